What follows belongs to an exercise in optimizing a design on an open flow for small area; a production flow would make more cautious choices.
At most, simulation tests tie the RTL to the original design; equivalence was not proved.
Order is by start time. A run may have started before the one above it ended, and the first run may already hold edits.
The series may have gaps, and a smaller design here may also do less where the tests do not look.
Function not checked in run 10: the RTL went through the layout flow alone.
No driver is modelled on the clock port, so clock power and skew are understated where the tree is cut down; a real chip needs a root buffer or a tree.
Power is estimated from default activity; no workload was simulated.

## design/flow/config.mk

```make
export PLATFORM = sky130hd
export DESIGN_NAME = uart_top
export DESIGN_NICKNAME = uart_top
export VERILOG_FILES = /design/flow/design.v
export SDC_FILE = /design/flow/constraint.sdc
export NUM_CORES = 4
export LEC_CHECK = 0
export CAP_MARGIN = 20
export CORE_MARGIN = 2
export CORE_UTILIZATION = 40
export SLEW_MARGIN = 20
```

## design/flow/constraint.sdc

```tcl
create_clock -name core_clock -period 20.0 [get_ports {clk}]
set_input_delay 4.0000 -clock core_clock [delete_from_list [all_inputs] [get_ports {clk}]]
set_output_delay 4.0000 -clock core_clock [all_outputs]
set_load 0.01 [all_outputs]
```

## design/flow/design.v

```verilog
module baud_controller(reset, clk, baud_select, sample_ENABLE);
input reset, clk;
input [2:0] baud_select;
output sample_ENABLE;
wire [2:0] baud_select;
reg [16:0] baud_rate;
reg sample_ENABLE;
reg [13:0] counter;
always @ ( baud_select )
begin
	case (baud_select)
	3'b000: baud_rate <= 17'd10416;		 
	3'b001: baud_rate <= 17'd2603;			 
	3'b010: baud_rate <= 17'd650;			 
	3'b011: baud_rate <= 17'd325;			 
	3'b100: baud_rate <= 17'd162;			 
	3'b101: baud_rate <= 17'd80;			 
	3'b110: baud_rate <= 17'd53; 			 
	3'b111: baud_rate <= 17'd26;			 
  default:baud_rate <= 17'd10416;
  endcase
end
always @ ( posedge clk or posedge reset )
begin
	if (reset == 1)
	begin
		counter <= 14'b0;
		sample_ENABLE <= 0;
	end
	else
	begin
		if (counter == baud_rate)
		begin
			counter <= 14'b0;
			sample_ENABLE <= 1'b1;
		end
		else
		begin
			counter <= counter + 14'b1;
			sample_ENABLE <= 1'b0;
		end
	end
end
endmodule
module counter_generator (clk, reset, sample_ENABLE, bit_cnt, next_data);
  input clk, reset, sample_ENABLE, next_data;
  output [3:0]bit_cnt;
  reg [3:0]counter;
  reg [3:0]bit_cnt;
  always @ ( posedge clk or posedge reset ) begin
    if (reset == 1'b1)
    begin
      counter <= 4'b0000;
      bit_cnt <= 4'b0000;
    end
    else
    begin
      if (next_data == 1'b0)
      begin
        if (sample_ENABLE == 1'b1)
        begin
          counter <= counter + 4'b0001;
          if (counter == 4'b1111)
          begin
            bit_cnt <= bit_cnt + 4'b0001;
          end
        end
      end
      else
      begin
        counter <= 4'b0000;
        bit_cnt <= 4'b0000;
      end
    end  
  end  
endmodule  
module receiver_counter_generator (clk, reset, sample_ENABLE, bit_cnt, counter, next_data);
  input clk, reset, sample_ENABLE, next_data;
  output [3:0]bit_cnt;
  output [3:0]counter;
  reg [3:0]counter;
  reg [3:0]bit_cnt;
  always @ ( posedge clk or posedge reset ) begin
    if (reset == 1'b1)
    begin
      counter <= 4'b0000;
      bit_cnt <= 4'b0000;
    end
    else
    begin
      if (next_data == 1'b0)
      begin
        if (sample_ENABLE == 1'b1)
        begin
          counter <= counter + 4'b0001;
          if (counter == 4'b1111)
          begin
            bit_cnt <= bit_cnt + 4'b0001;
          end
        end
      end
      else
      begin
        counter <= 4'b0000;
        bit_cnt <= 4'b0000;
      end
    end  
  end  
endmodule
module uart_transmitter(reset, clk, Tx_DATA, baud_select, Tx_WR, Tx_EN, TxD, Tx_BUSY);
input reset, clk;
input [7:0] Tx_DATA;
input [2:0] baud_select;
input Tx_EN;
input Tx_WR;
output TxD;
output Tx_BUSY;
wire Tx_sample_ENABLE;
wire [3:0]bit_cnt;
reg TxD, Tx_BUSY, next_data;
wire [3:0]state;
reg [3:0]next_state;
baud_controller baud_controller_tx_instance(
	.reset					(reset),
	.clk						(clk),
	.baud_select		(baud_select),
	.sample_ENABLE	(Tx_sample_ENABLE)
);
counter_generator counter_generator(
	.reset					(reset),
	.clk						(clk),
	.sample_ENABLE	(Tx_sample_ENABLE),
	.bit_cnt				(bit_cnt),
	.next_data			(next_data)
);
assign state = next_state;
always @ ( posedge clk or posedge reset ) begin
  if (reset == 1) begin
  	next_state <= 4'b0000;	 
  end
	else begin
	  case (state)
	    4'b0000: begin        
	      if (Tx_EN == 1'b1) begin
	        next_state <= 4'b0001;	 
	      end
	      else begin
	        next_state <= 4'b0000;	 
	      end
	    end
	    4'b0001: begin        
	      if (Tx_WR == 1'b1) begin
	        next_state <= 4'b0010;	 
	      end
	      else begin
	        next_state <= 4'b0001;	 
	      end
	    end
	    4'b0010: begin        
	      if (bit_cnt == 4'd1) begin
	        next_state <= 4'b0011;	 
	      end
	      else begin
	        next_state <= 4'b0010;	 
	      end
	    end
	    4'b0011: begin        
	      if (bit_cnt == 4'd2) begin
	        next_state <= 4'b0100;	 
	      end
	      else begin
	        next_state <= 4'b0011;	 
	      end
	    end
			4'b0100: begin        
	      if (bit_cnt == 4'd3) begin
	        next_state <= 4'b0101;	 
	      end
	      else begin
	        next_state <= 4'b0100;	 
	      end
	    end
			4'b0101: begin        
	      if (bit_cnt == 4'd4) begin
	        next_state <= 4'b0110;	 
	      end
	      else begin
	        next_state <= 4'b0101;	 
	      end
	    end
			4'b0110: begin        
	      if (bit_cnt == 4'd5) begin
	        next_state <= 4'b0111;	 
	      end
	      else begin
	        next_state <= 4'b0110;	 
	      end
	    end
			4'b0111: begin        
	      if (bit_cnt == 4'd6) begin
	        next_state <= 4'b1000;	 
	      end
	      else begin
	        next_state <= 4'b0111;	 
	      end
	    end
			4'b1000: begin        
	      if (bit_cnt == 4'd7) begin
	        next_state <= 4'b1001;	 
	      end
	      else begin
	        next_state <= 4'b1000;	 
	      end
	    end
			4'b1001: begin        
	      if (bit_cnt == 4'd8) begin
	        next_state <= 4'b1010;	 
	      end
	      else begin
	        next_state <= 4'b1001;	 
	      end
	    end
			4'b1010: begin        
	      if (bit_cnt == 4'd9) begin
	        next_state <= 4'b1011;	 
	      end
	      else begin
	        next_state <= 4'b1010;	 
	      end
	    end
	    4'b1011: begin        
	      if (bit_cnt == 4'd10) begin
	        next_state <= 4'b1100;	 
	      end
	      else begin
	        next_state <= 4'b1011;	 
	      end
	    end
	    4'b1100: begin        
				if (bit_cnt == 4'd11) begin
		      if (Tx_EN == 1'b0) begin
		        next_state <= 4'b0000;	 
		      end
					else begin
						next_state <= 4'b0001;	 
					end
				end
	      else begin
	        next_state <= 4'b1100;		 
	      end
	    end
	    default: begin        
	      next_state <= 4'b0000;	  
	    end
	  endcase
	end
end
always @ (posedge clk) begin
  case (state)
    4'b0000: begin        
      TxD <= 1'b1;
      Tx_BUSY <= 1'b0;
			next_data <= 1'b1;
    end
    4'b0001: begin        
      TxD <= 1'b1;
      Tx_BUSY <= 1'b0;
			next_data <= 1'b1;
    end
    4'b0010: begin        
      TxD <= 1'b0;       
      Tx_BUSY <= 1'b1;
			next_data <= 1'b0;
    end
    4'b0011: begin        
      TxD <= Tx_DATA[0];
      Tx_BUSY <= 1'b1;
			next_data <= 1'b0;
    end
		4'b0100: begin        
			TxD <= Tx_DATA[1];
			Tx_BUSY <= 1'b1;
			next_data <= 1'b0;
		end
		4'b0101: begin        
			TxD <= Tx_DATA[2];
			Tx_BUSY <= 1'b1;
			next_data <= 1'b0;
		end
		4'b0110: begin        
			TxD <= Tx_DATA[3];
			Tx_BUSY <= 1'b1;
			next_data <= 1'b0;
		end
		4'b0111: begin        
			TxD <= Tx_DATA[4];
			Tx_BUSY <= 1'b1;
			next_data <= 1'b0;
		end
		4'b1000: begin        
			TxD <= Tx_DATA[5];
			Tx_BUSY <= 1'b1;
			next_data <= 1'b0;
		end
		4'b1001: begin        
			TxD <= Tx_DATA[6];
			Tx_BUSY <= 1'b1;
			next_data <= 1'b0;
		end
		4'b1010: begin        
			TxD <= Tx_DATA[7];
			Tx_BUSY <= 1'b1;
			next_data <= 1'b0;
		end
    4'b1011: begin        
      TxD <= Tx_DATA[7]^Tx_DATA[6]^Tx_DATA[5]^Tx_DATA[4]^Tx_DATA[3]^Tx_DATA[2]^Tx_DATA[1]^Tx_DATA[0];
      Tx_BUSY <= 1'b1;
			next_data <= 1'b0;
    end
    4'b1100: begin        
      TxD <= 1'b1;       
      Tx_BUSY <= 1'b1;
			next_data <= 1'b0;
    end
    default: begin       
      TxD <= 1'b1;
      Tx_BUSY <= 1'b0;
			next_data <= 1'b0;
    end
  endcase
end
endmodule
module uart_receiver(reset, clk, Rx_DATA, baud_select, Rx_EN, RxD, Rx_FERROR, Rx_PERROR, Rx_VALID);
input reset, clk;
input [2:0] baud_select;
input Rx_EN;
input RxD;
output [7:0] Rx_DATA;
output Rx_FERROR;  
output Rx_PERROR;  
output Rx_VALID;  
wire [3:0]state;
reg [3:0]next_state;
reg [2:0]f_sampling;
wire [7:0]Rx_DATA;
reg [7:0]DATA;
reg Rx_FERROR, Rx_PERROR, Rx_VALID, next_data;
wire Rx_sample_ENABLE;
wire [3:0]counter;
wire [3:0]bit_cnt;
baud_controller baud_controller_rx_instance(
  .reset          (reset),
  .clk            (clk),
  .baud_select    (baud_select),
  .sample_ENABLE  (Rx_sample_ENABLE)
);
receiver_counter_generator receiver_counter_generator(
  .reset          (reset),
  .clk            (clk),
  .sample_ENABLE  (Rx_sample_ENABLE),
  .bit_cnt        (bit_cnt),
  .counter        (counter),
  .next_data      (next_data)
);
assign state = next_state;
assign Rx_DATA = DATA[7:0];
  always @ ( posedge clk or posedge reset ) begin
    if (reset == 1'b1) begin
      next_state <= 4'b0000;  
    end
    else begin
      case (state)
        4'd0: begin     
          if (Rx_EN == 1'b1) begin
            next_state <= 4'd1;  
          end
          else begin
            next_state <= 4'd0;  
          end
        end
        4'd1: begin     
          if (RxD == 1'b0) begin
            next_state <= 4'd2;  
          end
          else begin
            next_state <= 4'd1;  
          end
        end
        4'd2: begin     
          if (bit_cnt == 4'd1) begin
            if (f_sampling == 3'b000) begin
              next_state <= 4'd3;
            end
            else begin
              next_state <= 4'd14;  
            end
          end
          else begin
            next_state <= 4'd2;
          end
        end
        4'd3: begin     
          if (bit_cnt == 4'd2) begin
            next_state <= 4'd4;  
          end
          else begin
            next_state <= 4'd3;  
          end
        end
        4'd4: begin     
          if (bit_cnt == 4'd3) begin
            next_state <= 4'd5;  
          end
          else begin
            next_state <= 4'd4;  
          end
        end
        4'd5: begin     
          if (bit_cnt == 4'd4) begin
            next_state <= 4'd6;  
          end
          else begin
            next_state <= 4'd5;  
          end
        end
        4'd6: begin     
          if (bit_cnt == 4'd5) begin
            next_state <= 4'd7;  
          end
          else begin
            next_state <= 4'd6;  
          end
        end
        4'd7: begin     
          if (bit_cnt == 4'd6) begin
            next_state <= 4'd8;  
          end
          else begin
            next_state <= 4'd7;  
          end
        end
        4'd8: begin     
          if (bit_cnt == 4'd7) begin
            next_state <= 4'd9;  
          end
          else begin
            next_state <= 4'd8;  
          end
        end
        4'd9: begin     
          if (bit_cnt == 4'd8) begin
            next_state <= 4'd10;  
          end
          else begin
            next_state <= 4'd9;  
          end
        end
        4'd10: begin     
          if (bit_cnt == 4'd9) begin
            next_state <= 4'd11;  
          end
          else begin
            next_state <= 4'd10;  
          end
        end
        4'd11: begin     
          if (bit_cnt == 4'd10) begin
            if (RxD != ^DATA) begin
              next_state <= 4'd1;  
            end
            else begin
              next_state <= 4'd12;  
            end
          end
          else begin
            next_state <= 4'd11;  
          end
        end
        4'd12: begin     
          if (bit_cnt == 4'd11) begin
            if (f_sampling == 3'b111) begin
              next_state <= 4'd13;  
            end
            else begin
              next_state <= 4'd1;  
            end
          end
          else begin
            next_state <= 4'd12;  
          end
        end
        4'd13: begin     
          if (Rx_EN == 1'b0) begin
            next_state <= 4'd0;	 
          end
          else begin
            next_state <= 4'd1;	 
          end
        end
        4'd14: begin     
          if (bit_cnt == 4'd11) begin
            next_state <= 4'd1;  
          end
          else begin
            next_state <= 4'd14;  
          end
        end
        default: begin     
          next_state <= 4'd0;  
        end
      endcase
    end
  end
  always @ (posedge clk or posedge reset) begin
    if (reset == 1'b1) begin
      DATA <= 8'b00000000;
      Rx_FERROR <= 1'b0;
      Rx_PERROR <= 1'b0;
      Rx_VALID <= 1'b0;
      next_data <= 1'b1;
      f_sampling <= 3'b111;
    end else begin
      case (state)
        4'd0: begin     
          DATA <= 8'bxxxxxxxx;
          Rx_FERROR <= 1'b0;
          Rx_PERROR <= 1'b0;
          Rx_VALID <= 1'b0;
          next_data <= 1'b1;
        end
        4'd1: begin     
          DATA <= 8'bxxxxxxxx;
          Rx_FERROR <= 1'b0;
          Rx_PERROR <= 1'b0;
          Rx_VALID <= 1'b0;
          next_data <= 1'b1;
          f_sampling <= 3'b111;
        end
        4'd2: begin     
          DATA <= 8'bxxxxxxxx;
          if ((counter == 4'b1110 || counter == 4'b1111) && (Rx_sample_ENABLE == 1'b1)) begin
            if (f_sampling == 3'b000) begin
              Rx_FERROR <= 1'b0;
            end
            else begin
              Rx_FERROR <= 1'b1;
            end
          end
          Rx_PERROR <= 1'b0;
          Rx_VALID <= 1'b0;
          next_data <= 1'b0;
          if ((counter == 4'b0100) && (Rx_sample_ENABLE == 1'b1)) begin
            f_sampling[0] <= RxD;
          end
          if ((counter == 4'b1000) && (Rx_sample_ENABLE == 1'b1)) begin
            f_sampling[1] <= RxD;
          end
          if ((counter == 4'b1100) && (Rx_sample_ENABLE == 1'b1)) begin
            f_sampling[2] <= RxD;
          end
        end
        4'd3: begin     
          if ((counter == 4'b1000) && (Rx_sample_ENABLE == 1'b1)) begin
            DATA <= {RxD, DATA[7:1]};
          end
          Rx_FERROR <= 1'b0;
          Rx_PERROR <= 1'b0;
          Rx_VALID <= 1'b0;
          next_data <= 1'b0;
        end
        4'd4: begin     
          if ((counter == 4'b1000) && (Rx_sample_ENABLE == 1'b1)) begin
            DATA <= {RxD, DATA[7:1]};
          end
          Rx_FERROR <= 1'b0;
          Rx_PERROR <= 1'b0;
          Rx_VALID <= 1'b0;
          next_data <= 1'b0;
        end
        4'd5: begin     
          if ((counter == 4'b1000) && (Rx_sample_ENABLE == 1'b1)) begin
            DATA <= {RxD, DATA[7:1]};
          end
          Rx_FERROR <= 1'b0;
          Rx_PERROR <= 1'b0;
          Rx_VALID <= 1'b0;
          next_data <= 1'b0;
        end
        4'd6: begin     
          if ((counter == 4'b1000) && (Rx_sample_ENABLE == 1'b1)) begin
            DATA <= {RxD, DATA[7:1]};
          end
          Rx_FERROR <= 1'b0;
          Rx_PERROR <= 1'b0;
          Rx_VALID <= 1'b0;
          next_data <= 1'b0;
        end
        4'd7: begin     
          if ((counter == 4'b1000) && (Rx_sample_ENABLE == 1'b1)) begin
            DATA <= {RxD, DATA[7:1]};
          end
          Rx_FERROR <= 1'b0;
          Rx_PERROR <= 1'b0;
          Rx_VALID <= 1'b0;
          next_data <= 1'b0;
        end
        4'd8: begin     
          if ((counter == 4'b1000) && (Rx_sample_ENABLE == 1'b1)) begin
            DATA <= {RxD, DATA[7:1]};
          end
          Rx_FERROR <= 1'b0;
          Rx_PERROR <= 1'b0;
          Rx_VALID <= 1'b0;
          next_data <= 1'b0;
        end
        4'd9: begin     
          if ((counter == 4'b1000) && (Rx_sample_ENABLE == 1'b1)) begin
            DATA <= {RxD, DATA[7:1]};
          end
          Rx_FERROR <= 1'b0;
          Rx_PERROR <= 1'b0;
          Rx_VALID <= 1'b0;
          next_data <= 1'b0;
        end
        4'd10: begin     
          if ((counter == 4'b1000) && (Rx_sample_ENABLE == 1'b1)) begin
            DATA <= {RxD, DATA[7:1]};
          end
          Rx_FERROR <= 1'b0;
          Rx_PERROR <= 1'b0;
          Rx_VALID <= 1'b0;
          next_data <= 1'b0;
        end
        4'd11: begin     
          Rx_FERROR <= 1'b0;
          if ((counter == 4'b1000) && (Rx_sample_ENABLE == 1'b1)) begin
            if (RxD != ^DATA) begin
              Rx_PERROR <= 1'b1;
            end
            else begin
              Rx_PERROR <= 1'b0;
            end
          end
          Rx_VALID <= 1'b0;
          next_data <= 1'b0;
        end
        4'd12: begin     
          if ((counter == 4'b1110 || counter == 4'b1111) && (Rx_sample_ENABLE == 1'b1)) begin
            if (f_sampling == 3'b111) begin
              Rx_FERROR <= 1'b0;
            end
            else begin
              Rx_FERROR <= 1'b1;
            end
          end
          Rx_PERROR <= 1'b0;
          Rx_VALID <= 1'b0;
          next_data <= 1'b0;
          if ((counter == 4'b0100) && (Rx_sample_ENABLE == 1'b1)) begin
            f_sampling[0] <= RxD;
          end
          if ((counter == 4'b1000) && (Rx_sample_ENABLE == 1'b1)) begin
            f_sampling[1] <= RxD;
          end
          if ((counter == 4'b1100) && (Rx_sample_ENABLE == 1'b1)) begin
            f_sampling[2] <= RxD;
          end
        end
        4'd13: begin     
          Rx_FERROR <= 1'b0;
          Rx_PERROR <= 1'b0;
          Rx_VALID <= 1'b1;
          next_data <= 1'b0;
        end
        4'd14: begin     
          Rx_FERROR <= 1'b1;
          Rx_PERROR <= 1'b0;
          Rx_VALID <= 1'b0;
          next_data <= 1'b0;
        end
        default: begin     
          DATA <= 8'bxxxxxxxx;
          Rx_FERROR <= 1'b0;
          Rx_PERROR <= 1'b0;
          Rx_VALID <= 1'b0;
          next_data <= 1'b1;
        end
      endcase
    end
  end
endmodule
module uart_top (reset, clk, baud_select, Tx_EN, Tx_WR, Tx_DATA, TxD, Tx_BUSY,
                 Rx_EN, RxD, Rx_DATA, Rx_FERROR, Rx_PERROR, Rx_VALID);
input reset, clk;
input [2:0] baud_select;
input Tx_EN;
input Tx_WR;
input [7:0] Tx_DATA;
output TxD;
output Tx_BUSY;
input Rx_EN;
input RxD;
output [7:0] Rx_DATA;
output Rx_FERROR;
output Rx_PERROR;
output Rx_VALID;
uart_transmitter DUT_Transmitter(
  .reset        (reset),
  .clk          (clk),
  .Tx_DATA      (Tx_DATA),
  .baud_select  (baud_select),
  .Tx_WR        (Tx_WR),
  .Tx_EN        (Tx_EN),
  .TxD          (TxD),
  .Tx_BUSY      (Tx_BUSY)
);
uart_receiver DUT_Receiver(
  .reset        (reset),
  .clk          (clk),
  .baud_select  (baud_select),
  .Rx_EN        (Rx_EN),
  .RxD          (RxD),
  .Rx_DATA      (Rx_DATA),
  .Rx_FERROR    (Rx_FERROR),
  .Rx_PERROR    (Rx_PERROR),
  .Rx_VALID     (Rx_VALID)
);
endmodule
```

## design/flow/run.sh

```bash
#!/bin/bash
# synth_recipe.tcl (not shown) runs the flow's synth.tcl, then flattens the netlist and writes it again
# the make line also repeats each setting of config.mk as NAME=value (left out here)
make -C /OpenROAD-flow-scripts/flow DESIGN_CONFIG=/design/flow/config.mk WORK_HOME=/design/flow/orfs CLKGATE_MAP_FILE= SYNTH_SCRIPT=/design/flow/synth_recipe.tcl finish
```

==> flow_summary.yaml, run 1 <==
run_status:
  run_status: "no timing/DRC/antenna violations"
timing:
  hold_viol_final: 0
  setup_violations: 0
  skew_ps: 4.25
  totalNegativeSetupSlack_ps: 0
  fin_crit_ps: 6740
  whs_ps: 508
  final_max_slew_viol_count: 0
  timing.final.crit_share_pct: 33.7
  slew_headroom_pct: 41.9
  rsz0062_at_grt: "false"
  setup_ws_ps: 13260
  tightest_slew_ps: 872
  clock.fmax_ghz: 0.148
critical_path:
  cpLargestDelayFamily: "simple AND/OR/NAND/NOR gates"
  critPathSlowestCell: "clkdlybuf4s50_1"
  worstPathArrival_ps: 6930
  crit_type: "in2reg"
  cp-start-kind: "input pin"
  cp_max_fo: 14
  startpoint: "baud_select[0]"
  slowest_delay_ps: 680
  critPathCaptureType: "register"
  cp_cell_sequence: "clkdlybuf4s50_1 > inv_1 > ha_1 > or3_1 > a211oi_1 > a2bb2oi_1 > nor4_4 > nor2_1"
  crit_required_ps: 20190
  r2r-start: "DUT_Receiver.next_state[1]"
  cp_num_buf_inv: 2
routing:
  postRouteAntennaNets: 0
  wl_mm: 10.3
  vias: 3937
  drc: 0
  routed_via_density: 5.58
  drt-initial-drc-count: 266
  wire_per_inst_um: 14.6
  drt_pass1_iterations: 5
power_and_ir_drop:
  p_leak_uw: 0.00227
  powerDensity_nw_per_um2: 92.3
  peakVddDrop_mv: 0.0536
die:
  initial_core_util_pct: 40.8
  floorplan.die_area_um2: 13100
  design.core.area_um2: 12000
  num_io_pins: 30
  die_h_um: 114
  rows: 40
  die_x_um: 114
synth:
  syn_area_um2: 4880
  syn-num-nets: 586
  synthCells: 547
  seq_area_frac_synth_pct: 36.7
  ys.flop_type: "dfrtp_1"
  syn_area_per_cell_um2: 8.92
  ys_seq_elements: 72
  ys_warn_count: 5
  ys_types: 74
  synth-edff-count: 0
  synthArstFlopShare_pct: 95.8
finish:
  fin_cells: 706
  nFillCells: 1148
  syn_to_final_growth_pct: 12.6
  layout-drive-gt1-share_pct: 7.33
  final_nets: 593
  antenna_cells: 0
placed_design:
  port_buffers: 29
  gp_congestion: 0.937
  place_hpwl_mm: 7.18
  place_ws_ps: 12870
  dp.cells: 690
cts:
  clock-sinks: 72
  cts.path.max_buffers: 2
  root_buffer: "clkbuf_16"
  cts_hold_buf: 0
  cts_resized: 0
  cts_tree: "yes"
  clk_pin_slew_ps: 60
  htreeDepth: 3
  insertion_delay_ps: 340
  postCtsSetupBuffers: 0
  numCtsBuffers: 9
global_route:
  gr-total-overflow: 0
  grt_max_degree: 70
  antenna_found_initial: 0
  track_usage_pct: 17.1
  grt_pass1_wl_mm: 18.2
  grt_pass1_vias: 3797
worst_hold_path:
  hp-class: "reg2reg"
flow_run:
  cap_violations: 0
## metrics by stage
step	total power, uW	utilization [%]	area [um2]
floorplan	303	-	4880
global placement	346	43.4	5190
detailed placement	349	43.4	5190
CTS	513	45.9	5490
global route	540	45.9	5490
finish	507	45.9	5490
## Yosys cell counts (all sizes together), types with 6 or more instances
cell type  count  share of area (%)
dfrtp         65                 33
nor2b         16                2.3
mux2           8                1.8
nand2b        10                1.3
or3            6               0.77
xor2          26                4.7
nor2          59                4.5
a31oi          8                1.0
nand4         13                1.7
clkbuf        19                1.5
nand3b         6               0.92
mux2i          8                1.6
and3          10                1.3
buf           15                2.0
nand2         39                3.0
nand3         29                3.0
ha            22                5.6
a21oi         14                1.4
nor3          13                1.4
inv           24                1.8
o21ai         23                2.4
xnor2         35                6.4
## flip-flops by register name, indices dropped and copies added, names as in the netlist, 3 cells and up
signal,count
DUT_Receiver.DATA,8
DUT_Receiver.baud_controller_rx_instance.counter,14
DUT_Transmitter.counter_generator.counter,4
DUT_Receiver.receiver_counter_generator.counter,4
DUT_Transmitter.next_state,4
DUT_Receiver.f_sampling,3
DUT_Receiver.next_state,4
DUT_Transmitter.baud_controller_tx_instance.counter,14
DUT_Transmitter.counter_generator.bit_cnt,4
DUT_Receiver.receiver_counter_generator.bit_cnt,4
## final cells by class
| type | count | area, um2 | area share, % |
|---|---|---|---|
| clock buffers | 11 | 243 | 4.42 |
| clock inverters | 5 | 56.3 | 1.03 |
| inverters | 24 | 90.1 | 1.64 |
| multi-input cells | 417 | 2830 | 51.5 |
| flip-flops and latches | 72 | 1790 | 32.6 |
| well taps | 147 | 184 | 3.35 |
| repair buffers | 30 | 298 | 5.42 |
## path summary, 6_finish.rpt
| kind | slack [ps] | cells after the start | end |
|---|---|---|---|
| max in group asynchronous | 15180 | 3 | DUT_Receiver.DATA[7] |
| min in group asynchronous | 4250 | 3 | DUT_Transmitter.counter_generator.counter[3] |
| worst max-delay path | 13260 | 8 | register |
| worst max register to register | 17570 | 5 | DUT_Receiver.DATA[7] |
| worst min-delay path | 510 | 1 | register |
| worst min register to register | 510 | 1 | register |
## report_power, final
| part | total [uW] | internal [uW] | leakage [uW] | switching, uW |
|---|---|---|---|---|
| combinational | 147 | 81.7 | 0.00124 | 65.8 |
| clock | 160 | 99.6 | 0.000145 | 60.1 |
| sequential | 200 | 167 | 0.000881 | 33.0 |
| total | 507 | 348 | 0.00227 | 159 |
## layer usage
metal | vias to the layer above | share of wire, % | GRT usage (%)
met5 | - | 0 | 0
met4 | 0 | 1.4 | 6.34
met3 | 15 | 3.7 | 4.29
met2 | 73 | 47 | 26.5
met1 | 1908 | 48 | 23.2
li1 | 1941 | - | -
## cells in the final DEF, fill, tap and decap left out, drive strengths merged, types with 4 or more instances in the layout
| cell | instances |
|---|---|
| xnor2 | 35 |
| nand4 | 13 |
| o21ai | 23 |
| a2111oi | 4 |
| and3 | 10 |
| clkdlybuf4s50 | 29 |
| mux2 | 8 |
| ha | 22 |
| nand3b | 6 |
| xor2 | 26 |
| dfstp | 4 |
| nand2b | 10 |
| nor2b | 16 |
| clkbuf | 11 |
| or3 | 6 |
| nand3 | 29 |
| inv | 24 |
| nor3 | 13 |
| dfrtp | 65 |
| o22ai | 4 |
| a21oi | 14 |
| nor2 | 59 |
| nand2 | 39 |
| a31oi | 8 |
| mux2i | 8 |
## kinds of logic after synthesis
family | count (synthesis) | synth area share (%)
xor gates and xnor gates | 62 | 11.6
and+or+nand+nor | 222 | 23.9
buffers and inverters | 58 | 5.28
muxes | 16 | 3.49
AOI/OAI and AO/OA | 95 | 13.4
adders and majority gates | 22 | 5.64
DFF | 72 | 36.7
==> run 2: changes to the inputs <==
==> design/flow/design.v (replaced) <==
module baud_controller (reset, clk, baud_select, sample_ENABLE);
input reset, clk;
input [2:0] baud_select;
output sample_ENABLE;
reg  [13:0] baud_load;
reg  [13:0] bx;
reg         sample_ENABLE;
  localparam [13:0] BAUD_TERM = 14'b01100101110001;
  always @(*)
    case (baud_select)
      3'd0: baud_load = 14'b10001011011110;   
      3'd1: baud_load = 14'b11100010010001;   
      3'd2: baud_load = 14'b10001010011110;   
      3'd3: baud_load = 14'b11111100011111;   
      3'd4: baud_load = 14'b10011010010001;   
      3'd5: baud_load = 14'b11110111110000;   
      3'd6: baud_load = 14'b10011100110101;   
      3'd7: baud_load = 14'b11110010110111;   
      default: baud_load = 14'b0;
    endcase
wire baud_term = (bx == BAUD_TERM);
always @(posedge clk)
  if (reset || baud_term) bx <= baud_load;
  else                    bx <= {bx[12:0], bx[13] ^ bx[0]};
always @(posedge clk or posedge reset)
  if (reset) sample_ENABLE <= 1'b0;
  else       sample_ENABLE <= baud_term;
endmodule
module uart_top (reset, clk, baud_select, Tx_EN, Tx_WR, Tx_DATA, TxD, Tx_BUSY,
                 Rx_EN, RxD, Rx_DATA, Rx_FERROR, Rx_PERROR, Rx_VALID);
input reset, clk;
input [2:0] baud_select;
input Tx_EN;
input Tx_WR;
input [7:0] Tx_DATA;
output TxD;
output Tx_BUSY;
input Rx_EN;
input RxD;
output [7:0] Rx_DATA;
output Rx_FERROR;
output Rx_PERROR;
output Rx_VALID;
wire tick;
baud_controller u_tick (.reset(reset), .clk(clk), .baud_select(baud_select), .sample_ENABLE(tick));
localparam [3:0] T_D0 = 4'd0, T_D7 = 4'd7, T_PAR = 4'd8, T_STOP = 4'd9,
                 T_IDLE = 4'd12, T_OFF = 4'd14, T_START = 4'd15;
reg [3:0] ts;           
reg [3:0] tc;           
reg       t_adv;        
reg       TxD, Tx_BUSY;
always @(posedge clk) begin
  tc    <= Tx_BUSY ? tc + {3'b000, tick} : 4'd0;
  t_adv <= Tx_BUSY & tick & (tc == 4'd15);
end
always @(posedge clk or posedge reset)
  if (reset) ts <= T_OFF;
  else case (ts)
    T_OFF:   if (Tx_EN) ts <= T_IDLE;
    T_IDLE:  if (Tx_WR) ts <= T_START;
    T_STOP:  if (t_adv) ts <= Tx_EN ? T_IDLE : T_OFF;
    default: if (t_adv) ts <= ts + 4'd1;
  endcase
always @(posedge clk) begin
  Tx_BUSY <= !(ts == T_OFF || ts == T_IDLE);
  if (!ts[3])              TxD <= Tx_DATA[ts[2:0]];
  else if (ts == T_START)  TxD <= 1'b0;
  else if (ts == T_PAR)    TxD <= ^Tx_DATA;
  else                     TxD <= 1'b1;
end
localparam [3:0] R_PAR = 4'd0, R_FRM = 4'd1, R_DONE = 4'd2, R_OFF = 4'd4,
                 R_WAIT = 4'd5, R_SF = 4'd6, R_START = 4'd7;    
reg [3:0] rs;           
reg [3:0] rc;           
reg       r_adv;        
reg       rf;           
reg [7:0] DATA;
reg       Rx_FERROR, Rx_PERROR, Rx_VALID;
wire r_clr  = (rs == R_OFF) || (rs == R_WAIT) || (rs == R_SF);
wire r_data = rs[3];
wire s4     = tick && rc[1:0] == 2'b00 && rc[3:2] != 2'b00;    
wire s8     = tick && rc == 4'd8;
wire s14    = tick && rc[3:1] == 3'b111;                       
assign Rx_DATA = DATA;
always @(posedge clk) begin
  rc    <= r_clr ? 4'd0 : rc + {3'b000, tick};
  r_adv <= tick & (rc == 4'd15);
  if (r_data && s8) DATA <= {RxD, DATA[7:1]};
  case (rs)
    R_WAIT:  rf <= 1'b1;
    R_START: if (s4) rf <= rf & ~RxD;
    R_PAR:   if (r_adv) rf <= 1'b1;
    R_FRM:   if (s4) rf <= rf & RxD;
    default: if (r_data && s8) rf <= rf ^ RxD;
  endcase
end
always @(posedge clk or posedge reset)
  if (reset) rs <= R_OFF;
  else case (rs)
    R_OFF:   if (Rx_EN) rs <= R_WAIT;
    R_WAIT:  if (!RxD) rs <= R_SF;
    R_SF:    rs <= R_START;
    R_PAR:   if (r_adv) rs <= (!Rx_FERROR && RxD == rf) ? R_WAIT : R_FRM;
    R_FRM:   if (r_adv) rs <= Rx_FERROR ? R_WAIT : R_DONE;
    R_DONE:  rs <= Rx_EN ? R_WAIT : R_OFF;
    default: if (r_adv) rs <= rs + 4'd1;
  endcase
always @(posedge clk or posedge reset)
  if (reset) begin
    Rx_FERROR <= 1'b0;
    Rx_PERROR <= 1'b0;
    Rx_VALID  <= 1'b0;
  end else begin
    Rx_VALID <= (rs == R_DONE);
    case (rs)
      R_START: if (s14) Rx_FERROR <= ~rf;
      R_FRM:   if (s14) Rx_FERROR <= Rx_FERROR | ~rf;
      R_OFF, R_WAIT, R_DONE: Rx_FERROR <= 1'b0;
      default: ;
    endcase
    if (rs == R_PAR && !Rx_FERROR) begin
      if (s8) Rx_PERROR <= (RxD == rf);
    end else
      Rx_PERROR <= 1'b0;
  end
endmodule
==> run 2 against run 1 <==
Compared with the run above: count of clock-buffer cells in the layout fell by 6; via count fell by 52%; clock skew rose by 0.87 ps; sequential share of layout area rose by 3.7 points; worst setup slack improved by 1300 ps; die area fell by 45%; highest routed layer unchanged; register-to-register slack improved by 220 ps; first-iteration DRC count fell by 58%; global-route usage fell by 3.4 points.
==> flow_summary.yaml, run 2 <==
run_status:
  run_status: "no timing/DRC/antenna violations"
timing:
  rsz0062_at_grt: "false"
  timing.final.crit_share_pct: 26.9
  setup_violations: 0
  fin_crit_ps: 5390
  clock.fmax_ghz: 0.186
  skew_ps: 5.12
  slew_headroom_pct: 61.8
  totalNegativeSetupSlack_ps: 0
  final_max_slew_viol_count: 0
  tightest_slew_ps: 573
  hold_viol_final: 0
  whs_ps: 451
critical_path:
  r2r-end: "rs[0]"
  crit_required_ps: 16000
  worstPathArrival_ps: 1390
  crit_type: "reg2out"
  critPathCaptureType: "output pin"
  reg2reg_slack_ps: 17790
  r2r_cells: 6
  critPathSlowestCell: "clkdlybuf4s50_1"
  cpLargestDelayFamily: "buffers and inverters"
  cp-start-kind: "register"
  cp_num_buf_inv: 1
  slowest_delay_ps: 590
  cp_max_fo: 7
  r2r-start: "rs[1]"
  cp_cell_sequence: "clkdlybuf4s50_1"
global_route:
  track_usage_pct: 13.8
  antenna_found_initial: 0
  grt_pass1_vias: 1778
  grt_pass1_wl_mm: 8.11
  grt_max_degree: 23
  gr-total-overflow: 0
synth:
  synthArstFlopShare_pct: 25.5
  synthMostInstantiatedCell: "dfxtp_1"
  syn_area_per_cell_um2: 10.3
  ys_types: 62
  synth-edff-count: 9
  ys.flop_type: "dfxtp_1"
  synth_top_area_cell: "dfxtp_1"
  ys_seq_elements: 47
  synthCells: 251
  syn-num-nets: 288
  syn_area_um2: 2590
  yosys-top-cells-area: "dfxtp_1 20%, edfxtp_1 10%, ha_1 9.7%"
  netlist.area_leader.share_pct: 20.1
  yosys-top-cells-count: "26 x dfxtp_1, 20 x ha_1, 17 x nand2_1"
  ys_warn_count: 2
  seq_area_frac_synth_pct: 42.3
worst_hold_path:
  min_to: "u_tick.bx[4]"
  hold_depth: 1
  hp-class: "reg2reg"
  min_from: "u_tick.bx[3]"
power_and_ir_drop:
  p_int_uw: 132
  combPwrFrac_pct: 8.7
  p_switching_uw: 38.3
  p_leak_uw: 0.00123
  peakVddDrop_mv: 0.0334
  swShare_pct: 22.5
  powerDensity_nw_per_um2: 56.4
  power_frac_seq_pct: 59.7
  clkPwrFrac_pct: 31.6
finish:
  largest-register: "u_tick.bx"
  nFillCells: 617
  fin_cells: 356
  largest_register_ffs: 14
  final_core_util_pct: 47.8
  syn_to_final_growth_pct: 16.6
  final_cell_mix: "29 x clkdlybuf4s50_1, 26 x dfxtp_1, 20 x ha_1"
  seq_area_um2: 1100
  final_common_cell: "clkdlybuf4s50_1"
  multiInputGateArea_um2: 1390
  antenna_cells: 0
  layout-drive-gt1-share_pct: 9.68
  largestRegisters: "u_tick.bx: 14 flops, DATA: 8 flops"
  final_nets: 315
cts:
  cts_resized: 0
  root_buffer: "clkbuf_8"
  clock-sinks: 47
  cts.path.max_buffers: 2
  htreeDepth: 2
  cts_hold_buf: 0
  clk_pin_slew_ps: 80
  insertion_delay_ps: 290
  numCtsBuffers: 5
  cts_tree: "yes"
  postCtsSetupBuffers: 0
routing:
  postRouteAntennaNets: 0
  wire_per_inst_um: 13.2
  routed_via_density: 5.35
  drc: 0
  vias: 1903
  drt-initial-drc-count: 111
  drt_pass1_iterations: 4
  wl_mm: 4.70
flow_run:
  cap_violations: 0
placed_design:
  place_hpwl_mm: 3.53
  gp_congestion: 0.824
  port_buffers: 29
  dp.cells: 348
die:
  initial_core_util_pct: 41.0
  design.core.area_um2: 6310
  rows: 29
  floorplan.die_area_um2: 7140
  die_h_um: 84.5
  num_io_pins: 30
  die_x_um: 84.5
==> run 2: cell count changes after synthesis, moves of 23 or more <==
cell / change
nor2_1: -49
nand3_1: -26
xnor2_1: -24
dfrtp_1: -57
dfxtp_1: +23
xor2_1: -23
==> run 2: worst max-delay path by stage <==
| stage | start | end | slack (ps) | cells past startpoint |
|---|---|---|---|---|
| floorplan | Tx_DATA[3] | TxD | 14980 | 4 |
| global placement | RxD | rs[0] | 14380 | 5 |
| detailed placement | RxD | rs[0] | 14360 | 5 |
| CTS | Rx_FERROR | Rx_FERROR | 14600 | 1 |
| global route | Rx_FERROR | Rx_FERROR | 14570 | 1 |
| finish | Rx_FERROR | Rx_FERROR | 14610 | 1 |
==> run 2: through the flow <==
stage               power (uW)  worst slack (ps)  instance area [um2]
finish                     170             14610                 3020
global route               179             14570                 3020
CTS                        173             14600                 3020
detailed placement         119             14360                 2940
global placement           118             14380                 2940
floorplan                  112             14980                 2590
==> run 2: layer usage <==
metal,track usage (%),share of wire (%),up-vias
met5,0,0,-
met4,3.75,0.72,0
met3,3.05,4.8,5
met2,21.6,45,49
met1,19.2,49,888
li1,-,-,961
==> run 2: cells by family after synthesis <==
family	count (synthesis)	share of synthesized area, %
XOR/XNOR	13	4.39
flip-flops	47	42.3
buffers and inverters	25	4.06
multiplexers	17	7.92
adder cells (fa/ha/maj)	20	9.66
AO/OA/AOI/OAI	57	16.1
AND/OR/NAND/NOR	72	15.6
==> run 2: power by group through the flow <==
stage                     sequential, uW  combinational, uW  clock (uW)
final                                102               14.8        53.8
after global routing                 102               16.7        60.6
after CTS                            102               15.0        56.6
after detailed placement             104               15.0           0
after global placement               104               14.8           0
after floorplan                      103               9.13           0
==> run 2: cell type report <==
class,instances,share of cell area [%]
flip-flops and latches,47,36.3
clock inverters,3,0.497
multi-input cells,179,46.0
inverters,15,1.86
repair buffers,30,9.86
well taps,77,3.19
clock buffers,5,2.28
==> run 3: changes to the inputs <==
==> design/flow/flow/run.sh (new file) <==
#!/bin/bash
# Layout flow: the standard flow with smaller port buffers and clock buffers.
set -e
cp standard.sh standard_sh.txt
cp config.mk config_orig.txt
cat >> config.mk <<'EOC'
export BUFFER_PORTS_ARGS = -buffer_cell sky130_fd_sc_hd__buf_1
EOC
bash standard.sh finish > standard.log 2>&1
==> design/flow/standard.sh (new file) <==
#!/bin/bash
# synth_recipe.tcl (not shown) runs the flow's synth.tcl, then flattens the netlist and writes it again
# the make line also repeats each setting of config.mk as NAME=value (left out here)
make -C /OpenROAD-flow-scripts/flow DESIGN_CONFIG=/design/flow/config.mk WORK_HOME=/design/flow/orfs CLKGATE_MAP_FILE= SYNTH_SCRIPT=/design/flow/synth_recipe.tcl "${@:-finish}"
--- a/design/flow/config.mk
+++ b/design/flow/config.mk
@@ -10,2 +10,3 @@
 export CORE_UTILIZATION = 40
 export SLEW_MARGIN = 20
+export BUFFER_PORTS_ARGS = -buffer_cell sky130_fd_sc_hd__buf_1
removed: design/flow/run.sh
==> run 3 against run 2 <==
Compared with the run above: highest routed layer unchanged; critical endpoint unchanged; count of clock-buffer cells in the layout grew 1; non-clock buffer count is the same; global-route usage shrank 0.10 points; total power shrank 1.6%; sequential share of layout area grew 2.4 points; worst setup slack gained 410 ps; sequential power is essentially flat.
==> flow_summary.yaml, run 3 <==
run_status:
  run_status: "no timing/DRC/antenna violations"
synth:
  synthMostInstantiatedCell: "dfxtp_1"
  syn-num-nets: 288
  synthCells: 251
  yosys-top-cells-count: "26 x dfxtp_1, 20 x ha_1, 17 x nand2_1"
  ys_warn_count: 2
  seq_area_frac_synth_pct: 42.3
  synthArstFlopShare_pct: 25.5
  synth-edff-count: 9
  netlist.area_leader.share_pct: 20.1
  syn_area_per_cell_um2: 10.3
  syn_area_um2: 2590
  yosys-top-cells-area: "dfxtp_1 20%, edfxtp_1 10%, ha_1 9.7%"
  ys.flop_type: "dfxtp_1"
  ys_types: 62
  ys_seq_elements: 47
  synth_top_area_cell: "dfxtp_1"
timing:
  rsz0062_at_grt: "false"
  timing.final.crit_share_pct: 24.9
  tightest_slew_ps: 602
  setup_violations: 0
  skew_ps: 3.55
  slew_headroom_pct: 59.8
  hold_viol_final: 0
  final_max_slew_viol_count: 0
  fin_crit_ps: 4980
  totalNegativeSetupSlack_ps: 0
  clock.fmax_ghz: 0.201
global_route:
  grt_pass1_vias: 1800
  antenna_found_initial: 0
  grt_max_degree: 23
  gr-total-overflow: 0
  track_usage_pct: 13.7
  grt_pass1_wl_mm: 8.07
cts:
  clock-sinks: 47
  root_buffer: "clkbuf_8"
  cts_tree: "yes"
  clk_pin_slew_ps: 80
  cts_hold_buf: 0
  cts_resized: 0
  htreeDepth: 2
  insertion_delay_ps: 290
  postCtsSetupBuffers: 0
  cts.path.max_buffers: 2
  numCtsBuffers: 5
placed_design:
  placed_cell_area_um2: 2760
  gp_congestion: 0.836
  place_hpwl_mm: 3.51
  port_buffers: 29
  dp.cells: 348
routing:
  wl_met1_mm: 2.30
  routed_via_density: 5.38
  drc: 0
  wl_met2_mm: 2.17
  wire_per_inst_um: 13.2
  vias: 1914
  wl_met3_um: 208
  wl_mm: 4.71
  top_layer_used: "met4"
  drt-initial-drc-count: 148
  postRouteAntennaNets: 0
  drt_pass1_iterations: 4
worst_hold_path:
  hp-class: "reg2reg"
  min_from: "u_tick.bx[3]"
  hold_depth: 1
  min_to: "u_tick.bx[4]"
finish:
  multiInputGateArea_um2: 1390
  layout-drive-gt1-share_pct: 9.32
  seq_area_um2: 1100
  final_common_cell: "buf_1"
  largest-register: "u_tick.bx"
  final_cell_mix: "29 x buf_1, 26 x dfxtp_1, 20 x ha_1"
  antenna_cells: 0
  syn_to_final_growth_pct: 9.42
  final_nets: 315
  fin_cells: 356
  nFillCells: 619
  largestRegisters: "u_tick.bx: 14 flops, DATA: 8 flops"
  final_cell_area_um2: 2840
  largest_register_ffs: 14
die:
  die_h_um: 84.5
  num_io_pins: 30
  design.core.area_um2: 6310
  floorplan.die_area_um2: 7140
  die_x_um: 84.5
  initial_core_util_pct: 41.0
  rows: 29
critical_path:
  cp-start-kind: "register"
  r2r-start: "rs[1]"
  cp_num_buf_inv: 1
  crit_type: "reg2out"
  r2r_cells: 6
  worstPathArrival_ps: 980
  reg2reg_slack_ps: 17860
  r2r-end: "rs[0]"
  slowest_delay_ps: 500
  crit_required_ps: 16000
  cpLargestDelayFamily: "flip-flops"
  cp_max_fo: 7
  critPathSlowestCell: "dfrtp_1"
  cp_cell_sequence: "buf_1"
  critPathCaptureType: "output pin"
power_and_ir_drop:
  p_leak_uw: 0.00116
  peakVddDrop_mv: 0.0348
  powerDensity_nw_per_um2: 59.1
flow_run:
  cap_violations: 0
==> run 3: cell families after synthesis <==
| kind of cell | Yosys count | synth area share (%) |
|---|---|---|
| multiplexers | 17 | 7.92 |
| adder cells (fa/ha/maj) | 20 | 9.66 |
| AND/OR/NAND/NOR | 72 | 15.6 |
| flip-flops | 47 | 42.3 |
| buffers and inverters | 25 | 4.06 |
| AO/OA/AOI/OAI | 57 | 16.1 |
| XOR/XNOR | 13 | 4.39 |
==> run 3: worst register-to-register path, stage by stage (launching register included) <==
cell      delay (ps)
dfrtp_1          400
inv_1            140
ha_1             440
o21ai_0          250
a211oi_2         370
o21ai_2          120
mux2_4           300
==> run 3: worst max-delay path by stage <==
stage	end	slack, ps	depth (start not counted)	from
after detailed placement	rs[0]	14730	5	RxD
after CTS	Rx_FERROR	15020	1	Rx_FERROR
after global routing	rs[0]	14980	5	RxD
after global placement	rs[0]	14740	5	RxD
final	Rx_FERROR	15020	1	Rx_FERROR
after floorplan	TxD	14980	4	Tx_DATA[3]
==> run 3: report_power, final <==
| part | internal, uW | switching, uW |
|---|---|---|
| registers | 99.7 | 1.69 |
| logic | 6.22 | 6.44 |
| clock network | 23.9 | 29.6 |
==> run 3: cell type report <==
class,instances,share of cell area (%)
inverter,15,1.99
clock buffer,6,2.56
sequential,47,38.7
tap,77,3.40
timing repair buffer,30,4.10
multi-input combinational,179,49.0
clock inverter,2,0.265
==> run 3: per-layer routing <==
metal	up-vias	global-route usage [%]
li1	962	-
met2	41	22.3
met4	0	3.90
met1	907	18.2
met3	4	3.15
met5	-	0
==> run 3: metrics by stage <==
| stage | setup WS (ps) | util [%] | total power, uW | hold WS, ps |
|---|---|---|---|---|
| floorplan | 14980 | - | 112 | 409 |
| global placement | 14740 | 43.6 | 116 | 417 |
| detailed placement | 14730 | 43.6 | 116 | 436 |
| CTS | 15020 | 44.9 | 170 | 450 |
| global route | 14980 | 44.9 | 176 | 464 |
| finish | 15020 | 44.9 | 168 | 445 |
==> run 4: changes to the inputs <==
==> design/flow/flow/run.sh (replaced) <==
#!/bin/bash
# Layout flow: the standard flow (standard.sh) with three changes:
#  - port buffers are sky130_fd_sc_hd__buf_1 instead of the default choice,
#  - after synthesis every cell is swapped to the smallest drive strength of
#    the same function (the later repair steps size up where timing needs it),
#  - clock tree built from small clock buffers, without dummy loads.
# Each tool's output goes to a log file in this folder.
set -euo pipefail
cp config.mk config_my.mk
cat >> config.mk <<'EOC'
export BUFFER_PORTS_ARGS = -buffer_cell sky130_fd_sc_hd__buf_1
export CTS_ARGS = -sink_clustering_enable -repair_clock_nets -dont_use_dummy_load -buf_list "sky130_fd_sc_hd__clkbuf_2 sky130_fd_sc_hd__clkbuf_4 sky130_fd_sc_hd__clkbuf_8" -root_buf sky130_fd_sc_hd__clkbuf_8
EOC
bash standard.sh synth > synth.log 2>&1
R=orfs/results/sky130hd/uart_top/base
openroad -no_init -exit -threads 4 flow/downsize.tcl > downsize.log 2>&1
bash standard.sh finish > finish.log 2>&1
==> design/flow/flow/downsize.tcl (new file) <==
# Swap every cell of the synthesized netlist to the smallest-area cell with the
# same function and pins (e.g. sky130_fd_sc_hd__mux2_4 -> sky130_fd_sc_hd__mux2_1).
set plat $::env(FLOW_HOME)/platforms/sky130hd
read_liberty $plat/lib/sky130_fd_sc_hd__tt_025C_1v80.lib
set res orfs/results/sky130hd/uart_top/base
read_db $res/1_synth.odb
set block [ord::get_db_block]
set db [ord::get_db]
# smallest master per base name
array set best {}
foreach lib [$db getLibs] {
  foreach m [$lib getMasters] {
    set n [$m getName]
    if {[regexp {^(sky130_fd_sc_hd__[a-z0-9]+)_([0-9]+)$} $n -> base sz]} {
      set a [expr {[$m getWidth] * [$m getHeight]}]
      if {![info exists best($base)] || $a < [lindex $best($base) 1] ||
          ($a == [lindex $best($base) 1] && $sz > [lindex $best($base) 2])} {
        set best($base) [list $n $a $sz]
      }
    }
  }
}
set n 0
foreach inst [$block getInsts] {
  set m [[$inst getMaster] getName]
  if {[regexp {^(sky130_fd_sc_hd__[a-z0-9]+)_([0-9]+)$} $m -> base sz]} {
    set b [lindex $best($base) 0]
    if {$b ne $m} {
      puts "swap [$inst getName] $m -> $b"
      replace_cell [$inst getName] $b
      incr n
    }
  }
}
puts "swapped $n cells"
write_db $res/1_synth.odb
--- a/design/flow/config.mk
+++ b/design/flow/config.mk
@@ -11,2 +11,3 @@
 export SLEW_MARGIN = 20
 export BUFFER_PORTS_ARGS = -buffer_cell sky130_fd_sc_hd__buf_1
+export CTS_ARGS = -sink_clustering_enable -repair_clock_nets -dont_use_dummy_load -buf_list "sky130_fd_sc_hd__clkbuf_2 sky130_fd_sc_hd__clkbuf_4 sky130_fd_sc_hd__clkbuf_8" -root_buf sky130_fd_sc_hd__clkbuf_8
==> run 4 against run 3 <==
Compared with the run above: global-route usage is 0.73 points higher; highest routed layer unchanged; count of clock-buffer cells in the layout down 1; register-to-register slack lost 20 ps; synthesized area is 1.8% lower; worst hold slack lost 11 ps; die area fell by 1.7%; first-iteration DRC count is 50% lower; via count fell by 1.5%; still clean on timing, DRC and antenna; worst setup slack got worse by 310 ps.
==> flow_summary.yaml, run 4 <==
synth:
  syn_area_um2: 2540
  ys_warn_count: 2
  syn-num-nets: 288
  synthCells: 251
  syn_area_per_cell_um2: 10.1
cts:
  clock-sinks: 47
  postCtsSetupBuffers: 0
  insertion_delay_ps: 300
  numCtsBuffers: 5
  cts_tree: "yes"
  htreeDepth: 2
  cts_hold_buf: 0
  clk_pin_slew_ps: 90
  cts.path.max_buffers: 2
  root_buffer: "clkbuf_8"
  cts_resized: 0
die:
  die_h_um: 83.7
  floorplan.die_area_um2: 7010
  die_x_um: 83.7
  initial_core_util_pct: 40.8
  num_io_pins: 30
  rows: 29
  design.core.area_um2: 6240
flow_run:
  cap_violations: 0
critical_path:
  worstPathArrival_ps: 5480
  cp-start-kind: "input pin"
  crit_required_ps: 20190
  r2r_cells: 6
  critPathCaptureType: "register"
  r2r-end: "rs[0]"
  cp_max_fo: 14
  reg2reg_slack_ps: 17840
  crit_type: "in2reg"
  r2r-start: "rs[1]"
timing:
  hold_viol_final: 0
  final_max_slew_viol_count: 0
  setup_ws_ps: 14710
  rsz0062_at_grt: "false"
  fin_crit_ps: 5290
  slew_headroom_pct: 34.0
  tightest_slew_ps: 978
  skew_ps: 16.4
  clock.fmax_ghz: 0.189
  setup_violations: 0
  timing.final.crit_share_pct: 26.4
  totalNegativeSetupSlack_ps: 0
finish:
  largest_register_ffs: 14
  antenna_cells: 0
  layout-drive-gt1-share_pct: 13.0
  nFillCells: 618
  final_cell_mix: "29 x buf_1, 26 x dfxtp_1, 20 x ha_1"
  largestRegisters: "u_tick.bx: 14 flops, DATA: 8 flops"
  fin_cells: 353
  largest-register: "u_tick.bx"
  final_common_cell: "buf_1"
  final_nets: 315
  syn_to_final_growth_pct: 9.59
power_and_ir_drop:
  p_switching_uw: 36.0
  swShare_pct: 21.9
  power_frac_seq_pct: 61.6
  p_int_uw: 129
  clkPwrFrac_pct: 30.5
  powerDensity_nw_per_um2: 59.1
  peakVddDrop_mv: 0.0320
  combPwrFrac_pct: 7.9
  p_leak_uw: 0.00111
routing:
  vias: 1886
  wl_mm: 4.66
  postRouteAntennaNets: 0
  wl_met3_um: 207
  drc: 0
  wl_met2_mm: 2.18
  routed_via_density: 5.34
  wire_per_inst_um: 13.2
  drt_pass1_iterations: 4
  wl_met1_mm: 2.25
  top_layer_used: "met4"
  drt-initial-drc-count: 74
worst_hold_path:
  hold_depth: 2
  min_from: "u_tick.bx[9]"
  hp-class: "reg2reg"
  min_to: "u_tick.bx[10]"
placed_design:
  dp.cells: 348
  place_hpwl_mm: 3.50
  place_ws_ps: 14370
  gp_congestion: 0.866
  port_buffers: 29
global_route:
  antenna_found_initial: 0
  grt_pass1_wl_mm: 8.29
  grt_max_degree: 19
  grt_pass1_vias: 1818
  gr-total-overflow: 0
  track_usage_pct: 14.4
run_status:
  run_status: "no timing/DRC/antenna violations"
## run 4: worst max-delay path by stage
stage | from | to | slack [ps] | cells after the start
6_report | reset | u_tick.bx[2] | 14710 | 4
3_5_place_dp | reset | u_tick.bx[2] | 14370 | 4
2_1_floorplan | Rx_EN | rs[0] | 14940 | 4
5_1_grt | reset | u_tick.bx[2] | 14560 | 4
3_3_place_gp | reset | u_tick.bx[2] | 14380 | 4
4_1_cts | reset | u_tick.bx[2] | 14710 | 4
## run 4: routing by layer
metal  GRT usage, %  vias up
li1               -      959
met3           4.15        2
met1           19.2      889
met4           4.40        0
met2           22.7       36
met5              0        -
## run 4: layout make-up
type | count | area (um2) | area share (%)
multi-input combinational | 179 | 1350 | 48.6
inverter | 15 | 56.3 | 2.02
tap | 77 | 96.3 | 3.46
clock buffer | 5 | 68.8 | 2.47
timing repair buffer | 30 | 116 | 4.17
sequential | 47 | 1100 | 39.3
## run 4: power by group through the flow
stage	clock network (uW)	registers [uW]	logic, uW
2_1_floorplan	0	103	9.49
3_3_place_gp	0	104	13.0
3_5_place_dp	0	104	13.3
4_1_cts	53.5	101	13.3
5_1_grt	57.3	102	15.0
6_report	50.3	101	13.0
## run 4: through the flow
step | power (uW) | hold WS, ps | utilization [%] | area, um2
2_1_floorplan | 113 | 409 | - | 2540
3_3_place_gp | 117 | 423 | 43.6 | 2720
3_5_place_dp | 117 | 427 | 43.6 | 2720
4_1_cts | 168 | 442 | 44.7 | 2790
5_1_grt | 174 | 466 | 44.7 | 2790
6_report | 165 | 434 | 44.7 | 2790
## run 4: worst max-delay path, stage by stage
cell and delay [ps]:
buf_1 100, a41oi_1 750, buf_4 300, mux2_2 330
==> run 5: changes to the inputs <==
==> design/flow/design.v (replaced) <==
module baud_controller (reset, clk, baud_select, sample_ENABLE);
input reset, clk;
input [2:0] baud_select;
output sample_ENABLE;
reg  [13:0] bq;            
wire [13:0] bx = bq ^ INV_MASK;
wire [13:0] term_val;      
localparam [13:0] INV_MASK  = 14'b10101010101010;
localparam [13:0] START     = 14'b11111111111111;    
localparam [13:0] RESTART   = 14'b11111111111110;    
localparam [13:0] TERM_MASK = 14'b11101011111111;
assign term_val[13] = (~baud_select[2] & ~baud_select[1]) | (baud_select[1] & baud_select[0]);
assign term_val[12] = (~baud_select[2] & baud_select[0]) | (baud_select[2] & baud_select[1] & ~baud_select[0]);
assign term_val[11] = (~baud_select[2] & baud_select[1] & baud_select[0]) | (baud_select[2] & ~baud_select[1]);
assign term_val[10] = (~baud_select[2] & ~baud_select[1] & baud_select[0]);
assign term_val[9] = (~baud_select[2] & baud_select[0]) | (~baud_select[1] & ~baud_select[0]);
assign term_val[8] = (~baud_select[2] & ~baud_select[1]) | (~baud_select[2] & ~baud_select[0]);
assign term_val[7] = (~baud_select[2] & baud_select[0]);
assign term_val[6] = (~baud_select[1] & ~baud_select[0]);
assign term_val[5] = (~baud_select[2] & baud_select[1] & ~baud_select[0]) | (baud_select[2] & ~baud_select[1] & ~baud_select[0]);
assign term_val[4] = (~baud_select[2] & baud_select[1] & baud_select[0]) | (~baud_select[1] & ~baud_select[0]);
assign term_val[3] = (~baud_select[2] & ~baud_select[1]) | (~baud_select[2] & ~baud_select[0]) | (~baud_select[1] & ~baud_select[0]);
assign term_val[2] = (baud_select[2] & ~baud_select[1] & baud_select[0]);
assign term_val[1] = (~baud_select[1] & baud_select[0]) | (baud_select[1] & ~baud_select[0]);
assign term_val[0] = (~baud_select[2] & baud_select[0]) | (baud_select[1]);
assign sample_ENABLE = ((bx ^ term_val) & TERM_MASK) == 14'd0;
always @(posedge clk)
  if (reset)              bq <= START ^ INV_MASK;
  else if (sample_ENABLE) bq <= RESTART ^ INV_MASK;
  else                    bq <= {bx[12:0], bx[13] ^ bx[12]} ^ INV_MASK;
endmodule
module uart_top (reset, clk, baud_select, Tx_EN, Tx_WR, Tx_DATA, TxD, Tx_BUSY,
                 Rx_EN, RxD, Rx_DATA, Rx_FERROR, Rx_PERROR, Rx_VALID);
input reset, clk;
input [2:0] baud_select;
input Tx_EN;
input Tx_WR;
input [7:0] Tx_DATA;
output TxD;
output Tx_BUSY;
input Rx_EN;
input RxD;
output [7:0] Rx_DATA;
output Rx_FERROR;
output Rx_PERROR;
output Rx_VALID;
wire tick;
baud_controller u_tick (.reset(reset), .clk(clk), .baud_select(baud_select), .sample_ENABLE(tick));
localparam [3:0] T_PAR = 4'd8, T_STOP = 4'd9, T_OFF = 4'd13, T_IDLE = 4'd14, T_START = 4'd15;
reg [3:0] ts;           
reg [3:0] tc;           
reg       t_adv;        
reg       TxD, Tx_BUSY;
always @(posedge clk) begin
  tc    <= Tx_BUSY ? tc + {3'b000, tick} : 4'd0;
  t_adv <= Tx_BUSY & tick & (tc == 4'd15);
end
wire t_off  = (ts == T_OFF);
wire t_idle = (ts == T_IDLE);
wire t_ld   = (ts == T_STOP) & t_adv;
wire t_inc  = (t_off & Tx_EN) | (t_idle & Tx_WR) | (!t_off & !t_idle & t_adv);
always @(posedge clk or posedge reset)
  if (reset)      ts <= T_OFF;
  else if (t_ld)  ts <= Tx_EN ? T_IDLE : T_OFF;
  else if (t_inc) ts <= ts + 4'd1;
always @(posedge clk) begin
  Tx_BUSY <= !(t_off | t_idle);
  if (!ts[3])              TxD <= Tx_DATA[ts[2:0]];
  else if (ts == T_START)  TxD <= 1'b0;
  else if (ts == T_PAR)    TxD <= ^Tx_DATA;
  else                     TxD <= 1'b1;
end
localparam [3:0] R_PAR = 4'd0, R_FRM = 4'd1, R_DONE = 4'd2, R_OFF = 4'd4,
                 R_WAIT = 4'd5, R_SF = 4'd6, R_START = 4'd7;
reg [3:0] rs;           
reg [3:0] rc;           
reg       r_adv;        
reg       rf;           
reg [7:0] DATA;
reg       Rx_FERROR, Rx_PERROR, Rx_VALID;
wire r_off   = (rs == R_OFF);
wire r_wait  = (rs == R_WAIT);
wire r_sf    = (rs == R_SF);
wire r_start = (rs == R_START);
wire r_par   = (rs == R_PAR);
wire r_frm   = (rs == R_FRM);
wire r_done  = (rs == R_DONE);
wire r_data  = rs[3];
wire r_frame = r_data | r_start | r_par | r_frm;      
wire s4      = tick && rc[1:0] == 2'b00 && rc[3:2] != 2'b00;    
wire s8      = tick && rc == 4'd8;
wire s14     = tick && rc[3:1] == 3'b111;                       
wire p_fail  = !Rx_FERROR && RxD == rf;                         
assign Rx_DATA = DATA;
always @(posedge clk) begin
  rc    <= r_frame ? rc + {3'b000, tick} : 4'd0;
  r_adv <= tick & (rc == 4'd15);
  if (r_data && s8) DATA <= {RxD, DATA[7:1]};
  if (!r_frame || (r_par && r_adv))  rf <= 1'b1;
  else if ((r_start || r_frm) && s4) rf <= rf & (RxD == r_frm);
  else if (r_data && s8)             rf <= rf ^ RxD;
end
wire r_ld  = r_done | (r_adv & ((r_par & p_fail) | (r_frm & Rx_FERROR)));
wire r_inc = (r_off & Rx_EN) | (r_wait & !RxD) | r_sf | (r_frame & r_adv);
always @(posedge clk or posedge reset)
  if (reset)      rs <= R_OFF;
  else if (r_ld)  rs <= (r_done && !Rx_EN) ? R_OFF : R_WAIT;
  else if (r_inc) rs <= rs + 4'd1;
always @(posedge clk or posedge reset)
  if (reset) begin
    Rx_FERROR <= 1'b0;
    Rx_PERROR <= 1'b0;
    Rx_VALID  <= 1'b0;
  end else begin
    Rx_VALID  <= r_done;
    Rx_FERROR <= r_frame & (Rx_FERROR | ((r_start | r_frm) & s14 & ~rf));
    Rx_PERROR <= r_par & !Rx_FERROR & (s8 ? (RxD == rf) : Rx_PERROR);
  end
endmodule
==> run 5 against run 4 <==
Compared with the run above: still clean on timing, DRC and antenna; first-iteration DRC count shrank 57%; core utilization grew 1.2 points; critical path depth grew 4; cell count shrank 8.2%; synthesized area shrank 10%; design area shrank 9.4%.
==> flow_summary.yaml, run 5 <==
cts:
  htreeDepth: 2
  root_buffer: "clkbuf_8"
  clk_pin_slew_ps: 90
  postCtsSetupBuffers: 0
  cts.path.max_buffers: 2
  insertion_delay_ps: 300
  cts_hold_buf: 0
  cts_resized: 0
  numCtsBuffers: 5
  cts_tree: "yes"
  clock-sinks: 46
finish:
  final_common_cell: "buf_1"
  fin_cells: 324
  syn_to_final_growth_pct: 10.4
  largest-register: "u_tick.bq"
  final_cell_mix: "29 x buf_1, 27 x dfxtp_1, 22 x xnor2_1"
  largestRegisters: "u_tick.bq: 14 flops, DATA: 8 flops"
  final_nets: 284
  antenna_cells: 0
  largest_register_ffs: 14
  layout-drive-gt1-share_pct: 11.9
  nFillCells: 558
worst_hold_path:
  min_from: "u_tick.bq[7]"
  hold_depth: 1
  hp-class: "reg2reg"
  min_to: "u_tick.bq[8]"
global_route:
  use_met2_pct: 20.4
  grtUsageMet3_pct: 4.41
  gr-total-overflow: 0
  grt_max_degree: 16
  track_usage_pct: 12.7
  grt_pass1_wl_mm: 6.34
  grt_pass1_vias: 1493
  antenna_found_initial: 0
  met1_usage_pct: 16.2
  grt.busiest_layer: "met2"
placed_design:
  place_ws_ps: 13380
  dp.cells: 319
  port_buffers: 29
  place_hpwl_mm: 2.90
  gp_congestion: 0.832
timing:
  totalNegativeSetupSlack_ps: 0
  clock.fmax_ghz: 0.160
  setup_violations: 0
  slew_headroom_pct: 60.1
  final_max_slew_viol_count: 0
  hold_viol_final: 0
  timing.final.crit_share_pct: 31.3
  setup_ws_ps: 13730
  tightest_slew_ps: 596
  rsz0062_at_grt: "false"
  skew_ps: 14.6
  fin_crit_ps: 6270
routing:
  vias: 1627
  drt_pass1_iterations: 4
  postRouteAntennaNets: 0
  drt-initial-drc-count: 32
  wire_per_inst_um: 11.9
  drc: 0
  wl_mm: 3.85
  routed_via_density: 5.02
critical_path:
  cp_max_fo: 13
  crit_required_ps: 19940
  r2r-start: "u_tick.bq[12]"
  cpLargestDelayFamily: "simple AND/OR/NAND/NOR gates"
  slowest_delay_ps: 610
  cp-start-kind: "input pin"
  reg2reg_slack_ps: 17440
  crit_type: "in2reg"
  cp_cell_sequence: "buf_1 > inv_2 > ha_1 > xor2_1 > nand2_1 > nor4_1 > nand4_1 > nor2_1"
  critPathSlowestCell: "nor2_1"
  cp_num_buf_inv: 2
  critPathCaptureType: "register"
  r2r_cells: 5
  worstPathArrival_ps: 6210
  r2r-end: "DATA[2]"
die:
  design.core.area_um2: 5510
  die_x_um: 79.6
  floorplan.die_area_um2: 6340
  die_h_um: 79.6
  initial_core_util_pct: 41.5
  rows: 27
  num_io_pins: 30
synth:
  syn_area_per_cell_um2: 10.1
  ys_warn_count: 2
  syn_area_um2: 2290
  syn-num-nets: 256
  synthCells: 226
power_and_ir_drop:
  peakVddDrop_mv: 0.0241
  power_uw: 158
  p_leak_uw: 0.000973
  powerDensity_nw_per_um2: 62.6
run_status:
  run_status: "no timing/DRC/antenna violations"
flow_run:
  cap_violations: 0
==> run 5: final cells by class <==
class	instances	area, um2	share of cell area, %
multi-input cells	157	1140	45.1
flip-flops and latches	46	1060	42.0
well taps	72	90.1	3.57
inverters	15	56.3	2.23
clock buffers	5	68.8	2.73
repair buffers	29	109	4.31
==> run 5: worst max path at each step <==
stage / from / cells past startpoint / end / slack [ps]
after floorplan: baud_select[0] / 8 / DATA[0] / 13860
after global placement: baud_select[2] / 6 / DATA[4] / 13450
after detailed placement: baud_select[2] / 6 / DATA[5] / 13380
after CTS: baud_select[2] / 6 / DATA[2] / 13720
after global routing: baud_select[1] / 8 / DATA[2] / 13500
final: baud_select[1] / 8 / DATA[2] / 13730
==> run 5: metal layers <==
layer	part of all wire, %	vias to the layer above
met1	50	747
li1	-	840
met2	45	34
met3	4.0	6
met4	1.3	0
met5	0	-
==> run 5: metrics by stage <==
step / area (um2) / hold slack [ps] / utilization (%)
2_1_floorplan: 2290 / 368 / -
3_3_place_gp: 2460 / 370 / 44.6
3_5_place_dp: 2460 / 377 / 44.6
4_1_cts: 2520 / 384 / 45.9
5_1_grt: 2520 / 401 / 45.9
6_report: 2520 / 380 / 45.9
==> run 5: report_power, final <==
group | switching (uW) | internal, uW | total (uW) | leakage (uW)
combinational | 6.26 | 6.08 | 12.3 | 0.000525
sequential | 1.04 | 95.2 | 96.2 | 0.000412
clock | 26.9 | 22.5 | 49.5 | 0.0000359
total | 34.2 | 124 | 158 | 0.000973
==> run 6: changes to the inputs <==
==> design/flow/flow/run.sh (replaced) <==
#!/bin/bash
# Layout flow: the standard flow (standard.sh) with these changes:
#  - after the standard synthesis, the combinational logic is re-mapped for
#    area by yosys/ABC (flow/resynth.sh); every flip-flop instance of the
#    standard synthesis is kept as it is (same name, same cell);
#  - every cell is then swapped to the smallest cell of the same function
#    (flow/downsize.tcl); the later repair steps size up where timing needs;
#  - port buffers are sky130_fd_sc_hd__buf_1;
#  - the clock tree is built from clkbuf_8 without dummy loads.
# Each tool's output goes to a log file in this folder.
set -euo pipefail
cp config.mk config_my.mk
cat >> config.mk <<'EOC'
export BUFFER_PORTS_ARGS = -buffer_cell sky130_fd_sc_hd__buf_1
export CTS_ARGS = -sink_clustering_enable -repair_clock_nets -dont_use_dummy_load -buf_list {sky130_fd_sc_hd__clkbuf_8} -root_buf sky130_fd_sc_hd__clkbuf_8
EOC
R=orfs/results/sky130hd/uart_top/base
bash standard.sh synth > synth_standard.log 2>&1
cp $R/1_2_yosys.v synth_standard.v
mkdir -p resynth
bash flow/resynth.sh synth_standard.v synth_resynth.v resynth > resynth.log 2>&1
cp synth_resynth.v $R/1_2_yosys.v
rm -f $R/1_synth.odb $R/1_synth.sdc
bash standard.sh synth > synth_odb.log 2>&1
openroad -no_init -exit flow/downsize.tcl > downsize.log 2>&1
bash standard.sh finish > finish.log 2>&1
==> design/flow/flow/cellmodels.py (new file) <==
# Write Verilog models of the platform's combinational standard cells (from the
# liberty "function" of each output pin), so that yosys can flatten them into logic.
# usage: cellmodels.py LIB OUT.v CELL...   (only the listed cells that are combinational)
import re, sys
lib, out, want = sys.argv[1], sys.argv[2], set(sys.argv[3:])
txt = open(lib).read()
def groups(s, kind):
    # yield (name, body) of top-level "kind (name) { body }" groups in s
    for m in re.finditer(r'\b' + kind + r'\s*\(\s*"?([\w\[\]]+)"?\s*\)\s*\{', s):
        i, depth = m.end(), 1
        while depth:
            c = s[i]
            depth += (c == '{') - (c == '}')
            i += 1
        yield m.group(1), s[m.end():i - 1], m.start()
def conv(f):
    f = f.replace('!', '~').replace('+', '|').replace('*', '&')
    f = re.sub(r"(\w+)'", r'~\1', f)
    return f
mods = []
for name, body, _ in groups(txt, 'cell'):
    if name not in want:
        continue
    if re.search(r'\b(ff|latch|statetable)\s*\(', body):
        continue
    ins, outs = [], []
    ok = True
    for pn, pb, _ in groups(body, 'pin'):
        d = re.search(r'direction\s*:\s*"?(\w+)"?', pb).group(1)
        if d == 'input':
            ins.append(pn)
        elif d == 'output':
            f = re.search(r'\bfunction\s*:\s*"([^"]*)"', pb)
            if not f or 'three_state' in pb:
                ok = False
                break
            outs.append((pn, conv(f.group(1))))
    if not ok or not outs:
        continue
    ports = ins + [o for o, _ in outs]
    m = [f"module {name} ({', '.join(ports)});"]
    m += [f"  input {p};" for p in ins]
    m += [f"  output {o};" for o, _ in outs]
    m += [f"  assign {o} = {e};" for o, e in outs]
    m.append("endmodule")
    mods.append('\n'.join(m))
open(out, 'w').write('\n'.join(mods) + '\n')
print(f"{len(mods)} combinational cell models")
==> design/flow/flow/deep.abc (new file) <==
strash
&get -n
&st
&deepsyn -T 60
&put
dch -f
map -a
topo
dnsize
==> design/flow/flow/resynth.sh (new file) <==
#!/bin/bash
# resynth.sh IN.v OUT.v WORKDIR : re-map the combinational logic of a synthesized
# netlist for area; flip-flop instances are kept exactly as they are.
set -euo pipefail
IN=$1; OUT=$2; W=$3
HERE=$(cd "$(dirname "$0")" && pwd)
FLOW_HOME=${FLOW_HOME:-/OpenROAD-flow-scripts/flow}
YOSYS=$FLOW_HOME/../tools/install/yosys/bin/yosys
LIB=$FLOW_HOME/platforms/sky130hd/lib/sky130_fd_sc_hd__tt_025C_1v80.lib
DU=$(python3 - "$FLOW_HOME" <<'PY'
import re,sys
s=open(sys.argv[1]+'/platforms/sky130hd/config.mk').read()
m=re.search(r'DONT_USE_CELLS \+= \\\n(.*?)\n#',s,re.S)
print(' '.join('-dont_use '+c for c in re.findall(r'sky130\w+',m.group(1))))
PY
)
python3 $HERE/cellmodels.py $LIB $W/cellmodels.v $(grep -o "sky130_fd_sc_hd__[a-z0-9_]*" $IN | sort -u)
cat > $W/resynth.ys <<EOY
read_liberty -lib $LIB
read_verilog -overwrite $W/cellmodels.v
read_verilog $IN
hierarchy -check -top uart_top
flatten
simplemap
opt_clean -purge
abc -script $HERE/deep.abc -liberty $LIB $DU -D 20000
read_liberty -lib -ignore_redef $LIB
hierarchy -check -top uart_top
opt_clean -purge
hilomap -singleton -hicell sky130_fd_sc_hd__conb_1 HI -locell sky130_fd_sc_hd__conb_1 LO
insbuf -buf sky130_fd_sc_hd__buf_4 A X
splitnets
opt_clean -purge
stat -liberty $LIB
check -assert -mapped
write_verilog -noattr -nohex -nodec $OUT
EOY
$YOSYS -s $W/resynth.ys
--- a/design/flow/config.mk
+++ b/design/flow/config.mk
@@ -11,3 +11,3 @@
 export SLEW_MARGIN = 20
 export BUFFER_PORTS_ARGS = -buffer_cell sky130_fd_sc_hd__buf_1
-export CTS_ARGS = -sink_clustering_enable -repair_clock_nets -dont_use_dummy_load -buf_list "sky130_fd_sc_hd__clkbuf_2 sky130_fd_sc_hd__clkbuf_4 sky130_fd_sc_hd__clkbuf_8" -root_buf sky130_fd_sc_hd__clkbuf_8
+export CTS_ARGS = -sink_clustering_enable -repair_clock_nets -dont_use_dummy_load -buf_list {sky130_fd_sc_hd__clkbuf_8} -root_buf sky130_fd_sc_hd__clkbuf_8
==> run 6 against run 5 <==
Compared with the run above: still clean on timing, DRC and antenna; combinational power fell by 24%; via count rose by 10%; core utilization rose by 0.30 points; first-iteration DRC count rose by 59%; non-clock buffer count did not move; sequential cell count did not move; count of clock-buffer cells in the layout did not move; synthesized area fell by 9.2%; sequential power fell by 0.4%; fmax rose by 0.39%; largest cell class is now flip-flops and latches; largest power group unchanged.
==> flow_summary.yaml, run 6 <==
routing:
  routed_via_density: 4.89
  drt_pass1_iterations: 4
  postRouteAntennaNets: 0
  wl_mm: 3.85
  drc: 0
  drt-initial-drc-count: 51
  wire_per_inst_um: 10.5
  vias: 1793
critical_path:
  critPathSlowestCell: "nor2_1"
  slowest_delay_ps: 540
  worstPathArrival_ps: 6410
  cp_max_fo: 9
  cpLargestDelayFamily: "simple AND/OR/NAND/NOR gates"
  cp_num_buf_inv: 2
  crit_type: "in2reg"
  cp_cell_sequence: "buf_1 > clkinv_1 > nor2_1 > nor2_1 > nor2_1 > nand2_1 > nand3_1 > a21boi_1 > nand3_1 > nor4_1 > nand2_1 > nor2_1 > nand2_1 > o21ai_1 > o21ai_1"
  crit_required_ps: 20170
  critPathCaptureType: "register"
  cp-start-kind: "input pin"
  reg2reg_slack_ps: 17520
  crit_top_cell: "nor2_1"
finish:
  fin_cells: 367
  largestRegisters: "u_tick.bq: 14 flops, DATA: 8 flops"
  syn_to_final_growth_pct: 12.8
  largest-register: "u_tick.bq"
  largest_register_ffs: 14
  final_nets: 316
  layout-drive-gt1-share_pct: 3.37
  final_cell_mix: "41 x nor2_1, 41 x nand2_1, 40 x clkinv_1"
  antenna_cells: 0
placed_design:
  gp_congestion: 0.821
  place_hpwl_mm: 3.07
  port_buffers: 29
  dp.cells: 362
cts:
  clk_pin_slew_ps: 80
  cts.path.max_buffers: 2
  insertion_delay_ps: 290
  htreeDepth: 2
  cts_hold_buf: 0
  root_buffer: "clkbuf_8"
  clock-sinks: 46
  numCtsBuffers: 5
  cts_tree: "yes"
  postCtsSetupBuffers: 0
  cts_resized: 0
power_and_ir_drop:
  power_uw: 153
  swShare_pct: 20.8
  power_frac_seq_pct: 62.6
  p_leak_uw: 0.000821
  powerDensity_nw_per_um2: 65.3
  clkPwrFrac_pct: 31.2
  combPwrFrac_pct: 6.1
  peakVddDrop_mv: 0.0524
  p_int_uw: 121
  p_switching_uw: 31.8
timing:
  final_max_slew_viol_count: 0
  hold_viol_final: 0
  skew_ps: 18.1
  totalNegativeSetupSlack_ps: 0
  clock.fmax_ghz: 0.160
  rsz0062_at_grt: "false"
  fin_crit_ps: 6240
  setup_violations: 0
  timing.final.crit_share_pct: 31.2
  tightest_slew_ps: 664
  slew_headroom_pct: 55.6
synth:
  syn-num-nets: 280
  syn_area_per_cell_um2: 7.90
  ys_warn_count: 2
  synthCells: 263
  syn_area_um2: 2080
global_route:
  grt_max_degree: 16
  grt.busiest_layer: "met2"
  gr-total-overflow: 0
  track_usage_pct: 14.4
  grtUsageMet3_pct: 3.44
  met1_usage_pct: 19.2
  grt_pass1_vias: 1595
  grt_pass1_wl_mm: 6.92
  antenna_found_initial: 0
  use_met2_pct: 23.1
flow_run:
  cap_violations: 0
die:
  design.core.area_um2: 5070
  die_x_um: 76.1
  num_io_pins: 30
  rows: 26
  die_h_um: 76.1
  initial_core_util_pct: 40.9
  floorplan.die_area_um2: 5790
run_status:
  run_status: "no timing/DRC/antenna violations"
worst_hold_path:
  hp-class: "reg2reg"
==> run 6: final cells by class <==
class,count,area (um2)
sequential,46,1060
timing repair buffer,29,109
clock buffer,5,68.8
multi-input combinational,177,866
tap,70,87.6
fill,525,2730
inverter,40,150
==> run 6: worst paths after layout <==
kind,from,endpoint,cells after the start
max,baud_select[1],rf,15
min,u_tick.bq[10],u_tick.bq[11],1
max reg2reg,u_tick.bq[12],rf,12
min reg2reg,u_tick.bq[10],u_tick.bq[11],1
max in group asynchronous,reset,ts[2],2
min in group asynchronous,reset,Rx_FERROR,2
==> run 6: power groups by stage <==
stage | Clock (uW) | Sequential, uW | Combinational, uW
floorplan | 0 | 97.7 | 6.31
global placement | 0 | 97.8 | 9.45
detailed placement | 0 | 97.8 | 9.53
CTS | 50.0 | 95.8 | 9.56
global route | 52.8 | 95.9 | 10.9
finish | 47.8 | 95.8 | 9.40
==> run 6: stage by stage <==
stage / util (%) / worst slack (ps) / area [um2] / hold WS, ps
2_1_floorplan: - / 14110 / 2080 / 368
3_3_place_gp: 44.8 / 13600 / 2270 / 370
3_5_place_dp: 44.8 / 13430 / 2270 / 373
4_1_cts: 46.2 / 13740 / 2340 / 388
5_1_grt: 46.2 / 13330 / 2340 / 390
6_report: 46.2 / 13760 / 2340 / 385
==> run 6: per-layer routing <==
metal / up-vias / wire [um]
li1: 950 / -
met3: 5 / 150
met1: 807 / 1920
met5: - / 0
met4: 0 / 46
met2: 31 / 1730
==> run 7: changes to the inputs <==
--- a/design/flow/flow/run.sh
+++ b/design/flow/flow/run.sh
@@ -7,5 +7,7 @@
 #    (flow/downsize.tcl); the later repair steps size up where timing needs;
 #  - port buffers are sky130_fd_sc_hd__buf_1;
-#  - the clock tree is built from clkbuf_8 without dummy loads.
+#  - the clock tree is built from clkbuf_8 without dummy loads; when its root
+#    buffer only drives four clock buffers, the root is removed and the clock
+#    port drives those four buffers (flow/cts_trim.tcl).
 # Each tool's output goes to a log file in this folder.
 set -euo pipefail
@@ -24,3 +26,5 @@
 bash standard.sh synth > synth_odb.log 2>&1
 openroad -no_init -exit flow/downsize.tcl > downsize.log 2>&1
+bash standard.sh cts > cts.log 2>&1
+ODB=$R/4_cts.odb openroad -no_init -exit flow/cts_trim.tcl > cts_trim.log 2>&1
 bash standard.sh finish > finish.log 2>&1
==> design/flow/flow/cts_trim.tcl (new file) <==
read_db $::env(ODB)
set block [ord::get_db_block]
set clknet ""
foreach bt [$block getBTerms] {
  if {[$bt getName] eq "clk"} { set clknet [$bt getNet] }
}
set iterms [$clknet getITerms]
if {[llength $iterms] != 1} {
  puts "clock port drives [llength $iterms] pins; nothing to do"
  exit
}
set root [[lindex $iterms 0] getInst]
set rootm [[$root getMaster] getName]
if {![string match "sky130_fd_sc_hd__clkbuf_*" $rootm]} { puts "root is $rootm; nothing to do"; exit }
set out [[$root findITerm X] getNet]
set loads {}
foreach it [$out getITerms] {
  if {[$it getInst] ne $root} { lappend loads $it }
}
set ok [expr {[llength $loads] <= 4}]
foreach it $loads {
  if {![string match "sky130_fd_sc_hd__clkbuf_*" [[[$it getInst] getMaster] getName]]} { set ok 0 }
}
if {!$ok} { puts "root drives [llength $loads] pins, not all clock buffers; nothing to do"; exit }
foreach it $loads { $it disconnect; $it connect $clknet }
[$root findITerm A] disconnect
[$root findITerm X] disconnect
odb::dbInst_destroy $root
odb::dbNet_destroy $out
puts "removed root clock buffer [$root getName] ($rootm); clock port now drives [llength $loads] clock buffers"
write_db $::env(ODB)
==> design/flow/flow/resynth.sh (replaced) <==
#!/bin/bash
# resynth.sh IN.v OUT.v WORKDIR : re-map the combinational logic of a synthesized
# netlist for area with yosys/ABC; every flip-flop instance is kept as it is.
# Several ABC scripts (deepsyn seeds x area mappers) run in parallel; the
# smallest result is kept.
set -euo pipefail
mkdir -p "$3"; IN=$(realpath -m "$1"); OUT=$(realpath -m "$2"); W=$(realpath -m "$3")
HERE=$(cd "$(dirname "$0")" && pwd)
FLOW_HOME=${FLOW_HOME:-/OpenROAD-flow-scripts/flow}
YOSYS=$FLOW_HOME/../tools/install/yosys/bin/yosys
LIB=$FLOW_HOME/platforms/sky130hd/lib/sky130_fd_sc_hd__tt_025C_1v80.lib
T=${RESYNTH_T:-45}
JOBS=${RESYNTH_JOBS:-4}
DU=$(python3 - "$FLOW_HOME" <<'PY'
import re,sys
s=open(sys.argv[1]+'/platforms/sky130hd/config.mk').read()
m=re.search(r'DONT_USE_CELLS \+= \\\n(.*?)\n#',s,re.S)
print(' '.join('-dont_use '+c for c in re.findall(r'sky130\w+',m.group(1))))
PY
)
mkdir -p $W
python3 $HERE/cellmodels.py $LIB $W/cellmodels.v $(grep -o "sky130_fd_sc_hd__[a-z0-9_]*" $IN | sort -u)
run_one() {  # $1 = job name, $2 = seed, $3 = mapper
  local J=$W/$1; mkdir -p $J
  { echo "strash"; echo "&get -n"; echo "&st"; echo "&deepsyn -S $2 -T $T"; echo "&put"
    case $3 in
      nf)   echo "&get -n"; echo "&dch"; echo "&nf -a -R 1000"; echo "&put" ;;
      amap) echo "dch -f"; echo "amap" ;;
      map)  echo "dch -f"; echo "map -a"; echo "topo"; echo "dnsize" ;;
    esac; } > $J/script.abc
  cat > $J/resynth.ys <<EOY
read_liberty -lib $LIB
read_verilog -overwrite $W/cellmodels.v
read_verilog $IN
hierarchy -check -top uart_top
flatten
simplemap
opt_clean -purge
abc -script $J/script.abc -liberty $LIB $DU -D 20000
read_liberty -lib -ignore_redef $LIB
hierarchy -check -top uart_top
opt_clean -purge
hilomap -singleton -hicell sky130_fd_sc_hd__conb_1 HI -locell sky130_fd_sc_hd__conb_1 LO
insbuf -buf sky130_fd_sc_hd__buf_4 A X
splitnets
opt_clean -purge
stat -liberty $LIB
check -assert -mapped
write_verilog -noattr -nohex -nodec $J/out.v
EOY
  if $YOSYS -s $J/resynth.ys > $J/yosys.log 2>&1; then
    grep -o "Chip area for module .*: [0-9.]*" $J/yosys.log | tail -1 | awk -v j=$1 '{print $NF, j}' > $J/area.txt
  fi
}
N=0
for seed in ${RESYNTH_SEEDS:-0 1 2 3 4 5 6 7}; do
  for mapper in nf amap; do
    run_one s${seed}_$mapper $seed $mapper &
    N=$((N+1))
    if (( N % JOBS == 0 )); then wait; fi
  done
done
wait
cat $W/*/area.txt | sort -n > $W/areas.txt
cat $W/areas.txt
BEST=$(head -1 $W/areas.txt | awk '{print $2}')
echo "best: $BEST"
cp $W/$BEST/out.v $OUT
removed: design/flow/flow/deep.abc
==> run 7 against run 6 <==
Compared with the run above: synthesized area down 5.4%; combinational power fell by 0.9%; clock skew fell by 5.0 ps; wire length is 0.42% higher; sequential power is essentially flat; die area fell by 5.1%; still clean on timing, DRC and antenna; design area down 5.2%; total power fell by 4.3%; count of clock-buffer cells in the layout shrank 1; critical endpoint is now DATA[7]; sequential cell count stayed put; global-route usage rose by 0.76 points.
==> flow_summary.yaml, run 7 <==
timing:
  slew_headroom_pct: 62.7
  fin_crit_ps: 6010
  final_max_slew_viol_count: 0
  setup_ws_ps: 13990
  clock.fmax_ghz: 0.166
  skew_ps: 13.1
  totalNegativeSetupSlack_ps: 0
  rsz0062_at_grt: "false"
  setup_violations: 0
  tightest_slew_ps: 556
  hold_viol_final: 0
  timing.final.crit_share_pct: 30.0
die:
  design.core.area_um2: 4720
  floorplan.die_area_um2: 5490
  rows: 25
  die_h_um: 74.1
  initial_core_util_pct: 41.6
  die_x_um: 74.1
  num_io_pins: 30
routing:
  vias: 1585
  wire_per_inst_um: 12.5
  drc: 0
  routed_via_density: 5.11
  wl_met3_um: 206
  wl_mm: 3.86
  drt-initial-drc-count: 109
  wl_met1_mm: 1.90
  wl_met2_mm: 1.73
  top_layer_used: "met4"
  postRouteAntennaNets: 0
  drt_pass1_iterations: 4
global_route:
  grt_max_degree: 15
  grt_pass1_wl_mm: 6.47
  gr-total-overflow: 0
  grt_pass1_vias: 1388
  track_usage_pct: 15.2
  antenna_found_initial: 0
cts:
  postCtsSetupBuffers: 0
  clock-sinks: 46
  insertion_delay_ps: 150
  cts_hold_buf: 0
  clk_pin_slew_ps: 70
  cts_resized: 0
finish:
  final_common_cell: "buf_1"
  largest-register: "u_tick.bq"
  final_cell_area_um2: 2220
  layout-drive-gt1-share_pct: 4.12
  final_cell_mix: "29 x buf_1, 27 x dfxtp_1, 27 x nor2_1"
  final_nets: 262
  largestRegisters: "u_tick.bq: 14 flops, DATA: 8 flops"
  fin_cells: 310
  syn_to_final_growth_pct: 13.0
  antenna_cells: 0
  largest_register_ffs: 14
power_and_ir_drop:
  peakVddDrop_mv: 0.0379
  p_leak_uw: 0.000769
  power_uw: 146
  powerDensity_nw_per_um2: 65.9
placed_design:
  place_hpwl_mm: 2.84
  gp_congestion: 0.864
  placed_cell_area_um2: 2170
  place_ws_ps: 13810
  dp.cells: 306
  port_buffers: 29
critical_path:
  cp_max_fo: 10
  crit_type: "in2reg"
  critPathCaptureType: "register"
  cp-start-kind: "input pin"
  crit_required_ps: 19800
  worstPathArrival_ps: 5810
synth:
  syn-num-nets: 226
  synthCells: 209
  syn_area_um2: 1970
  ys_warn_count: 2
  syn_area_per_cell_um2: 9.40
flow_run:
  cap_violations: 0
run_status:
  run_status: "no timing/DRC/antenna violations"
worst_hold_path:
  hp-class: "reg2reg"
[run 7: per-stage QoR]
stage | utilization (%) | hold WS (ps)
global route | 47.0 | 397
finish | 47.0 | 383
CTS | 47.3 | 388
detailed placement | 45.9 | 380
global placement | 45.9 | 369
floorplan | - | 366
[run 7: layout make-up]
type / instances / area (um2)
clock buffer: 4 / 55.1
fill: 478 / 2500
inverter: 11 / 41.3
multi-input combinational: 152 / 863
sequential: 46 / 1060
tap: 67 / 83.8
timing repair buffer: 30 / 116
[run 7: report_power, final]
part           internal (uW)  switching (uW)  leakage [uW]  total (uW)
registers               95.2           0.981      0.000415        96.1
clock network           18.3            22.7     0.0000288        41.0
logic                   4.10            5.22      0.000326        9.32
[run 7: critical path, cell delays in order]
cell      delay (ps)
buf_1            300
xnor2_1          160
nand2_1           60
nand2_1           60
o211ai_1         130
nor4_1           280
buf_4            200
and4b_1          250
and2_1           360
[run 7: per-layer routing]
metal / up-vias / global-route usage [%]
met5: - / 0
met4: 0 / 3.64
met3: 2 / 4.20
met2: 42 / 22.8
met1: 719 / 21.8
li1: 822 / -
[run 7: final timing paths]
path	from	endpoint	slack (ps)	cells past startpoint
setup / recovery	baud_select[0]	DATA[7]	13990	9
hold / removal	u_tick.bq[8]	u_tick.bq[9]	380	1
setup reg to reg	u_tick.bq[12]	DATA[7]	17520	9
hold reg to reg	u_tick.bq[8]	u_tick.bq[9]	380	1
max in group asynchronous	reset	ts[0]	15870	2
min in group asynchronous	reset	Rx_PERROR	3820	2
==> run 8: changes to the inputs <==
==> design/flow/flow/resynth.sh (replaced) <==
#!/bin/bash
# resynth.sh IN.v OUT.v WORKDIR : re-map the combinational logic of a synthesized
# netlist for area with yosys/ABC; every flip-flop instance is kept as it is.
# The combinational logic is optimized by ABC's deepsyn from several seeds,
# each result is mapped with several area mappers, and the smallest mapping
# is put back into the netlist by yosys.
set -euo pipefail
mkdir -p "$3"; IN=$(realpath -m "$1"); OUT=$(realpath -m "$2"); W=$(realpath -m "$3")
HERE=$(cd "$(dirname "$0")" && pwd)
FLOW_HOME=${FLOW_HOME:-/OpenROAD-flow-scripts/flow}
YOSYS=$FLOW_HOME/../tools/install/yosys/bin/yosys
ABC=$FLOW_HOME/../tools/install/yosys/bin/yosys-abc
LIB=$FLOW_HOME/platforms/sky130hd/lib/sky130_fd_sc_hd__tt_025C_1v80.lib
T=${RESYNTH_T:-40}
JOBS=${RESYNTH_JOBS:-4}
SEEDS=${RESYNTH_SEEDS:-0 1 2 3 4 5 6 7}
DUL=$(python3 - "$FLOW_HOME" <<'PY'
import re,sys
s=open(sys.argv[1]+'/platforms/sky130hd/config.mk').read()
m=re.search(r'DONT_USE_CELLS \+= \\\n(.*?)\n#',s,re.S)
print(' '.join(re.findall(r'sky130\w+',m.group(1))))
PY
)
DU=$(for c in $DUL; do printf -- '-dont_use %s ' $c; done)
DX=$(for c in $DUL; do printf -- '-X %s ' $c; done)
python3 $HERE/cellmodels.py $LIB $W/cellmodels.v $(grep -o "sky130_fd_sc_hd__[a-z0-9_]*" $IN | sort -u)
ys() {  # $1 = abc script file, $2 = output netlist, $3 = log
  cat > $W/resynth.ys <<EOY
read_liberty -lib $LIB
read_verilog -overwrite $W/cellmodels.v
read_verilog $IN
hierarchy -check -top uart_top
flatten
simplemap
opt_clean -purge
abc -script $1 -liberty $LIB $DU -D 20000
read_liberty -lib -ignore_redef $LIB
hierarchy -check -top uart_top
opt_clean -purge
hilomap -singleton -hicell sky130_fd_sc_hd__conb_1 HI -locell sky130_fd_sc_hd__conb_1 LO
insbuf -buf sky130_fd_sc_hd__buf_4 A X
splitnets
opt_clean -purge
stat -liberty $LIB
check -assert -mapped
write_verilog -noattr -nohex -nodec $2
EOY
  $YOSYS -s $W/resynth.ys > $3 2>&1
}
# 1. the combinational logic as ABC sees it
printf 'strash\nwrite_blif %s\nmap\n' $W/logic.blif > $W/dump.abc
ys $W/dump.abc $W/dump.v $W/dump.log
# 2. deepsyn from several seeds, several mappers each
MAPPERS=("&get -n; &dch; &nf -a -R 1000; &put"
         "&get -n; &nf -a -R 1000; &put"
         "dch -f; amap"
         "amap"
         "dch -f; map -a"
         "&get -n; &dch -f; &nf -a -R 1000 -F 20 -A 20; &put"
         "&get -n; &synch2; &nf -a -R 1000; &put")
one_seed() {
  local s=$1
  $ABC -c "read_blif $W/logic.blif; strash; &get -n; &st; &deepsyn -S $s -T $T; &put; write_aiger -s $W/d$s.aig" > $W/d$s.log 2>&1 || return 0
  local k=0
  for m in "${MAPPERS[@]}"; do
    $ABC -c "read_lib -w $DX $LIB; read_aiger $W/d$s.aig; $m; write_blif $W/m${s}_$k.blif; print_stats" > $W/m${s}_$k.log 2>&1 || true
    a=$(grep -oE "area =[ 0-9.]+" $W/m${s}_$k.log | tail -1 | tr -dc '0-9.')
    [ -n "$a" ] && echo "$a m${s}_$k $m" >> $W/areas_$s.txt
    k=$((k+1))
  done
}
N=0
for s in $SEEDS; do
  one_seed $s &
  N=$((N+1)); if (( N % JOBS == 0 )); then wait; fi
done
wait
cat $W/areas_*.txt | sort -n > $W/areas.txt
head -5 $W/areas.txt
BEST=$(head -1 $W/areas.txt | awk '{print $2}')
echo "best: $BEST"
# 3. put the best mapping back (yosys extracts the same logic, so names match)
sed 's/^\.model .*/.model netlist/' $W/$BEST.blif > $W/best.blif
# the chosen mapping must be equivalent to the logic it replaces
$ABC -c "read_lib -w $DX $LIB; cec $W/logic.blif $W/best.blif" > $W/cec.log 2>&1
grep -q "Networks are equivalent" $W/cec.log || { echo "cec failed"; cat $W/cec.log; exit 1; }
printf 'read_blif %s\n' $W/best.blif > $W/final.abc
ys $W/final.abc $OUT $W/final.log
grep -o "Chip area for module .*: [0-9.]*" $W/final.log | tail -1
==> run 8 against run 7 <==
Compared with the run above: worst setup slack worse by 430 ps; global-route usage shrank 1.1 points; clock power is 3% lower; critical path type unchanged; highest routed layer unchanged.
==> flow_summary.yaml, run 8 <==
run_status:
  run_status: "no timing/DRC/antenna violations"
synth:
  syn-num-nets: 219
  ys_warn_count: 2
  synthCells: 202
  syn_area_um2: 1950
  syn_area_per_cell_um2: 9.64
routing:
  routed_via_density: 5.11
  wire_per_inst_um: 11.9
  postRouteAntennaNets: 0
  wl_mm: 3.62
  drt_pass1_iterations: 4
  drt-initial-drc-count: 147
  vias: 1548
  drc: 0
timing:
  timing.final.crit_share_pct: 32.2
  final_max_slew_viol_count: 0
  clock.fmax_ghz: 0.155
  fin_crit_ps: 6440
  slew_headroom_pct: 52.2
  totalNegativeSetupSlack_ps: 0
  hold_viol_final: 0
  rsz0062_at_grt: "false"
  setup_violations: 0
  tightest_slew_ps: 713
  setup_ws_ps: 13560
  skew_ps: 11.2
power_and_ir_drop:
  power_uw: 142
  powerDensity_nw_per_um2: 64.3
  peakVddDrop_mv: 0.0352
  p_leak_uw: 0.000791
finish:
  antenna_cells: 0
  syn_to_final_growth_pct: 13.2
  largest_register_ffs: 14
  largestRegisters: "u_tick.bq: 14 flops, DATA: 8 flops"
  final_common_cell: "buf_1"
  final_nets: 255
  largest-register: "u_tick.bq"
  layout-drive-gt1-share_pct: 5.51
  nFillCells: 451
  seq_area_um2: 1060
  final_cell_area_um2: 2200
  multiInputGateArea_um2: 840
  final_cell_mix: "29 x buf_1, 27 x dfxtp_1, 26 x nor2_1"
global_route:
  gr-total-overflow: 0
  grt_max_degree: 14
  grt_pass1_wl_mm: 5.95
  track_usage_pct: 14.1
  antenna_found_initial: 0
  grt_pass1_vias: 1335
critical_path:
  cp_max_fo: 9
  cp_cell_sequence: "buf_1 > a21oi_1 > nand2_1 > a21oi_1 > o21ai_1 > a2111oi_1 > buf_4 > nor3b_1 > nand3b_1 > nor2_1 > nand2_1 > o21ai_1 > o21ai_1"
  slowest_delay_ps: 570
  crit_top_cell: "o21ai_1"
  critPathSlowestCell: "nor2_1"
  cp-start-kind: "input pin"
  crit_required_ps: 20030
  crit_type: "in2reg"
  cp_num_buf_inv: 2
  worstPathArrival_ps: 6460
  cpLargestDelayFamily: "simple AND/OR/NAND/NOR gates"
  critPathCaptureType: "register"
die:
  design.core.area_um2: 4720
  die_x_um: 73.8
  rows: 25
  initial_core_util_pct: 41.2
  floorplan.die_area_um2: 5440
  num_io_pins: 30
  die_h_um: 73.8
cts:
  insertion_delay_ps: 140
  postCtsSetupBuffers: 0
  cts_resized: 0
  clk_pin_slew_ps: 80
  cts_hold_buf: 0
  clock-sinks: 46
placed_design:
  place_ws_ps: 13410
  placed_cell_area_um2: 2150
  port_buffers: 29
  gp_congestion: 0.838
  place_hpwl_mm: 2.74
flow_run:
  cap_violations: 0
worst_hold_path:
  hp-class: "reg2reg"
-- run 8: final timing paths --
path                                 to      startpoint  slack, ps  cells past startpoint
max                                  rf  baud_select[2]      13560                     13
min                        u_tick.bq[9]    u_tick.bq[8]        380                      1
max reg2reg                          rf   u_tick.bq[13]      16970                     13
min reg2reg                u_tick.bq[9]    u_tick.bq[8]        380                      1
max in group asynchronous         ts[3]           reset      15880                      2
min in group asynchronous     Rx_FERROR           reset       3820                      2
-- run 8: per-layer routing --
layer | vias up | wire, um | GRT usage, %
met5 | - | 0 | 0
met4 | 0 | 52 | 4.85
met3 | 6 | 240 | 4.39
met2 | 53 | 1440 | 18.9
met1 | 698 | 1890 | 21.0
li1 | 791 | - | -
-- run 8: cell type report --
| cell class | count | share of cell area (%) |
|---|---|---|
| Timing Repair Buffer | 30 | 5.28 |
| Tap cell | 67 | 3.80 |
| Inverter | 13 | 2.21 |
| Sequential cell | 46 | 48.1 |
| Clock buffer | 4 | 2.50 |
| Multi-Input combinational cell | 143 | 38.1 |
-- run 8: per-stage QoR --
step	util, %	cells	hold slack [ps]
after floorplan	-	202	368
after global routing	46.7	303	396
after global placement	45.5	299	370
after detailed placement	45.5	299	375
final	46.7	303	384
after CTS	47.0	304	388
-- run 8: power by group --
part,internal [uW],switching [uW],leakage [uW]
logic,2.92,3.92,0.000332
clock network,18.2,21.4,0.0000288
registers,94.7,0.555,0.000430
==> run 9: changes to the inputs <==
--- a/design/flow/design.v
+++ b/design/flow/design.v
@@ -60,11 +60,11 @@
 wire t_ld   = (ts == T_STOP) & t_adv;
 wire t_inc  = (t_off & Tx_EN) | (t_idle & Tx_WR) | (!t_off & !t_idle & t_adv);
-always @(posedge clk or posedge reset)
-  if (reset)      ts <= T_OFF;
-  else if (t_ld)  ts <= Tx_EN ? T_IDLE : T_OFF;
-  else if (t_inc) ts <= ts + 4'd1;
+always @(posedge clk)
+  if (reset || t_ld) ts <= (reset || !Tx_EN) ? T_OFF : T_IDLE;
+  else               ts <= ts + {3'b000, t_inc};
 always @(posedge clk) begin
-  Tx_BUSY <= !(t_off | t_idle);
-  if (!ts[3])              TxD <= Tx_DATA[ts[2:0]];
+  Tx_BUSY <= !(reset | t_off | t_idle);
+  if (reset)               TxD <= 1'b1;
+  else if (!ts[3])         TxD <= Tx_DATA[ts[2:0]];
   else if (ts == T_START)  TxD <= 1'b0;
   else if (ts == T_PAR)    TxD <= ^Tx_DATA;
@@ -103,8 +103,7 @@
 wire r_ld  = r_done | (r_adv & ((r_par & p_fail) | (r_frm & Rx_FERROR)));
 wire r_inc = (r_off & Rx_EN) | (r_wait & !RxD) | r_sf | (r_frame & r_adv);
-always @(posedge clk or posedge reset)
-  if (reset)      rs <= R_OFF;
-  else if (r_ld)  rs <= (r_done && !Rx_EN) ? R_OFF : R_WAIT;
-  else if (r_inc) rs <= rs + 4'd1;
+always @(posedge clk)
+  if (reset || r_ld) rs <= (reset || (r_done && !Rx_EN)) ? R_OFF : R_WAIT;
+  else               rs <= rs + {3'b000, r_inc};
 always @(posedge clk or posedge reset)
   if (reset) begin
--- a/design/flow/flow/resynth.sh
+++ b/design/flow/flow/resynth.sh
@@ -14,5 +14,5 @@
 T=${RESYNTH_T:-40}
 JOBS=${RESYNTH_JOBS:-4}
-SEEDS=${RESYNTH_SEEDS:-0 1 2 3 4 5 6 7}
+SEEDS=${RESYNTH_SEEDS:-0 1 2 3 4 5 6 7 8 9 10 11 12 13 14 15}
 DUL=$(python3 - "$FLOW_HOME" <<'PY'
 import re,sys
==> run 9 against run 8 <==
Compared with the run above: sequential share of layout area decreased by 0.45 points; critical path depth down 1; combinational power grew about 90%; fmax is 3.0% lower; worst setup slack worse by 200 ps; sequential cell count did not move; synthesized area shrank 2.5%; total power rose by 7.0%; design area fell by 3.3%; wire length grew 7.5%; largest power group unchanged; highest routed layer unchanged.
==> flow_summary.yaml, run 9 <==
run_status:
  run_status: "no timing/DRC/antenna violations"
routing:
  drt_pass1_iterations: 4
  vias: 1589
  wire_per_inst_um: 13.1
  drt-initial-drc-count: 90
  drc: 0
  postRouteAntennaNets: 0
  wl_mm: 3.89
  routed_via_density: 5.35
die:
  floorplan.die_area_um2: 5320
  design.core.area_um2: 4660
  rows: 25
  die_x_um: 72.9
  die_h_um: 72.9
  num_io_pins: 30
  initial_core_util_pct: 40.8
critical_path:
  critPathSlowestCell: "a21oi_1"
  slowest_delay_ps: 540
  cp_max_fo: 10
  crit_required_ps: 20080
  cp_cell_sequence: "buf_1 > clkinv_1 > o21ai_1 > a21oi_1 > a2111oi_0 > o2111ai_1 > a21oi_1 > and4b_1 > and2_1 > a211o_1 > a21oi_1 > a21oi_1"
  r2r_cells: 10
  cp-start-kind: "input pin"
  worstPathArrival_ps: 6710
  crit_type: "in2reg"
  crit_top_cell: "a21oi_1"
  critPathCaptureType: "register"
  reg2reg_slack_ps: 17190
flow_run:
  cap_violations: 0
finish:
  antenna_cells: 0
  largest-register: "u_tick.bq"
  layout-drive-gt1-share_pct: 2.06
  nFillCells: 463
  final_cell_mix: "35 x dfxtp_1, 34 x nor2_1, 29 x buf_1"
  final_nets: 262
  final_common_cell: "dfxtp_1"
  largest_register_ffs: 14
  syn_to_final_growth_pct: 12.2
  largestRegisters: "u_tick.bq: 14 flops, DATA: 8 flops"
power_and_ir_drop:
  p_leak_uw: 0.000726
  power_frac_seq_pct: 65.1
  powerDensity_nw_per_um2: 71.2
  combPwrFrac_pct: 8.6
  clkPwrFrac_pct: 26.4
  p_int_uw: 120
  p_switching_uw: 32.1
  swShare_pct: 21.1
  peakVddDrop_mv: 0.0296
cts:
  cts_hold_buf: 0
  postCtsSetupBuffers: 0
  insertion_delay_ps: 140
  cts_resized: 0
  clock-sinks: 46
  clk_pin_slew_ps: 80
global_route:
  antenna_found_initial: 0
  grt_pass1_wl_mm: 6.42
  gr-total-overflow: 0
  grt_pass1_vias: 1389
  grt_max_degree: 14
  track_usage_pct: 15.6
timing:
  tightest_slew_ps: 657
  hold_viol_final: 0
  totalNegativeSetupSlack_ps: 0
  clock.fmax_ghz: 0.151
  setup_ws_ps: 13360
  rsz0062_at_grt: "false"
  fin_crit_ps: 6640
  slew_headroom_pct: 56.0
  timing.final.crit_share_pct: 33.2
  setup_violations: 0
  skew_ps: 12.9
  final_max_slew_viol_count: 0
synth:
  synthCells: 210
  syn-num-nets: 227
  ys_warn_count: 2
  syn_area_per_cell_um2: 9.04
  syn_area_um2: 1900
worst_hold_path:
  hold_depth: 1
  hp-class: "reg2reg"
placed_design:
  place_hpwl_mm: 2.85
  gp_congestion: 0.880
  place_ws_ps: 13190
  port_buffers: 29
==> run 9: cell count changes in the layout (fill, tap and decap cells not counted), moves of 4 or more <==
cell,delta
dfxtp_1,+8
nor3_1,+5
nor2_1,+8
dfrtp_1,-4
nand2_1,+4
dfstp_2,-4
==> run 9: worst paths after layout <==
check                               start       endpoint
max                        baud_select[2]             rf
min                         u_tick.bq[10]  u_tick.bq[11]
max reg2reg                  u_tick.bq[4]             rf
min reg2reg                 u_tick.bq[10]  u_tick.bq[11]
max in group asynchronous           reset      Rx_FERROR
min in group asynchronous           reset      Rx_PERROR
==> run 9: critical path: cells and delay by family <==
family	cells	cell delay, ps
AOI/OAI and AO/OA	8	1560
and+or+nand+nor	2	760
buffers and inverters	2	380
==> run 9: per-layer routing <==
metal  share of wire [%]  vias to the layer above  GRT usage [%]
li1                    -                      818              -
met1                  50                      728           21.6
met2                  45                       36           24.1
met3                 3.6                        7           4.14
met4                 1.6                        0           4.32
met5                   0                        -              0
==> run 9: power groups by stage <==
stage / Clock (uW) / Sequential (uW) / Combinational (uW)
finish: 40.0 / 98.7 / 13.0
global route: 44.0 / 99.2 / 14.6
CTS: 51.0 / 98.7 / 13.1
detailed placement: 0 / 101 / 12.9
global placement: 0 / 101 / 13.0
floorplan: 0 / 100 / 8.90
==> run 9: area by class of cell <==
cell class | count | area [um2] | area share (%)
clock buffers | 4 | 55.1 | 2.58
inverters | 11 | 41.3 | 1.94
multi-input cells | 153 | 842 | 39.5
flip-flops and latches | 46 | 1020 | 47.7
well taps | 54 | 67.6 | 3.17
repair buffers | 29 | 109 | 5.11
==> run 9: stage by stage <==
| stage | hold slack (ps) | cells | util, % | cell area (um2) | total power [uW] |
|---|---|---|---|---|---|
| floorplan | 368 | 210 | - | 1900 | 109 |
| global placement | 371 | 293 | 44.5 | 2080 | 114 |
| detailed placement | 373 | 293 | 44.5 | 2080 | 114 |
| CTS | 384 | 298 | 46.0 | 2140 | 163 |
| global route | 389 | 297 | 45.7 | 2130 | 158 |
| finish | 382 | 297 | 45.7 | 2130 | 152 |
==> run 10: changes to the inputs <==
--- a/design/flow/design.v
+++ b/design/flow/design.v
@@ -60,11 +60,11 @@
 wire t_ld   = (ts == T_STOP) & t_adv;
 wire t_inc  = (t_off & Tx_EN) | (t_idle & Tx_WR) | (!t_off & !t_idle & t_adv);
-always @(posedge clk)
-  if (reset || t_ld) ts <= (reset || !Tx_EN) ? T_OFF : T_IDLE;
-  else               ts <= ts + {3'b000, t_inc};
+always @(posedge clk or posedge reset)
+  if (reset)      ts <= T_OFF;
+  else if (t_ld)  ts <= Tx_EN ? T_IDLE : T_OFF;
+  else            ts <= ts + {3'b000, t_inc};
 always @(posedge clk) begin
-  Tx_BUSY <= !(reset | t_off | t_idle);
-  if (reset)               TxD <= 1'b1;
-  else if (!ts[3])         TxD <= Tx_DATA[ts[2:0]];
+  Tx_BUSY <= !(t_off | t_idle);
+  if (!ts[3])              TxD <= Tx_DATA[ts[2:0]];
   else if (ts == T_START)  TxD <= 1'b0;
   else if (ts == T_PAR)    TxD <= ^Tx_DATA;
==> run 10 against run 9 <==
Compared with the run above: sequential power is 1% lower; core utilization is 0.27 points higher; wire length is 8.5% lower; non-clock buffer count is 1 higher; critical path type unchanged; critical endpoint unchanged; largest cell class unchanged.
==> flow_summary.yaml, run 10 <==
die:
  design.core.area_um2: 4660
  floorplan.die_area_um2: 5330
  die_h_um: 73
  rows: 25
  num_io_pins: 30
  initial_core_util_pct: 40.9
  die_x_um: 73
synth:
  synthCells: 198
  syn_area_per_cell_um2: 9.62
  ys_warn_count: 2
  syn-num-nets: 215
  syn_area_um2: 1900
timing:
  skew_ps: 9.40
  clock.fmax_ghz: 0.155
  setup_violations: 0
  whs_ps: 383
  timing.final.crit_share_pct: 32.3
  rsz0062_at_grt: "false"
  final_max_slew_viol_count: 0
  slew_headroom_pct: 33.0
  hold_viol_final: 0
  totalNegativeSetupSlack_ps: 0
  tightest_slew_ps: 997
  fin_crit_ps: 6460
  setup_ws_ps: 13540
finish:
  final_nets: 251
  antenna_cells: 0
  nFillCells: 454
  syn_to_final_growth_pct: 12.5
  final_cell_area_um2: 2140
  final_cell_mix: "31 x dfxtp_1, 29 x buf_1, 28 x nor2_1"
  largestRegisters: "u_tick.bq: 14 flops, DATA: 8 flops"
  layout-drive-gt1-share_pct: 4.31
  largest_register_ffs: 14
  largest-register: "u_tick.bq"
  final_common_cell: "dfxtp_1"
routing:
  drc: 0
  postRouteAntennaNets: 0
  drt_pass1_iterations: 4
  vias: 1542
  wl_mm: 3.56
  routed_via_density: 5.39
  drt-initial-drc-count: 115
  wire_per_inst_um: 12.4
global_route:
  grt_max_degree: 13
  grt_pass1_vias: 1291
  gr-total-overflow: 0
  grt_pass1_wl_mm: 5.89
  track_usage_pct: 14.1
  antenna_found_initial: 0
placed_design:
  port_buffers: 29
  placed_cell_area_um2: 2090
  gp_congestion: 0.820
  place_hpwl_mm: 2.66
  place_ws_ps: 13390
cts:
  clock-sinks: 46
  insertion_delay_ps: 140
  postCtsSetupBuffers: 0
  clk_pin_slew_ps: 70
  cts_resized: 0
  cts_hold_buf: 0
critical_path:
  worstPathArrival_ps: 6490
  critPathSlowestCell: "and2_1"
  cp-start-kind: "input pin"
  cp_max_fo: 11
  cp_cell_sequence: "buf_1 > clkinv_1 > nor4_1 > o21ai_1 > o31a_1 > a2111oi_0 > a31oi_1 > nor3_1 > buf_4 > and4b_1 > and2_1 > nand2_1 > xnor2_1 > nor2_1"
  slowest_delay_ps: 370
  critPathCaptureType: "register"
  crit_required_ps: 20030
  crit_type: "in2reg"
run_status:
  run_status: "no timing/DRC/antenna violations"
worst_hold_path:
  hp-class: "reg2reg"
power_and_ir_drop:
  p_leak_uw: 0.000748
  power_uw: 148
  peakVddDrop_mv: 0.0289
  powerDensity_nw_per_um2: 69.2
flow_run:
  cap_violations: 0
[run 10: cell count changes in the layout (fill, tap and decap cells not counted), sizes merged, moves of 4 or more]
cell / previous run / this run
o21ai: 12 / 18
and3: 2 / 6
nor3b: 5 / 1
nor2: 34 / 28
clkinv: 11 / 7
a21oi: 19 / 5
nor4: 0 / 4
nand2: 20 / 12
nand3: 2 / 6
dfxtp: 35 / 31
[run 10: worst paths after layout]
path	start	to	slack (ps)	cells after the start
min reg2reg	u_tick.bq[10]	u_tick.bq[11]	380	1
max in group asynchronous	reset	ts[2]	15900	2
min	u_tick.bq[10]	u_tick.bq[11]	380	1
min in group asynchronous	reset	ts[1]	3850	2
max reg2reg	u_tick.bq[13]	rf	17180	10
max	baud_select[0]	rf	13540	14
[run 10: area by class of cell]
class	instances	area, um2	share of cell area [%]
clock buffer	4	55.1	2.57
sequential	46	1040	48.5
multi-input combinational	145	838	39.1
inverter	7	26.3	1.23
tap	54	67.6	3.15
timing repair buffer	30	116	5.43
[run 10: per-layer routing]
metal / GRT usage [%] / vias to the layer above / routed length, um
li1: - / 797 / -
met1: 19.8 / 707 / 1770
met2: 21.6 / 34 / 1580
met3: 4.56 / 4 / 174
met4: 2.47 / 0 / 31
met5: 0 / - / 0
[run 10: where the power goes]
part / leakage [uW] / internal (uW) / switching, uW / total (uW)
Clock: 0.0000288 / 18.3 / 22.0 / 40.2
Sequential: 0.000406 / 95.5 / 2.24 / 97.7
Combinational: 0.000314 / 4.27 / 6.16 / 10.4
[run 10: through the flow]
stage               utilization [%]  instances
floorplan                         -        198
global placement               44.8        282
detailed placement             44.8        282
CTS                            46.3        287
global route                   46.0        286
finish                         46.0        286
[run 10: worst max-delay path, delay by kind of cell]
family | cells | cell delay (ps)
simple gates | 6 | 1260
compound gates | 4 | 640
buf+inv | 3 | 440
xor+xnor | 1 | 180
==> run 11: changes to the inputs <==
--- a/design/flow/design.v
+++ b/design/flow/design.v
@@ -60,11 +60,11 @@
 wire t_ld   = (ts == T_STOP) & t_adv;
 wire t_inc  = (t_off & Tx_EN) | (t_idle & Tx_WR) | (!t_off & !t_idle & t_adv);
-always @(posedge clk or posedge reset)
-  if (reset)      ts <= T_OFF;
-  else if (t_ld)  ts <= Tx_EN ? T_IDLE : T_OFF;
-  else            ts <= ts + {3'b000, t_inc};
+always @(posedge clk)
+  if (reset || t_ld) ts <= (reset || !Tx_EN) ? T_OFF : T_IDLE;
+  else               ts <= ts + {3'b000, t_inc};
 always @(posedge clk) begin
-  Tx_BUSY <= !(t_off | t_idle);
-  if (!ts[3])              TxD <= Tx_DATA[ts[2:0]];
+  Tx_BUSY <= !(reset | t_off | t_idle);
+  if (reset)               TxD <= 1'b1;
+  else if (!ts[3])         TxD <= Tx_DATA[ts[2:0]];
   else if (ts == T_START)  TxD <= 1'b0;
   else if (ts == T_PAR)    TxD <= ^Tx_DATA;
--- a/design/flow/flow/resynth.sh
+++ b/design/flow/flow/resynth.sh
@@ -12,5 +12,5 @@
 ABC=$FLOW_HOME/../tools/install/yosys/bin/yosys-abc
 LIB=$FLOW_HOME/platforms/sky130hd/lib/sky130_fd_sc_hd__tt_025C_1v80.lib
-T=${RESYNTH_T:-40}
+T=${RESYNTH_T:-60}
 JOBS=${RESYNTH_JOBS:-4}
 SEEDS=${RESYNTH_SEEDS:-0 1 2 3 4 5 6 7 8 9 10 11 12 13 14 15}
==> run 11 against run 10 <==
Compared with the run above: still clean; sequential share of layout area shrank 0.63 points; design area shrank 0.99%; synthesized area shrank 0.72%; count of clock-buffer cells in the layout is the same; total power grew 2.6%; fmax grew 7.0%; first-iteration DRC count shrank 38%; critical path depth shrank 3; worst setup slack gained 420 ps; wire length grew 5.2%; die area shrank 0.68%; combinational power grew 25%; critical endpoint unchanged.
==> flow_summary.yaml, run 11 <==
run_status:
  run_status: "no timing/DRC/antenna violations"
finish:
  final_common_cell: "dfxtp_1"
  final_nets: 259
  largestRegisters: "u_tick.bq: 14 flops, DATA: 8 flops"
  largest-register: "u_tick.bq"
  final_cell_mix: "35 x dfxtp_1, 34 x nor2_1, 29 x buf_1"
  layout-drive-gt1-share_pct: 2.08
  largest_register_ffs: 14
  final_core_util_pct: 45.8
  antenna_cells: 0
  syn_to_final_growth_pct: 12.2
routing:
  drt_pass1_iterations: 4
  drt-initial-drc-count: 71
  wl_mm: 3.75
  wire_per_inst_um: 12.7
  vias: 1567
  routed_via_density: 5.33
  drc: 0
  postRouteAntennaNets: 0
critical_path:
  crit_type: "in2reg"
  slowest_delay_ps: 360
  startpoint: "baud_select[2]"
  worstPathArrival_ps: 6070
  cp_cell_sequence: "buf_1 > xnor2_1 > nand4_1 > o21ai_1 > a22o_1 > o2111ai_1 > nor3_1 > and3b_1 > and2_1 > nand2_1 > xor2_1"
  r2r-start: "u_tick.bq[4]"
  reg2reg_slack_ps: 17630
  critPathSlowestCell: "and2_1"
  crit_required_ps: 20030
  critPathCaptureType: "register"
  cp-start-kind: "input pin"
  cp_max_fo: 9
flow_run:
  cap_violations: 0
timing:
  final_max_slew_viol_count: 0
  slew_headroom_pct: 58.1
  setup_violations: 0
  timing.final.crit_share_pct: 30.2
  totalNegativeSetupSlack_ps: 0
  rsz0062_at_grt: "false"
  hold_viol_final: 0
  fin_crit_ps: 6040
  skew_ps: 16.3
  tightest_slew_ps: 623
  clock.fmax_ghz: 0.166
die:
  rows: 25
  floorplan.die_area_um2: 5290
  design.core.area_um2: 4630
  die_x_um: 72.8
  num_io_pins: 30
  die_h_um: 72.8
  initial_core_util_pct: 40.8
global_route:
  grt_pass1_vias: 1373
  grt_pass1_wl_mm: 6.22
  gr-total-overflow: 0
  antenna_found_initial: 0
  track_usage_pct: 15.0
  grt_max_degree: 15
cts:
  clk_pin_slew_ps: 80
  cts_hold_buf: 0
  postCtsSetupBuffers: 0
  cts_resized: 0
  insertion_delay_ps: 140
  clock-sinks: 46
worst_hold_path:
  min_from: "u_tick.bq[8]"
  hp-class: "reg2reg"
power_and_ir_drop:
  powerDensity_nw_per_um2: 71.8
  p_leak_uw: 0.000759
  peakVddDrop_mv: 0.0371
synth:
  ys_warn_count: 2
  syn-num-nets: 224
  synthCells: 207
  syn_area_um2: 1890
  syn_area_per_cell_um2: 9.13
placed_design:
  port_buffers: 29
  gp_congestion: 0.901
  place_hpwl_mm: 2.74
-- run 11: layout make-up --
class                      count  area [um2]
multi-input combinational    154         848
timing repair buffer          29         109
tap                           54        67.6
fill                         469        2510
sequential                    46        1020
inverter                       7        26.3
clock buffer                   4        55.1
-- run 11: where the power goes --
| part | switching (uW) | internal, uW |
|---|---|---|
| Clock | 21.6 | 18.3 |
| Sequential | 3.61 | 95.9 |
| Combinational | 7.36 | 5.62 |
-- run 11: per-stage QoR --
step	power [uW]	cells	area, um2	hold WS (ps)	setup WS [ps]
2_1_floorplan	110	207	1890	368	14290
3_3_place_gp	115	290	2070	371	13860
3_5_place_dp	114	290	2070	381	13820
4_1_cts	163	295	2140	395	14110
5_1_grt	160	294	2120	409	13740
6_report	152	294	2120	392	13960
-- run 11: worst paths after layout --
path / to / cells after the start
min in group asynchronous: Rx_VALID / 2
max in group asynchronous: Rx_FERROR / 2
max: rf / 11
min: u_tick.bq[9] / 1
max reg2reg: rf / 9
min reg2reg: u_tick.bq[9] / 1
-- run 11: critical path, delay by kind of cell --
family	cells	cell delay [ps]
XOR/XNOR	2	330
AO/OA/AOI/OAI	3	450
AND/OR/NAND/NOR	5	1090
buffers and inverters	1	200
-- run 11: metal layers --
metal	vias to the layer above	part of all wire (%)	global-route usage, %
met3	4	4.5	4.28
met2	32	45	22.8
li1	812	-	-
met1	719	50	21.1
met4	0	0.91	3.70
met5	-	0	0
==> run 12: changes to the inputs <==
--- a/design/flow/flow/resynth.sh
+++ b/design/flow/flow/resynth.sh
@@ -12,5 +12,5 @@
 ABC=$FLOW_HOME/../tools/install/yosys/bin/yosys-abc
 LIB=$FLOW_HOME/platforms/sky130hd/lib/sky130_fd_sc_hd__tt_025C_1v80.lib
-T=${RESYNTH_T:-60}
+T=${RESYNTH_T:-90}
 JOBS=${RESYNTH_JOBS:-4}
 SEEDS=${RESYNTH_SEEDS:-0 1 2 3 4 5 6 7 8 9 10 11 12 13 14 15}
@@ -58,5 +58,7 @@
          "dch -f; map -a"
          "&get -n; &dch -f; &nf -a -R 1000 -F 20 -A 20; &put"
-         "&get -n; &synch2; &nf -a -R 1000; &put")
+         "&get -n; &synch2; &nf -a -R 1000; &put"
+         "&get -n; &dch -f; &nf -a -R 2000 -F 30 -A 30; &put"
+         "&get -n; &dch; &nf -a -R 1000 -F 20 -A 20; &put")
 one_seed() {
   local s=$1
==> run 12 against run 11 <==
Compared with the run above: critical path type unchanged; total power rose by 0.80%; synthesized area fell by 0.73%; cell count did not move; critical endpoint unchanged; synthesized cell count rose by 0.97%; highest routed layer unchanged; worst hold slack got worse by 2.2 ps; wire length fell by 1.2%; still clean on timing, DRC and antenna; combinational power barely moved.
==> flow_summary.yaml, run 12 <==
timing:
  fin_crit_ps: 6330
  timing.final.crit_share_pct: 31.7
  totalNegativeSetupSlack_ps: 0
  skew_ps: 24.4
  whs_ps: 390
  slew_headroom_pct: 49.9
  tightest_slew_ps: 751
  rsz0062_at_grt: "false"
  hold_viol_final: 0
  clock.fmax_ghz: 0.158
  final_max_slew_viol_count: 0
  setup_violations: 0
global_route:
  track_usage_pct: 15.8
  gr-total-overflow: 0
  grt_max_degree: 17
  antenna_found_initial: 0
  grt_pass1_vias: 1427
  grt_pass1_wl_mm: 6.57
worst_hold_path:
  hp-class: "reg2reg"
  min_to: "u_tick.bq[11]"
  hold_depth: 1
  min_from: "u_tick.bq[10]"
finish:
  syn_to_final_growth_pct: 12.2
  largest_register_ffs: 14
  antenna_cells: 0
  layout-drive-gt1-share_pct: 2.07
  final_common_cell: "nor2_1"
  fin_cells: 294
  final_cell_mix: "41 x nor2_1, 35 x dfxtp_1, 29 x buf_1"
  largestRegisters: "u_tick.bq: 14 flops, DATA: 8 flops"
  largest-register: "u_tick.bq"
  final_nets: 261
routing:
  drt-initial-drc-count: 50
  wl_mm: 3.70
  wl_met1_mm: 1.88
  wl_met2_mm: 1.62
  top_layer_used: "met4"
  vias: 1599
  routed_via_density: 5.44
  wire_per_inst_um: 12.6
  drc: 0
  postRouteAntennaNets: 0
  wl_met3_um: 125
  drt_pass1_iterations: 4
run_status:
  run_status: "no timing/DRC/antenna violations"
synth:
  syn-num-nets: 226
  ys_warn_count: 2
  synthCells: 209
  syn_area_per_cell_um2: 8.98
  syn_area_um2: 1880
critical_path:
  critPathCaptureType: "register"
  worstPathArrival_ps: 6370
  reg2reg_slack_ps: 17120
  crit_type: "in2reg"
  r2r-start: "u_tick.bq[11]"
  r2r_cells: 11
  crit_required_ps: 20040
  cp-start-kind: "input pin"
  r2r-end: "rf"
  startpoint: "baud_select[2]"
  cp_max_fo: 11
die:
  rows: 24
  die_x_um: 72.5
  initial_core_util_pct: 42.2
  num_io_pins: 30
  design.core.area_um2: 4440
  die_h_um: 72.5
  floorplan.die_area_um2: 5260
power_and_ir_drop:
  peakVddDrop_mv: 0.0383
  powerDensity_nw_per_um2: 72.9
  p_leak_uw: 0.000732
placed_design:
  dp.cells: 290
  place_hpwl_mm: 2.71
  port_buffers: 29
  gp_congestion: 0.888
cts:
  cts_hold_buf: 0
  clock-sinks: 46
  postCtsSetupBuffers: 0
  cts_resized: 0
  clk_pin_slew_ps: 100
  insertion_delay_ps: 150
flow_run:
  cap_violations: 0
[run 12: power breakdown]
part	total, uW	switching, uW	internal, uW	leakage (uW)
sequential	98.8	3.15	95.7	0.000399
clock	41.6	23.2	18.3	0.0000288
combinational	13.1	7.32	5.82	0.000304
total	153	33.7	120	0.000732
[run 12: how the worst max path moves through the flow]
stage | end | slack, ps | cells after the start
after floorplan | rf | 14070 | 9
after global placement | rf | 13540 | 13
after detailed placement | rf | 13490 | 11
after CTS | rf | 13830 | 11
after global routing | rf | 13310 | 13
final | rf | 13670 | 11
[run 12: per-layer routing]
metal  vias up  GRT usage [%]
li1        818              -
met5         -              0
met3         7           2.78
met1       744           22.3
met4         0           6.58
met2        30           23.9
[run 12: layout make-up]
type / instances / area (um2)
inverter: 5 / 18.8
fill: 453 / 2340
multi-input combinational: 158 / 842
timing repair buffer: 29 / 109
clock buffer: 4 / 55.1
sequential: 46 / 1020
tap: 52 / 65.1
[run 12: worst max-delay path, stage by stage]
cell      delay [ps]
buf_1            200
xnor2_1          170
nand4_1          100
o21ai_1           90
o211ai_1         100
a21oi_1          620
o211ai_1         230
nor2_1           200
and2_1           390
nand2_1          120
xor2_1           170
[run 12: through the flow]
step	total power [uW]	worst slack, ps	cell area, um2	util, %
2_1_floorplan	109	14070	1880	-
3_3_place_gp	114	13540	2050	46.1
3_5_place_dp	114	13490	2050	46.1
4_1_cts	164	13830	2120	47.7
5_1_grt	160	13310	2110	47.4
6_report	153	13670	2110	47.4
==> run 13: changes to the inputs <==
--- a/design/flow/flow/resynth.sh
+++ b/design/flow/flow/resynth.sh
@@ -12,7 +12,7 @@
 ABC=$FLOW_HOME/../tools/install/yosys/bin/yosys-abc
 LIB=$FLOW_HOME/platforms/sky130hd/lib/sky130_fd_sc_hd__tt_025C_1v80.lib
-T=${RESYNTH_T:-90}
+T=${RESYNTH_T:-120}
 JOBS=${RESYNTH_JOBS:-4}
-SEEDS=${RESYNTH_SEEDS:-0 1 2 3 4 5 6 7 8 9 10 11 12 13 14 15}
+SEEDS=${RESYNTH_SEEDS:-0 1 2 3 4 5 6 7 8 9 10 11 12 13 14 15 16 17 18 19 20 21 22 23}
 DUL=$(python3 - "$FLOW_HOME" <<'PY'
 import re,sys
==> run 13 against run 12 <==
Compared with the run above: still clean on timing, DRC and antenna; synthesized area fell by 0.13%; cell count fell by 2.0%; fmax fell by 2.9%.
==> flow_summary.yaml, run 13 <==
run_status:
  run_status: "no timing/DRC/antenna violations"
routing:
  drt_pass1_iterations: 4
  postRouteAntennaNets: 0
  routed_via_density: 5.49
  wl_met1_mm: 1.94
  wire_per_inst_um: 13.2
  top_layer_used: "met4"
  wl_mm: 3.80
  wl_met2_mm: 1.70
  vias: 1581
  drc: 0
  drt-initial-drc-count: 76
  wl_met3_um: 140
power_and_ir_drop:
  power_uw: 170
  p_switching_uw: 43.1
  clkPwrFrac_pct: 23.7
  peakVddDrop_mv: 0.0459
  powerDensity_nw_per_um2: 80.7
  power_frac_seq_pct: 61.6
  p_int_uw: 127
  p_leak_uw: 0.000738
  combPwrFrac_pct: 14.7
  swShare_pct: 25.4
timing:
  setup_ws_ps: 13480
  final_max_slew_viol_count: 0
  hold_viol_final: 0
  skew_ps: 27.2
  totalNegativeSetupSlack_ps: 0
  tightest_slew_ps: 537
  clock.fmax_ghz: 0.153
  timing.final.crit_share_pct: 32.6
  fin_crit_ps: 6520
  setup_violations: 0
  rsz0062_at_grt: "false"
  slew_headroom_pct: 63.9
synth:
  synthCells: 203
  syn-num-nets: 220
  syn_area_per_cell_um2: 9.23
  syn_area_um2: 1870
  ys_warn_count: 2
flow_run:
  cap_violations: 0
critical_path:
  critPathCaptureType: "register"
  cpLargestDelayFamily: "simple AND/OR/NAND/NOR gates"
  critPathSlowestCell: "nor2_1"
  startpoint: "baud_select[0]"
  cp_cell_sequence: "buf_1 > clkinv_1 > a211oi_1 > nor2_1 > a21oi_1 > o2111ai_1 > nor2_1 > o211ai_1 > nor2_1 > and2_1 > nand2_1 > xnor2_1 > nor2_1"
  slowest_delay_ps: 420
  crit_required_ps: 20000
  crit_type: "in2reg"
  cp-start-kind: "input pin"
  cp_num_buf_inv: 2
  worstPathArrival_ps: 6520
  r2r-start: "u_tick.bq[0]"
  cp_max_fo: 10
  crit_top_cell: "nor2_1"
die:
  floorplan.die_area_um2: 5250
  die_x_um: 72.5
  design.core.area_um2: 4440
  num_io_pins: 30
  initial_core_util_pct: 42.2
  die_h_um: 72.5
  rows: 24
finish:
  largestRegisters: "u_tick.bq: 14 flops, DATA: 8 flops"
  final_core_util_pct: 47.3
  syn_to_final_growth_pct: 12.2
  fin_cells: 288
  final_nets: 255
  antenna_cells: 0
  final_cell_mix: "35 x dfxtp_1, 30 x nor2_1, 29 x buf_1"
  layout-drive-gt1-share_pct: 2.12
  nFillCells: 459
  largest-register: "u_tick.bq"
  final_common_cell: "dfxtp_1"
  largest_register_ffs: 14
cts:
  insertion_delay_ps: 150
  postCtsSetupBuffers: 0
  cts_hold_buf: 0
  clock-sinks: 46
  cts_resized: 0
  clk_pin_slew_ps: 70
placed_design:
  place_hpwl_mm: 2.83
  port_buffers: 29
  gp_congestion: 0.903
  place_ws_ps: 13340
  dp.cells: 284
global_route:
  grt_max_degree: 17
  track_usage_pct: 15.5
  antenna_found_initial: 0
  grt_pass1_wl_mm: 6.44
  grt_pass1_vias: 1371
  gr-total-overflow: 0
worst_hold_path:
  min_from: "u_tick.bq[10]"
  hp-class: "reg2reg"
[run 13: changes by cell type in the layout (fill, tap and decap cells not counted), sizes merged, moves of 2 or more]
cell    change
o22ai       -3
nor3        -5
o21ai       +3
a21oi       +5
nor2       -11
o221ai      +2
xor2        +2
nand3       -2
o211ai      -2
o21bai      -2
clkinv      +4
nor3b       -2
[run 13: path summary, 6_finish.rpt]
path | endpoint | slack, ps | cells after the start
worst max-delay path | rf | 13480 | 13
worst min register to register | u_tick.bq[11] | 380 | 1
max in group asynchronous | Rx_PERROR | 15900 | 2
worst max register to register | rf | 17290 | 12
worst min-delay path | u_tick.bq[11] | 380 | 1
min in group asynchronous | Rx_VALID | 3880 | 2
[run 13: cell type report]
class                      instances  area [um2]  area share [%]
tap                               52        65.1            3.09
inverter                           9        33.8            1.61
multi-input combinational        148         825            39.2
timing repair buffer              29         109            5.18
sequential                        46        1020            48.3
clock buffer                       4        55.1            2.62
[run 13: layer usage]
| layer | vias up | global-route usage [%] |
|---|---|---|
| li1 | 799 | - |
| met2 | 36 | 23.6 |
| met5 | - | 0 |
| met3 | 2 | 4.44 |
| met4 | 0 | 4.32 |
| met1 | 744 | 21.6 |
[run 13: power groups by stage]
stage	registers, uW	clock network, uW	logic [uW]
6_report	105	40.2	24.9
5_1_grt	105	45.7	28.4
4_1_cts	104	51.8	24.9
3_5_place_dp	107	0	24.7
3_3_place_gp	107	0	24.9
2_1_floorplan	106	0	17.7
[run 13: worst reg2reg max path: cells and delay by family (launching register included)]
family                    cells  cell delay (ps)
DFF                           1              410
and+or+nand+nor               7             1360
AOI/OAI and AO/OA             4              610
xor gates and xnor gates      1              170
[run 13: stage by stage]
step           area [um2]  hold slack (ps)
2_1_floorplan        1870              368
3_3_place_gp         2050              370
3_5_place_dp         2050              376
4_1_cts              2120              386
5_1_grt              2100              393
6_report             2100              382

what the ideal ports hide:
In the flow no input, the clock included, has a driving cell. The finished layouts below were timed again as built, in two steps.
Step 1 sets driving cells, clkbuf_16 on the clock port and buf_2 on the other inputs (assumed; they add their load-dependent delay and slew).
Step 2 times the ports against the registers' clock, not the clock port: input delays grow and output delays shrink by t, the midpoint of the rising clock arrivals with the driver on.
Three values: ideal ports, drivers, drivers and shift; two values: the first two.
run	t, ns	slack for setup (ns)	hold slack, ns	clock arrival spread, ns	pins driven straight from the clock port
run 1	0.373	13.261 / 13.279 / 12.906	0.508 / 0.508 / 0.508	0.004 / 0.004	1
run 2	0.316	14.611 / 14.584 / 14.352	0.451 / 0.451 / 0.451	0.005 / 0.005	1
run 3	0.318	15.022 / 14.993 / 14.726	0.445 / 0.445 / 0.445	0.004 / 0.003	1
run 4	0.316	14.712 / 14.713 / 14.398	0.434 / 0.434 / 0.434	0.017 / 0.017	1
run 5	0.317	13.734 / 13.737 / 13.420	0.380 / 0.380 / 0.380	0.015 / 0.015	1
run 6	0.311	13.758 / 13.763 / 13.452	0.385 / 0.385 / 0.385	0.018 / 0.018	1
run 7	0.190	13.990 / 14.018 / 13.829	0.383 / 0.383 / 0.383	0.014 / 0.013	4
run 8	0.185	13.563 / 13.596 / 13.411	0.384 / 0.384 / 0.384	0.011 / 0.011	4
run 9	0.188	13.364 / 13.395 / 13.207	0.382 / 0.382 / 0.382	0.013 / 0.013	4
run 10	0.184	13.538 / 13.563 / 13.379	0.383 / 0.383 / 0.383	0.009 / 0.010	4
run 11	0.189	13.959 / 13.985 / 13.797	0.392 / 0.392 / 0.392	0.017 / 0.017	4
run 12	0.196	13.669 / 13.700 / 13.504	0.390 / 0.390 / 0.390	0.027 / 0.027	4
run 13	0.191	13.480 / 13.507 / 13.316	0.382 / 0.382 / 0.382	0.027 / 0.027	4
After both steps every run listed still meets setup and hold. The setup slack of run 1, which loses most, moves by +0.018 ns with the drivers and by -0.355 ns with both steps.
